Background: an optimization exercise with open tools, aiming at small area. Do not read the settings as production practice.
Function was checked by simulation only, so behaviour that the tests miss may differ from the original.
Order is by start time. A run may have started before the one above it ended, and the first run may already hold edits.
The series may have gaps, and a smaller design here may also do less where the tests do not look.
The clock cells of runs 7 to 14 come from the design's own scripts or RTL, not from TritonCTS.
The flow treats the clock pin as an ideal source. Dropping or thinning the clock tree relies on that and would not hold on a real chip.
Power and IR drop assume default switching activity.

==> run.sh <==
#!/bin/bash
# synth_recipe.tcl (not shown) runs the flow's synth.tcl, then flattens the netlist and writes it again
# the make line also repeats each setting of config.mk as NAME=value (left out here)
make -C /OpenROAD-flow-scripts/flow DESIGN_CONFIG=/design/flow/config.mk WORK_HOME=/design/flow/orfs CLKGATE_MAP_FILE= SYNTH_SCRIPT=/design/flow/synth_recipe.tcl finish
==> constraint.sdc <==
create_clock -name core_clock -period 70.0 [get_ports {clk}]
set_input_delay 14.0000 -clock core_clock [delete_from_list [all_inputs] [get_ports {clk}]]
set_output_delay 14.0000 -clock core_clock [all_outputs]
set_load 0.01 [all_outputs]
==> design.v <==
module ALU #(
  parameter integer REG     = 4,
  parameter integer ARIF    = 4,
  parameter integer IND_1   = 11,
  parameter integer CONTROL = 3,
  parameter integer BIG_1   = 11
)(
  input [ REG - 1  : 00 ] reg_1_from_sw,
  input [ REG - 1  : 00 ] reg_2_from_sw,
  input [ ARIF - 1 : 00 ] arif_from_top,
  input clk_ALU,
  input rst_ALU,
  output reg [ IND_1 - 1   : 00 ] ind_1,
  output reg [ CONTROL - 1 : 00 ] control
);
  parameter integer PLUS    = 4'b1110;
  parameter integer MINUS   = 4'b1101;
  parameter integer UMNOG   = 4'b1011;
  parameter integer DELEN   = 4'b0111;
  parameter integer CODE_P  = 0;
  parameter integer CODE_M  = 1;
  parameter integer CODE_D0 = 2;
  parameter integer CODE_D  = 4;
  wire [ BIG_1 - 1 : 00 ] big_1 = reg_1_from_sw;
  always@(posedge clk_ALU)
    begin
      if(rst_ALU)
        begin
          ind_1 <= 0;
          control <= CODE_P;
        end
      else
      case(arif_from_top)
        PLUS: begin
          ind_1 <= reg_1_from_sw + reg_2_from_sw;
          control <= CODE_P;
        end
        MINUS: begin
          if(reg_1_from_sw < reg_2_from_sw)
            begin
              ind_1 <= reg_2_from_sw - reg_1_from_sw;
              control <= CODE_M;
            end
          else
            begin
              ind_1 <= reg_1_from_sw - reg_2_from_sw;
              control <= CODE_P;
            end
        end
        UMNOG: begin
          ind_1 <= reg_1_from_sw * reg_2_from_sw;
          control <= CODE_P;
        end
        DELEN:  begin
          if(reg_2_from_sw == 0)
            begin
              control <= CODE_D0;
            end
          else
            begin
              ind_1 <= (big_1 * 100) / reg_2_from_sw;
              control <= CODE_D;
            end
        end
      endcase
    end
endmodule
module segment #(
  parameter integer IND_SW  = 4,
  parameter integer IND_ALU = 11,
  parameter integer C_ALU   = 3,
  parameter integer ARIFS   = 4,
  parameter integer ANODES  = 4,
  parameter integer SEG     = 8,
  parameter integer DATA    = 11,
  parameter integer CONTR   = 3,
  parameter integer CNT     = 12
)(
  input clk,
  input rst,
  input [ IND_SW - 1   : 00 ] ind_from_sw,
  input [ IND_ALU - 1  : 00 ] ind_from_ALU,
  input [ C_ALU - 1    : 00 ] c_from_ALU,
  input [ ARIFS - 1    : 00 ] arifs,
  output [ ANODES - 1  : 00 ] anodes,
  output reg [ SEG - 1 : 00 ] segments
);
  reg [ DATA - 1  : 00 ] data;
  reg [ CONTR - 1 : 00 ] contr;
  parameter integer NUMBER_TO_SEG  = 4;
  parameter integer ANODE_1        = 4'b1110;
  parameter integer ANODE_2        = 4'b1101;
  parameter integer ANODE_3        = 4'b1011;
  parameter integer ANODE_4        = 4'b0111;
  parameter DIG_0                  = 7'b1000000;
  parameter DIG_1                  = 7'b1111001;
  parameter DIG_2                  = 7'b0100100;
  parameter DIG_3                  = 7'b0110000;
  parameter DIG_4                  = 7'b0011001;
  parameter DIG_5                  = 7'b0010010;
  parameter DIG_6                  = 7'b0000010;
  parameter DIG_7                  = 7'b1111000;
  parameter DIG_8                  = 7'b0000000;
  parameter DIG_9                  = 7'b0010000;
  parameter MINUS                  = 7'b0111111;
  parameter ERROR                  = 7'b0000110;
  parameter OFF_DOT                = 1'b1;
  parameter ON_DOT                 = 1'b0; 
  always@ (posedge clk)
    begin
      if(rst)
        begin
          data <= 0;
          contr <= 0;
        end
      else if(arifs == 15)
        begin
          data <= ind_from_sw;
          contr <= 0;
        end
      else if(arifs <15)
        begin
          data <= ind_from_ALU;
          contr <= c_from_ALU;
        end
    end
  reg [ CNT - 1 : 00 ] cnt;
  reg clk2;
  reg [1:0]shift;
  always@ (posedge clk)
    begin
      if(rst)
        begin
          cnt <= 0;
          clk2 <= 1'b0;
          shift <= 0;
        end
      else
        begin
          cnt <= cnt + 'b1;
          clk2 <= cnt[ CNT - 1 ];
          if(!clk2 && cnt[ CNT - 1 ])
            shift <= shift + 2'b1;
        end
    end
  assign anodes = (4'b1111 - (4'b0001 << shift));
  reg [ NUMBER_TO_SEG - 1 : 00 ] number_to_seg;
  always@ (posedge clk)
    begin
      if(rst) begin
        number_to_seg <= 0;
        segments <= {OFF_DOT, DIG_0};
      end
      else if(contr == 0) begin
        case (anodes)
          ANODE_1: number_to_seg <= (data%10);
          ANODE_2: number_to_seg <= ((data - (data % 10)) % 100) / 10;
          ANODE_3: number_to_seg <= ((data - (data % 100)) % 1000) / 100;
          ANODE_4: number_to_seg <= ((data - (data % 1000)) % 10000) / 1000;
        endcase
        case (number_to_seg)
          4'd0:    segments <= {OFF_DOT, DIG_0};
          4'd1:    segments <= {OFF_DOT, DIG_1};
          4'd2:    segments <= {OFF_DOT, DIG_2};
          4'd3:    segments <= {OFF_DOT, DIG_3};
          4'd4:    segments <= {OFF_DOT, DIG_4};
          4'd5:    segments <= {OFF_DOT, DIG_5};
          4'd6:    segments <= {OFF_DOT, DIG_6};
          4'd7:    segments <= {OFF_DOT, DIG_7};
          4'd8:    segments <= {OFF_DOT, DIG_8};
          4'd9:    segments <= {OFF_DOT, DIG_9};
          default: segments <= {OFF_DOT, DIG_0};
        endcase
      end
      else if(contr == 1) begin
        case (anodes)
          ANODE_1: number_to_seg <= (data%10);
          ANODE_2: number_to_seg <= ((data - (data % 10)) % 100) / 10;
          ANODE_3: number_to_seg <= ((data - (data % 100)) % 1000) / 100;
          ANODE_4: number_to_seg <= 10;
        endcase
        case (number_to_seg)
          4'd0:   segments <= {OFF_DOT, DIG_0};
          4'd1:   segments <= {OFF_DOT, DIG_1};
          4'd2:   segments <= {OFF_DOT, DIG_2};
          4'd3:   segments <= {OFF_DOT, DIG_3};
          4'd4:   segments <= {OFF_DOT, DIG_4};
          4'd5:   segments <= {OFF_DOT, DIG_5};
          4'd6:   segments <= {OFF_DOT, DIG_6};
          4'd7:   segments <= {OFF_DOT, DIG_7};
          4'd8:   segments <= {OFF_DOT, DIG_8};
          4'd9:   segments <= {OFF_DOT, DIG_9};
          4'd10:  segments <= {OFF_DOT, MINUS};
          default segments <= {OFF_DOT, DIG_0};
        endcase
      end
      else if(contr == 2) begin
        case (anodes)
          ANODE_1: number_to_seg <= 11;
          ANODE_2: number_to_seg <= 0;
          ANODE_3: number_to_seg <= 0;
          ANODE_4: number_to_seg <= 0;
        endcase
        case (number_to_seg)
          4'd0:   segments <= {OFF_DOT, DIG_0};
          4'd11:  segments <= {OFF_DOT, ERROR};
          default segments <= {OFF_DOT, DIG_0};
        endcase
      end
      else if(contr == 4) begin
        case (anodes)
          ANODE_1: number_to_seg <= (data%10);
          ANODE_2: number_to_seg <= ((data - (data % 10)) % 100) / 10;
          ANODE_3: number_to_seg <= ((data - (data % 100)) % 1000) / 100;
          ANODE_4: number_to_seg <= ((data - (data % 1000)) % 10000) / 1000;
        endcase
        if (anodes == ANODE_3)
          begin
            case (number_to_seg)
          4'd0:   segments <= {ON_DOT, DIG_0};
          4'd1:   segments <= {ON_DOT, DIG_1};
          4'd2:   segments <= {ON_DOT, DIG_2};
          4'd3:   segments <= {ON_DOT, DIG_3};
          4'd4:   segments <= {ON_DOT, DIG_4};
          4'd5:   segments <= {ON_DOT, DIG_5};
          4'd6:   segments <= {ON_DOT, DIG_6};
          4'd7:   segments <= {ON_DOT, DIG_7};
          4'd8:   segments <= {ON_DOT, DIG_8};
          4'd9:   segments <= {ON_DOT, DIG_9};
          default segments <= {OFF_DOT, DIG_0};
            endcase
          end
        else
          begin
            case (number_to_seg)
          4'd0:   segments <= {OFF_DOT, DIG_0};
          4'd1:   segments <= {OFF_DOT, DIG_1};
          4'd2:   segments <= {OFF_DOT, DIG_2};
          4'd3:   segments <= {OFF_DOT, DIG_3};
          4'd4:   segments <= {OFF_DOT, DIG_4};
          4'd5:   segments <= {OFF_DOT, DIG_5};
          4'd6:   segments <= {OFF_DOT, DIG_6};
          4'd7:   segments <= {OFF_DOT, DIG_7};
          4'd8:   segments <= {OFF_DOT, DIG_8};
          4'd9:   segments <= {OFF_DOT, DIG_9};
          default segments <= {OFF_DOT, DIG_0};
            endcase
          end
      end
    end
endmodule
module calculator #(
  parameter integer ENTER_SW = 4,
  parameter integer ALU_SW   = 4,
  parameter integer RECORD   = 2,
  parameter integer ANODES   = 4,
  parameter integer SEG_7    = 8,
  parameter integer LED      = 3,
  parameter integer IND_REG  = 4,
  parameter integer CONTROLS = 3,
  parameter integer IND_CON  = 11
)(
  input clk,
  input rst,
  input [ ENTER_SW - 1 : 00 ] in_number,
  input [ ALU_SW - 1   : 00 ] arif,
  input [ RECORD -1    : 00 ] key,
  output [ ANODES -1   : 00 ] anodes,
  output [ SEG_7 -1    : 00 ] segments,
  output reg [ LED -1  : 00 ] led
);
  parameter integer LED1 = 3'b110;
  parameter integer LED2 = 3'b101;
  parameter integer LED3 = 3'b011;
  parameter integer KEY1 = 2'b10;
  parameter integer KEY2 = 2'b01;
  reg [ IND_REG - 1 : 00 ] ind;
  reg [ IND_REG - 1 : 00 ] reg_1;
  reg [ IND_REG - 1 : 00 ] reg_2;
  always@(posedge clk)
    begin
      if(rst)
        begin
          led <= LED1;
        end
      else
        begin
          if(arif < 15)
            begin
              led <= LED1;
            end
          case(key)
            KEY1: led <= LED2;
            KEY2: led <= LED3;
          endcase
        end
    end
  always@(posedge clk)
    begin
      if(rst)
        begin
          ind <= 0;
          reg_1 <= 0;
          reg_2 <= 0;
        end
      else
        begin
          ind <= ~in_number;
          case(key)
            KEY2: begin
              reg_2 <= ~in_number;
            end
            KEY1: begin
              reg_1 <= ~in_number;
            end
          endcase
        end
    end
  wire [ CONTROLS - 1 : 00 ] controls;
  wire [  IND_CON - 1 : 00 ] ind_con;
  ALU ALU(
    .clk_ALU(clk),
    .rst_ALU(rst),
    .reg_1_from_sw  (reg_1   ),
    .reg_2_from_sw  (reg_2   ),
    .arif_from_top  (arif    ),
    .ind_1          (ind_con ),
    .control        (controls)
  );
  segment segment(
    .clk           (clk     ),
    .rst           (rst     ),
    .ind_from_sw   (ind     ),
    .ind_from_ALU  (ind_con ),
    .c_from_ALU    (controls),
    .arifs         (arif    ),
    .anodes        (anodes  ),
    .segments      (segments)
  );
endmodule
==> config.mk <==
export PLATFORM = sky130hd
export DESIGN_NAME = calculator
export DESIGN_NICKNAME = calculator
export VERILOG_FILES = /design/flow/design.v
export SDC_FILE = /design/flow/constraint.sdc
export NUM_CORES = 8
export LEC_CHECK = 0
export CAP_MARGIN = 20
export CORE_MARGIN = 2
export CORE_UTILIZATION = 40
export SLEW_MARGIN = 20
==> flow_summary.yaml, run 1 <==
run_status:
  status: "finished clean"
placement:
  dpl.hpwl_um: 102000
  place_ws_ns: -0.877
  placement.io_buffers: 26
  placed_area_sq_mm: 0.0388
  gp_congestion: 0.957
critical_path:
  critical_path_required_ns: 70.22
  path_max_fanout: 16
  slowest_stage: "or4_4"
  crit_type: "register to register"
  end_kind: "register"
  critPathLaunchType: "register"
  cp_common_cell: "ha_1"
  critPathArrivalTime_ns: 65.00
  crit_start: "reg_1[1]"
  reg2reg_from: "reg_1[1]"
  max_stage_delay_ns: 0.62
synth:
  synth_top_area_share_pct: 7.41
  syn-cell-area_sq_mm: 0.0370
  synth_edf_count: 0
  synth_cell_types: 163
  synth_commonest_cells: "561 x nor2_1, 465 x nand2_1, 411 x a21oi_1"
  synthesis.instances: 5403
  ys_seq_area_share_pct: 4.60
  ys_warn_count: 3
  synth_largest_area_cell: "xnor2_1"
  synth.avg_cell_area_sq_um: 6.84
  async_flop_share_pct: 0
  ys_ff_latch: 85
  synth_most_common_cell: "nor2_1"
  synth_top_flop_cell: "dfxtp_1"
  synthTopCellsByArea: "xnor2_1 7.4%, ha_1 7.0%, nor2_1 5.7%"
  syn_nets: 5631
sta:
  finalMaxSlewViolations: 0
  hold_ws_ns: 0.449
  fin_skew_ns: 0.0142
  setup_viol: 0
  setup_ws_ns: 5.22
  worst_pin_slew_ns: 1.04
  hold_viol: 0
  max_slew_margin_pct: 30.0
  fmax_ghz: 0.0154
  fin_crit_ns: 64.78
  fin_crit_sh_pct: 92.5
clocking:
  cts_tree: "done"
  clock_latency_ns: 0.35
  htreeDepth: 3
  cts_made_buffers: 9
  cts-hold-fix-buffers: 0
  clkTransAtPathRegs_ns: 0.08
  root_buffer: "clkbuf_16"
  cts_max_path_buffers: 2
  numClockSinks: 85
job:
  maxCapViolations: 0
grt:
  grt_use_total_pct: 25.4
  grt_max_degree: 62
  grt_pass1_vias: 38300
  grt_first_pass_wirelength_um: 203000
  antenna_found_initial: 3
  gr-total-overflow: 0
cells_and_area:
  area_growth_syn_to_layout_pct: 7.82
  fill_cells: 9549
  drive_gt1_share_pct: 11.0
  nets: 5684
  design_area_sq_mm: 0.0399
die:
  die_area_sq_mm: 0.0949
  die_w_um: 308
  fp.dieH_um: 308
  core_area_sq_mm: 0.0917
  ioPinCount: 27
  rows: 111
  start_util_pct: 40.3
route:
  totalWireLength_um: 127000
  vias_per_cell: 6.34
  dr.pass1.iters: 5
  drt_first_iter_violations: 4029
  drc: 0
  wl_per_cell_um: 19.2
  antenna_left: 0
  num_vias: 42100
hold_path:
  worstHoldPathType: "register to register"
  worstHoldStart: "segment.cnt[0]"
path summary, 6_finish.rpt:
check	slack (ns)	cells past startpoint	endpoint
setup / recovery	5.22	317	ALU.ind_1[0]
setup reg to reg	5.22	317	ALU.ind_1[0]
hold reg to reg	0.45	1	segment.cnt[0]
hold / removal	0.45	1	segment.cnt[0]
cells by family (layout without fill, tap and decap cells):
family / after synthesis / count (layout) / share of synthesized area [%]
other: 0 / 1 / 0
AOI/OAI and AO/OA: 1724 / 1724 / 32.6
muxes: 113 / 113 / 3.22
buffers and inverters: 375 / 433 / 5.17
adders and majority gates: 232 / 232 / 7.92
and+or+nand+nor: 2382 / 2382 / 34.6
xor gates and xnor gates: 492 / 492 / 11.8
DFF: 85 / 85 / 4.60
repair_timing:
item | in CTS | in global routing
pin swaps | 0 | 14
resized for setup | 9 | 87
buffers inserted | 0 | 40
endpoints found under the setup margin | 1 | 4
per-stage QoR:
stage          TNS, ns  util, %  cells
3_5_place_dp    -0.877     42.3   6591
3_3_place_gp         0     42.3   6591
5_1_grt         -0.157     43.5   6647
4_1_cts              0     42.7   6607
2_1_floorplan        0        -   5403
6_report             0     43.5   6648
layout make-up:
cell class              count  area [sq um]  share of cell area, %
diodes                      1          2.50                0.00628
clock buffers               9           225                  0.565
clock inverters             7          91.3                  0.229
inverters                 175           662                   1.66
multi-input cells        4943         33800                   84.8
flip-flops and latches     85          1700                   4.27
well taps                1186          1480                   3.72
repair buffers            242          1880                   4.73
layer usage:
metal	track usage, %	vias to the layer above	routed length [um]
met5	0	-	24
met4	5.74	4	2720
met3	1.78	197	6920
met2	41.9	1436	57500
met1	35.8	19900	60100
li1	-	20600	-
worst max-delay path: cells and delay by family, from the launching register on:
| kind | cells | cell delay, ns |
|---|---|---|
| adders and majority gates | 35 | 10.99 |
| muxes | 4 | 1.11 |
| and+or+nand+nor | 143 | 26.50 |
| xor gates and xnor gates | 5 | 0.79 |
| buffers and inverters | 19 | 3.17 |
| DFF | 1 | 0.34 |
| AOI/OAI and AO/OA | 111 | 21.58 |
layout by cell type, fill, tap and decap left out, types with 91 or more instances in the layout:
master	Yosys	routed
xnor2_1	313	313
inv_1	168	165
ha_1	207	207
and3_1	92	91
a21o_1	106	106
nor2_1	561	551
buf_4	70	214
nand2_1	465	461
a31oi_1	95	94
and2_1	99	97
a21oi_1	411	396
xor2_1	170	170
o21ai_0	286	281
nand4_1	101	101
nand3_1	192	188
nor3_1	196	193
Power of run 1 is left out: the tool's default activity adds up to more than one toggle a clock period on the data nets, which glitch-free logic cannot reach.
==> run 2, diff against run 1 <==
==> design.v (replaced) <==
module digit_unit (
  input  [3:0] a,
  input  [3:0] b,
  input  [1:0] k,
  input  [1:0] s,
  output reg [3:0] g,
  output neg,
  output dz
);
  function [4:0] rstep;            
    input [3:0] pr; input bitin; input [3:0] d;
    reg [4:0] t; reg [4:0] df;
    begin
      t = {pr, bitin};
      df = t - {1'b0, d};
      rstep = df[4] ? {1'b0, t[3:0]} : {1'b1, df[3:0]};
    end
  endfunction
  assign neg = (k == 2'd1) & (a < b);
  assign dz  = (k == 2'd3) & (b == 4'd0);
  wire [4:0] sum = a + b;
  wire [3:0] dif = neg ? b - a : a - b;
  wire [7:0] prd = a * b;
  wire [4:0] s3 = rstep(4'd0,  a[3], b);
  wire [4:0] s2 = rstep(s3[3:0], a[2], b);
  wire [4:0] s1 = rstep(s2[3:0], a[1], b);
  wire [4:0] s0 = rstep(s1[3:0], a[0], b);
  wire [3:0] qi = {s3[4], s2[4], s1[4], s0[4]};
  wire [3:0] r  = s0[3:0];
  wire [8:0] y  = r * 5'd25;                  
  wire [4:0] z6 = rstep(y[8:5], y[4], b);
  wire [4:0] z5 = rstep(z6[3:0], y[3], b);
  wire [4:0] z4 = rstep(z5[3:0], y[2], b);
  wire [4:0] z3 = rstep(z4[3:0], y[1], b);
  wire [4:0] z2 = rstep(z3[3:0], y[0], b);
  wire [4:0] z1 = rstep(z2[3:0], 1'b0, b);
  wire [4:0] z0 = rstep(z1[3:0], 1'b0, b);
  wire [6:0] z  = {z6[4], z5[4], z4[4], z3[4], z2[4], z1[4], z0[4]};
  wire [7:0] v = (k == 2'd0) ? {3'd0, sum} : (k == 2'd1) ? {4'd0, dif} :
                 (k == 2'd2) ? prd : {1'b0, z};
  wire [4:0] c4 = rstep({1'b0, v[7:5]}, v[4], 4'd10);
  wire [4:0] c3 = rstep(c4[3:0], v[3], 4'd10);
  wire [4:0] c2 = rstep(c3[3:0], v[2], 4'd10);
  wire [4:0] c1 = rstep(c2[3:0], v[1], 4'd10);
  wire [4:0] c0 = rstep(c1[3:0], v[0], 4'd10);
  wire [4:0] q10 = {c4[4], c3[4], c2[4], c1[4], c0[4]};    
  wire [3:0] u   = c0[3:0];
  wire       h2  = (q10 >= 5'd20);
  wire       h1  = (q10 >= 5'd10) & ~h2;
  wire [3:0] t   = q10[3:0] - (h2 ? 4'd4 : h1 ? 4'd10 : 4'd0);    
  always @* begin
    if (dz) g = (s == 2'd0) ? 4'd11 : 4'd0;
    else case (s)
      2'd0: g = u;
      2'd1: g = t;
      2'd2: g = (k == 2'd3) ? ((qi >= 4'd10) ? qi - 4'd10 : qi) : {2'b00, h2, h1};
      default: g = (k == 2'd3) ? {3'd0, qi >= 4'd10} : (neg ? 4'd10 : 4'd0);
    endcase
  end
endmodule
module calculator (
  input        clk,
  input        rst,
  input  [3:0] in_number,
  input  [3:0] arif,
  input  [1:0] key,
  output [3:0] anodes,
  output [7:0] segments,
  output [2:0] led
);
  wire [3:0] nin = rst ? 4'd0 : ~in_number;
  wire ld1 = (key == 2'b10);
  wire ld2 = (key == 2'b01);
  reg [3:0] r1, r2, ind;
  reg [1:0] lq;                       
  always @(posedge clk) begin
    ind <= nin;
    if (ld1 | rst) r1 <= nin;
    if (ld2 | rst) r2 <= nin;
    if (rst) lq <= 2'b10;
    else if (ld1) lq <= 2'b01;
    else if (ld2) lq <= 2'b11;
    else if (arif != 4'b1111) lq <= 2'b10;
  end
  assign led = {~(lq[1] & lq[0]), lq};
  reg [3:0] aA, aB;
  reg [1:0] ak;
  wire valid = (arif == 4'b1110) | (arif == 4'b1101) | (arif == 4'b1011) | (arif == 4'b0111);
  always @(posedge clk) begin
    if (valid | rst) begin
      aA <= r1;
      aB <= rst ? 4'd0 : r2;
      ak <= rst ? 2'd2 : {~arif[2] | ~arif[3], ~arif[1] | ~arif[3]};
    end
  end
  wire       sw = (arif == 4'b1111);
  wire [3:0] xA = sw ? ind : aA;
  wire [3:0] xB = sw ? 4'd0 : aB;
  wire [1:0] xk = sw ? 2'd0 : ak;
  reg  [11:0] sr;
  reg  [1:0]  shift;
  wire        z11   = (sr[10:0] == 11'd0);
  wire        pulse = z11 & ~sr[11];
  wire        fb    = sr[11] ^ sr[0] ^ sr[1] ^ sr[7] ^ z11;
  wire [1:0]  shift_n = shift + {1'b0, pulse};
  always @(posedge clk) begin
    sr    <= rst ? 12'hd41 : {sr[10:0], fb};
    shift <= rst ? 2'd0 : shift_n;
  end
  assign anodes = ~(4'b0001 << shift);
  wire [3:0] g;
  wire neg, dz;
  digit_unit du (.a(xA), .b(xB), .k(xk), .s(shift_n), .g(g), .neg(neg), .dz(dz));
  wire [1:0] cc = dz ? 2'd2 : (xk == 2'd3) ? 2'd3 : neg ? 2'd1 : 2'd0;
  reg [3:0] p;           
  reg [4:0] s1;          
  reg [4:0] code;        
  wire le9 = (p <= 4'd9);
  reg [4:0] f;
  always @* begin
    case (cc)
      2'd0: f = {1'b0, le9 ? p : 4'd0};
      2'd1: f = {1'b0, (p <= 4'd10) ? p : 4'd0};
      2'd2: f = {1'b0, (p == 4'd11) ? 4'd11 : 4'd0};
      default: f = {le9 & (shift_n == 2'd2), le9 ? p : 4'd0};
    endcase
  end
  always @(posedge clk) begin
    p    <= rst ? 4'd0 : g;
    s1   <= rst ? 5'd0 : f;
    code <= rst ? 5'd0 : s1;
  end
  wire [3:0] c = code[3:0];
  wire [15:0] hot = 16'd1 << c;
  wire seg_a = hot[1] | hot[4] | hot[10];
  wire seg_b = hot[5] | hot[6] | hot[11] | hot[10];
  wire seg_c = hot[2] | hot[10] | hot[11];
  wire seg_d = hot[1] | hot[4] | hot[7] | hot[10];
  wire seg_e = hot[1] | hot[3] | hot[4] | hot[5] | hot[7] | hot[9] | hot[10];
  wire seg_f = hot[1] | hot[2] | hot[3] | hot[7] | hot[10];
  wire seg_g = hot[0] | hot[1] | hot[7];
  assign segments = {~code[4], seg_g, seg_f, seg_e, seg_d, seg_c, seg_b, seg_a};
endmodule
==> flow/run.sh (new file) <==
#!/bin/bash
# Own layout flow: the standard ORFS flow, with
#  - an area-only ABC script and no hard adder cells in synthesis (registers are untouched),
#  - minimum-size port buffers and a small clock tree.
set -euo pipefail
W=$(pwd)
rm -rf "$W/own_scripts"
cp -r "$FLOW_HOME/scripts" "$W/own_scripts"
cp "$W/flow/abc_area.script" "$W/own_scripts/abc_area.script"
ARGS=(
  "SCRIPTS_DIR=$W/own_scripts"
  "ADDER_MAP_FILE="
  "ABC_AREA=1"
  "SYNTH_INSBUF=0"
  "BUFFER_PORTS_ARGS=-buffer_cell sky130_fd_sc_hd__buf_1"
  "CTS_ARGS=-sink_clustering_enable -repair_clock_nets -dont_use_dummy_load -buf_list sky130_fd_sc_hd__clkbuf_8 -root_buf sky130_fd_sc_hd__clkbuf_8"
)
bash standard.sh "${ARGS[@]}" synth > "$W/own_synth.log" 2>&1
bash standard.sh "${ARGS[@]}" finish > "$W/own_layout.log" 2>&1
==> flow/abc_area.script (new file) <==
strash
&get -n
&deepsyn -T 120
&put
dch -f
amap
topo
==> standard.sh (new file) <==
#!/bin/bash
# synth_recipe.tcl (not shown) runs the flow's synth.tcl, then flattens the netlist and writes it again
# the make line also repeats each setting of config.mk as NAME=value (left out here)
make -C /OpenROAD-flow-scripts/flow DESIGN_CONFIG=/design/flow/config.mk WORK_HOME=/design/flow/orfs CLKGATE_MAP_FILE= SYNTH_SCRIPT=/design/flow/synth_recipe.tcl "${@:-finish}"
removed: run.sh
==> run 2 against run 1 <==
Net effect:
- clock skew up 0.019 ns
- clock-buffer cell count down 4
- die area down 89%
- fmax up 140%
- critical path depth down 247
- register-to-register slack better by 50 ns
- synthesized cell count down 90%
- utilization up 0.58 points
- critical endpoint is now p[1]
- highest routed layer is now met4
==> flow_summary.yaml, run 2 <==
critical_path:
  max_stage_delay_ns: 0.55
  critical_path_required_ns: 70.20
  cp_common_cell: "nor2_1"
  crit_type: "input port to register"
  path_max_fanout: 12
  path_buf_inv: 7
  critPathTopFamily: "compound AO/OA/AOI/OAI gates"
  slowest_stage: "o32ai_1"
  critPathArrivalTime_ns: 27.21
  end_kind: "register"
  critPathLaunchType: "input port"
cells_and_area:
  fill_cells: 980
  area_growth_syn_to_layout_pct: 8.45
  design_area_sq_mm: 0.00402
  final_common_cell: "nor2_1"
  final_cell_mix: "139 x nor2_1, 63 x clkinv_1, 63 x nand2_1"
  largestRegisters: "sr: 12 flops, code: 5 flops, s1: 5 flops"
  nets: 605
  largest_register_ffs: 12
  antenna_cells: 0
  largest-register: "sr"
  drive_gt1_share_pct: 1.02
sta:
  max_slew_margin_pct: 55.6
  fin_crit_ns: 27.01
  fin_skew_ns: 0.0331
  setup_viol: 0
  tns_ns: 0
  finalMaxSlewViolations: 0
  fmax_ghz: 0.0370
  hold_viol: 0
  rsz0062_at_grt: "false"
  fin_crit_sh_pct: 38.6
  worst_pin_slew_ns: 0.662
clocking:
  root_buffer: "clkbuf_8"
  cts_resized: 0
  htreeDepth: 2
  cts_tree: "done"
  cts_max_path_buffers: 2
  cts_setup_buffers: 0
  clkTransAtPathRegs_ns: 0.09
  cts_made_buffers: 5
  cts-hold-fix-buffers: 0
  numClockSinks: 52
  clock_latency_ns: 0.30
placement:
  gp_congestion: 0.958
  placement.io_buffers: 26
  dpl.hpwl_um: 7800
  placed_area_sq_mm: 0.00395
route:
  vias_per_cell: 5.66
  drt_first_iter_violations: 367
  totalWireLength_um: 9930
  dr.pass1.iters: 5
  antenna_left: 0
  drc: 0
  wl_per_cell_um: 14.2
  num_vias: 3974
synth:
  synth_commonest_cells: "139 x nor2_1, 63 x clkinv_1, 63 x nand2_1"
  synth_edf_count: 18
  ys_ff_latch: 52
  synthesis.instances: 559
  syn_nets: 571
  synth_cell_types: 38
  ys_warn_count: 2
  synth_most_common_cell: "nor2_1"
  synthTopCellsByArea: "dfxtp_1 18%, edfxtp_1 15%, nor2_1 14%"
  synth_largest_area_cell: "dfxtp_1"
  synth.avg_cell_area_sq_um: 6.62
  synth_top_area_share_pct: 18.4
  synth_top_flop_cell: "dfxtp_1"
  ys_seq_area_share_pct: 33.0
  syn-cell-area_sq_mm: 0.00370
  async_flop_share_pct: 0
die:
  start_util_pct: 40.6
  die_area_sq_mm: 0.0100
  rows: 35
  core_area_sq_mm: 0.00911
  fp.dieH_um: 100
  ioPinCount: 27
  die_w_um: 100
power:
  vdd_drop_max_mv: 0.0142
  finalPower_uw: 120
  power.density_mw_per_mm2: 30.0
  p_leak_nw: 1.38
grt:
  grt_use_total_pct: 20.4
  grt_pass1_vias: 3530
  grt_max_degree: 30
  gr-total-overflow: 0
  grt_first_pass_wirelength_um: 16600
  antenna_found_initial: 0
run_status:
  status: "finished clean"
hold_path:
  worstHoldPathType: "register to register"
job:
  maxCapViolations: 0
[run 2: changes by cell type after synthesis, sizes merged, moves of 105 or more]
cell / previous run / this run
buf: 122 / 0
o21ai: 343 / 41
a21oi: 418 / 34
nand3: 195 / 15
nand2: 474 / 63
inv: 171 / 0
nor2: 571 / 139
xor2: 172 / 1
ha: 207 / 0
nand4: 105 / 0
nor3: 208 / 21
xnor2: 320 / 0
a21o: 106 / 0
[run 2: metal layers]
layer	vias up	wire (um)	global-route usage (%)
met1	1765	4640	27.8
met5	-	0	0
li1	2045	-	-
met2	133	4440	33.1
met3	31	562	2.58
met4	0	289	7.27
[run 2: logic make-up after synthesis]
kind of cell,after synthesis,share of synthesized area [%]
buffers and inverters,63,6.39
xor gates and xnor gates,1,0.237
AOI/OAI and AO/OA,159,27.2
DFF,52,33.0
and+or+nand+nor,284,33.2
[run 2: final timing paths]
path / from / end / slack [ns] / cells past startpoint
worst max register to register: aB[1] / p[1] / 55.23 / 72
worst max-delay path: arif[3] / p[1] / 42.99 / 70
worst min-delay path: r1[1] / aA[1] / 0.42 / 0
worst min register to register: r1[1] / aA[1] / 0.42 / 0
[run 2: worst register-to-register path: cells and delay by family (launching register included)]
family | cells | cell delay [ns]
AOI/OAI and AO/OA | 35 | 8.64
and+or+nand+nor | 31 | 3.93
buffers and inverters | 6 | 1.40
DFF | 1 | 0.72
[run 2: metrics by stage]
stage	hold slack, ns	util, %	std cells	setup slack, ns
final	0.417	44.1	702	42.99
after global routing	0.428	44.1	702	40.93
after CTS	0.418	44.1	702	43.20
after detailed placement	0.405	43.3	697	42.91
after global placement	0.402	43.3	697	43.56
after floorplan	0.400	-	559	45.68
[run 2: layout make-up]
cell class	count	area [sq um]	area share (%)
multi-input combinational	444	2240	55.9
sequential	52	1220	30.4
inverter	63	236	5.89
tap	111	139	3.46
timing repair buffer	27	105	2.62
clock buffer	5	68.8	1.71
[run 2: where the power goes]
part | internal (mW) | switching (mW) | total (mW) | leakage (nW)
sequential | 0.0351 | 0.00341 | 0.0385 | 0.464
clock | 0.00646 | 0.00828 | 0.0147 | 0.0359
combinational | 0.0229 | 0.0441 | 0.0670 | 0.880
==> run 3, diff against run 2 <==
--- a/flow/run.sh
+++ b/flow/run.sh
@@ -13,7 +13,7 @@
   "ABC_AREA=1"
   "SYNTH_INSBUF=0"
   "BUFFER_PORTS_ARGS=-buffer_cell sky130_fd_sc_hd__buf_1"
-  "CTS_ARGS=-sink_clustering_enable -repair_clock_nets -dont_use_dummy_load -buf_list sky130_fd_sc_hd__clkbuf_8 -root_buf sky130_fd_sc_hd__clkbuf_8"
+  "CTS_ARGS=-repair_clock_nets -dont_use_dummy_load -buf_list sky130_fd_sc_hd__clkbuf_8 -root_buf sky130_fd_sc_hd__clkbuf_8 -sink_clustering_size 30 -sink_clustering_max_diameter 400 -sink_clustering_enable"
 )
 bash standard.sh "${ARGS[@]}" synth > "$W/own_synth.log" 2>&1
 bash standard.sh "${ARGS[@]}" finish > "$W/own_layout.log" 2>&1
==> run 3 against run 2 <==
Net effect:
- still clean on timing, DRC and antenna
- sequential cell count did not move
- clock power barely moved
- register-to-register slack barely moved
- critical path depth did not move
- final cell count did not move
- first-iteration DRC count did not move
- design area did not move
- critical endpoint unchanged
- largest cell class unchanged
- largest power group unchanged
- highest routed layer unchanged
==> flow_summary.yaml, run 3 <==
die:
  ioPinCount: 27
  fp.dieH_um: 100
  start_util_pct: 40.6
  core_area_sq_mm: 0.00911
  die_w_um: 100
  die_area_sq_mm: 0.0100
  rows: 35
critical_path:
  end_kind: "register"
  slowest_stage: "o32ai_1"
  path_max_fanout: 12
  reg2reg_depth: 72
  cp_common_cell: "nor2_1"
  critPathLaunchType: "input port"
  reg2reg_to: "p[1]"
  r2r_slack_ns: 55.23
  critical_path_required_ns: 70.20
  critPathArrivalTime_ns: 27.21
  max_stage_delay_ns: 0.55
  reg2reg_from: "aB[1]"
  crit_type: "input port to register"
placement:
  placement.io_buffers: 26
  placed_area_sq_mm: 0.00395
  gp_congestion: 0.958
  dpl.hpwl_um: 7800
cells_and_area:
  final_cell_mix: "139 x nor2_1, 63 x clkinv_1, 63 x nand2_1"
  nets: 605
  multi_input_comb_area_sq_mm: 0.00224
  regArea_sq_mm: 0.00122
  drive_gt1_share_pct: 1.02
  largest_register_ffs: 12
  largest-register: "sr"
  largestRegisters: "sr: 12 flops, code: 5 flops, s1: 5 flops"
  area_growth_syn_to_layout_pct: 8.45
  final_common_cell: "nor2_1"
  fill_cells: 980
  design_area_sq_mm: 0.00402
  antenna_cells: 0
sta:
  hold_ws_ns: 0.417
  setup_viol: 0
  hold_viol: 0
  fin_crit_ns: 27.01
  rsz0062_at_grt: "false"
  fin_crit_sh_pct: 38.6
  fmax_ghz: 0.0370
  finalMaxSlewViolations: 0
  max_slew_margin_pct: 55.6
  tns_ns: 0
  fin_skew_ns: 0.0331
  worst_pin_slew_ns: 0.662
synth:
  synth-simple-area-share_pct: 33.2
  ys_warn_count: 2
  syn_nets: 571
  synthTopCellsByArea: "dfxtp_1 18%, edfxtp_1 15%, nor2_1 14%"
  async_flop_share_pct: 0
  synth_top_family_by_area: "simple AND/OR/NAND/NOR gates"
  synthXorXnorAreaFrac_pct: 0.237
  synth_compound_area_share_pct: 27.2
  syn-cell-area_sq_mm: 0.00370
  synth_cell_types: 38
  synth_most_common_cell: "nor2_1"
  ys_ff_latch: 52
  synth_top_area_share_pct: 18.4
  synthesis.instances: 559
  synth.area.mux_share_pct: 0
  synth_largest_area_cell: "dfxtp_1"
  synth_top_flop_cell: "dfxtp_1"
  synth.avg_cell_area_sq_um: 6.62
  synth_commonest_cells: "139 x nor2_1, 63 x clkinv_1, 63 x nand2_1"
  ys_seq_area_share_pct: 33.0
  synthAdderAreaFrac_pct: 0
  synth_edf_count: 18
route:
  dr.pass1.iters: 5
  drc: 0
  num_vias: 3974
  antenna_left: 0
  wl_per_cell_um: 14.2
  totalWireLength_um: 9930
  vias_per_cell: 5.66
  drt_first_iter_violations: 367
grt:
  grt_max_degree: 30
  antenna_found_initial: 0
  grt_pass1_vias: 3530
  gr-total-overflow: 0
  grt_first_pass_wirelength_um: 16600
  grt_use_total_pct: 20.4
job:
  maxCapViolations: 0
power:
  p_leak_nw: 1.38
  vdd_drop_max_mv: 0.0142
  power.density_mw_per_mm2: 30.0
hold_path:
  worstHoldStart: "r1[1]"
  hold_end: "aA[1]"
  worstHoldPathType: "register to register"
  hold_depth: 0
clocking:
  cts_max_path_buffers: 2
  htreeDepth: 2
  cts_made_buffers: 5
  clock_latency_ns: 0.30
  cts_resized: 0
  cts_setup_buffers: 0
  cts_tree: "done"
  root_buffer: "clkbuf_8"
  numClockSinks: 52
  clkTransAtPathRegs_ns: 0.09
  cts-hold-fix-buffers: 0
run_status:
  status: "finished clean"
run 3: cell counts after synthesis:
No cell type changed its count.
run 3: stage by stage:
step	std cells	worst slack, ns	util [%]	power, mW
floorplan	559	45.68	-	0.0904
global placement	697	43.56	43.3	0.104
detailed placement	697	42.91	43.3	0.105
CTS	702	43.20	44.1	0.120
global route	702	40.93	44.1	0.132
finish	702	42.99	44.1	0.120
run 3: where the power goes:
part           total (mW)  internal (mW)  switching, mW
Clock              0.0147        0.00646        0.00828
Combinational      0.0670         0.0229         0.0441
Sequential         0.0385         0.0351        0.00341
Total               0.120         0.0645         0.0558
run 3: worst max-delay path, delay by kind of cell:
kind	cells	cell delay, ns
AO/OA/AOI/OAI	30	7.36
AND/OR/NAND/NOR	33	4.40
buffers and inverters	7	1.41
run 3: cells by family (layout without fill, tap and decap cells):
group,count (synthesis),count (layout)
AND/OR/NAND/NOR,284,284
buffers and inverters,63,95
XOR/XNOR,1,1
flip-flops,52,52
AO/OA/AOI/OAI,159,159
run 3: how the worst max path moves through the flow:
stage,start,endpoint,slack [ns],depth (start not counted)
2_1_floorplan,arif[3],p[1],45.68,69
3_3_place_gp,arif[3],p[1],43.56,70
3_5_place_dp,arif[3],p[1],42.91,70
4_1_cts,arif[3],p[1],43.20,70
5_1_grt,arif[3],p[1],40.93,70
6_report,arif[3],p[1],42.99,70
run 3: cell type report:
class                   instances  share of cell area [%]
multi-input cells             444                    55.9
inverters                      63                    5.89
clock buffers                   5                    1.71
flip-flops and latches         52                    30.4
repair buffers                 27                    2.62
well taps                     111                    3.46
run 3: per-layer routing:
layer	vias up	wire length (um)	track usage, %
li1	2045	-	-
met1	1765	4640	27.8
met2	133	4440	33.1
met3	31	562	2.58
met4	0	289	7.27
met5	-	0	0
==> run 4, diff against run 3 <==
--- a/flow/run.sh
+++ b/flow/run.sh
@@ -13,7 +13,7 @@
   "ABC_AREA=1"
   "SYNTH_INSBUF=0"
   "BUFFER_PORTS_ARGS=-buffer_cell sky130_fd_sc_hd__buf_1"
-  "CTS_ARGS=-repair_clock_nets -dont_use_dummy_load -buf_list sky130_fd_sc_hd__clkbuf_8 -root_buf sky130_fd_sc_hd__clkbuf_8 -sink_clustering_size 30 -sink_clustering_max_diameter 400 -sink_clustering_enable"
+  "CTS_ARGS=-sink_clustering_enable -repair_clock_nets -dont_use_dummy_load -buf_list sky130_fd_sc_hd__clkbuf_16 -root_buf sky130_fd_sc_hd__clkbuf_16 -sink_clustering_size 64 -sink_clustering_max_diameter 400"
 )
 bash standard.sh "${ARGS[@]}" synth > "$W/own_synth.log" 2>&1
 bash standard.sh "${ARGS[@]}" finish > "$W/own_layout.log" 2>&1
==> run 4 against run 3 <==
Net effect:
- largest power group unchanged
- still clean on timing, DRC and antenna
- register-to-register slack got worse by 0.16 ns
- die area is the same
- clock skew fell by 0.010 ns
- sequential cell count did not move
- via count increased by 0.15%
- synthesized area stayed put
- clock power increased by 47%
- critical path depth stayed put
- synthesized cell count unchanged
==> flow_summary.yaml, run 4 <==
synth:
  syn-cell-area_sq_mm: 0.00370
  async_flop_share_pct: 0
  synth_cell_types: 38
  ys_warn_count: 2
  syn_nets: 571
  synthTopCellsByArea: "dfxtp_1 18%, edfxtp_1 15%, nor2_1 14%"
  ys_seq_area_share_pct: 33.0
  synth_edf_count: 18
  synth_largest_area_cell: "dfxtp_1"
  synth_most_common_cell: "nor2_1"
  ys_ff_latch: 52
  synth_commonest_cells: "139 x nor2_1, 63 x clkinv_1, 63 x nand2_1"
  synthesis.instances: 559
  synth_top_area_share_pct: 18.4
  synth.avg_cell_area_sq_um: 6.62
  synth_top_flop_cell: "dfxtp_1"
critical_path:
  crit_start: "arif[3]"
  path_depth: 70
  r2r_slack_ns: 55.07
  reg2reg_from: "aB[1]"
  reg2reg_to: "p[1]"
  critPathTopFamily: "compound AO/OA/AOI/OAI gates"
  critPathLaunchType: "input port"
  reg2reg_depth: 72
  path_buf_inv: 7
  crit_type: "input port to register"
  critical_path_required_ns: 70.18
  critPathArrivalTime_ns: 27.34
  crit_path_end: "p[1]"
  slowest_stage: "o32ai_1"
  cp_common_cell: "nor2_1"
  path_max_fanout: 12
  max_stage_delay_ns: 0.57
  end_kind: "register"
power:
  p_leak_nw: 1.41
  power.density_mw_per_mm2: 31.3
  finalPower_uw: 128
  vdd_drop_max_mv: 0.0165
clocking:
  clock_latency_ns: 0.28
  root_buffer: "clkbuf_16"
  cts_max_path_buffers: 2
  cts-hold-fix-buffers: 0
  htreeDepth: 2
  cts_setup_buffers: 0
  cts_resized: 0
  numClockSinks: 52
  clkTransAtPathRegs_ns: 0.07
  cts_made_buffers: 5
  cts_tree: "done"
sta:
  fmax_ghz: 0.0368
  max_slew_margin_pct: 54.1
  setup_viol: 0
  rsz0062_at_grt: "false"
  hold_viol: 0
  finalMaxSlewViolations: 0
  tns_ns: 0
  fin_crit_sh_pct: 38.8
  fin_skew_ns: 0.0229
  fin_crit_ns: 27.16
  hold_ws_ns: 0.413
  worst_pin_slew_ns: 0.685
cells_and_area:
  final_cell_mix: "139 x nor2_1, 63 x clkinv_1, 63 x nand2_1"
  regArea_sq_mm: 0.00122
  largest_register_ffs: 12
  final_util_pct: 44.7
  largestRegisters: "sr: 12 flops, code: 5 flops, s1: 5 flops"
  multi_input_comb_area_sq_mm: 0.00224
  drive_gt1_share_pct: 1.02
  area_growth_syn_to_layout_pct: 9.97
  nets: 605
  fill_cells: 975
  antenna_cells: 0
  final_common_cell: "nor2_1"
  largest-register: "sr"
job:
  maxCapViolations: 0
grt:
  antenna_found_initial: 0
  grt_pass1_vias: 3564
  grt_use_total_pct: 20.3
  grt_max_degree: 30
  gr-total-overflow: 0
  grt_first_pass_wirelength_um: 16700
die:
  start_util_pct: 40.6
  die_w_um: 100
  rows: 35
  fp.dieH_um: 100
  ioPinCount: 27
  die_area_sq_mm: 0.0100
  core_area_sq_mm: 0.00911
placement:
  dpl.hpwl_um: 7800
  gp_congestion: 0.958
  placement.io_buffers: 26
route:
  drt_first_iter_violations: 377
  totalWireLength_um: 10000
  drc: 0
  num_vias: 3980
  wl_per_cell_um: 14.3
  dr.pass1.iters: 5
  vias_per_cell: 5.67
  antenna_left: 0
hold_path:
  worstHoldPathType: "register to register"
run_status:
  status: "finished clean"
[run 4: final cells by class]
class | count | area share [%]
tap | 111 | 3.41
timing repair buffer | 27 | 2.58
multi-input combinational | 444 | 55.1
clock buffer | 5 | 3.07
inverter | 63 | 5.81
sequential | 52 | 30.0
[run 4: worst register-to-register path, delay by kind of cell (launching register included)]
family / cells / cell delay, ns
flip-flops: 1 / 0.71
AO/OA/AOI/OAI: 35 / 8.77
buffers and inverters: 6 / 1.41
AND/OR/NAND/NOR: 31 / 3.99
[run 4: worst min-delay path by stage]
stage / from / endpoint / depth (start not counted)
finish: r1[0] / aA[0] / 0
global route: r1[1] / aA[1] / 0
CTS: r1[0] / aA[0] / 0
detailed placement: r1[0] / aA[0] / 0
global placement: r1[0] / aA[0] / 0
floorplan: r1[0] / aA[0] / 0
[run 4: kinds of logic (layout without fill, tap and decap cells)]
kind of cell	count (synthesis)	count (layout)	share of synthesized area [%]
and+or+nand+nor	284	284	33.2
DFF	52	52	33.0
buffers and inverters	63	95	6.39
xor gates and xnor gates	1	1	0.237
AOI/OAI and AO/OA	159	159	27.2
[run 4: layer usage]
layer,routed length [um],share of wire (%),up-vias,global-route usage (%)
li1,-,-,2046,-
met1,4610,46,1750,27.8
met2,4450,44,159,33.1
met3,716,7.1,25,2.44
met4,260,2.6,0,7.27
met5,0,0,-,0
[run 4: power by group]
| part | internal (mW) | switching (mW) | total [mW] |
|---|---|---|---|
| logic | 0.0229 | 0.0444 | 0.0673 |
| clock network | 0.0126 | 0.00899 | 0.0216 |
| registers | 0.0352 | 0.00344 | 0.0386 |
| total | 0.0707 | 0.0568 | 0.128 |
[run 4: through the flow]
stage                     std cells  cell area (sq um)  setup WS (ns)
after global placement          697               3950          43.56
after global routing            702               4070          40.92
after detailed placement        697               3950          42.91
after floorplan                 559               3700          45.68
after CTS                       702               4070          43.19
final                           702               4070          42.84
==> run 5, diff against run 4 <==
--- a/flow/run.sh
+++ b/flow/run.sh
@@ -13,7 +13,7 @@
   "ABC_AREA=1"
   "SYNTH_INSBUF=0"
   "BUFFER_PORTS_ARGS=-buffer_cell sky130_fd_sc_hd__buf_1"
-  "CTS_ARGS=-sink_clustering_enable -repair_clock_nets -dont_use_dummy_load -buf_list sky130_fd_sc_hd__clkbuf_16 -root_buf sky130_fd_sc_hd__clkbuf_16 -sink_clustering_size 64 -sink_clustering_max_diameter 400"
+  "CTS_ARGS=-sink_clustering_enable -repair_clock_nets -dont_use_dummy_load -buf_list sky130_fd_sc_hd__clkbuf_2 -root_buf sky130_fd_sc_hd__clkbuf_8"
 )
 bash standard.sh "${ARGS[@]}" synth > "$W/own_synth.log" 2>&1
 bash standard.sh "${ARGS[@]}" finish > "$W/own_layout.log" 2>&1
==> run 5 against run 4 <==
Net effect:
- sequential cell count unchanged
- critical endpoint unchanged
- die area unchanged
- largest power group unchanged
- clock-buffer cell count unchanged
==> flow_summary.yaml, run 5 <==
clocking:
  cts_made_buffers: 5
  clkTransAtPathRegs_ns: 0.09
  cts_tree: "done"
  cts_max_path_buffers: 2
  cts_resized: 0
  htreeDepth: 2
  root_buffer: "clkbuf_8"
  clock_latency_ns: 0.30
  cts_setup_buffers: 0
  numClockSinks: 52
  cts-hold-fix-buffers: 0
sta:
  fmax_ghz: 0.0370
  fin_crit_ns: 27.01
  max_slew_margin_pct: 55.6
  setup_viol: 0
  tns_ns: 0
  fin_crit_sh_pct: 38.6
  fin_skew_ns: 0.0331
  worst_pin_slew_ns: 0.662
  finalMaxSlewViolations: 0
  rsz0062_at_grt: "false"
  hold_viol: 0
  setup_ws_ns: 42.99
critical_path:
  critical_path_required_ns: 70.20
  path_max_fanout: 12
  max_stage_delay_ns: 0.55
  slowest_stage: "o32ai_1"
  end_kind: "register"
  crit_type: "input port to register"
  critPathLaunchType: "input port"
  critPathArrivalTime_ns: 27.21
  cp_common_cell: "nor2_1"
die:
  die_area_sq_mm: 0.0100
  die_w_um: 100
  start_util_pct: 40.6
  fp.dieH_um: 100
  rows: 35
  ioPinCount: 27
  core_area_sq_mm: 0.00911
synth:
  synthesis.instances: 559
  ys_seq_area_share_pct: 33.0
  synth.avg_cell_area_sq_um: 6.62
  synthTopCellsByArea: "dfxtp_1 18%, edfxtp_1 15%, nor2_1 14%"
  syn_nets: 571
  synth_commonest_cells: "139 x nor2_1, 63 x clkinv_1, 63 x nand2_1"
  synth_largest_area_cell: "dfxtp_1"
  synth_cell_types: 38
  synth_most_common_cell: "nor2_1"
  synth_edf_count: 18
  async_flop_share_pct: 0
  synth_top_flop_cell: "dfxtp_1"
  ys_warn_count: 2
  synth_top_area_share_pct: 18.4
  syn-cell-area_sq_mm: 0.00370
  ys_ff_latch: 52
power:
  p_leak_nw: 1.38
  power.density_mw_per_mm2: 30.0
  finalPower_uw: 120
  vdd_drop_max_mv: 0.0142
cells_and_area:
  drive_gt1_share_pct: 1.02
  area_growth_syn_to_layout_pct: 8.45
  largest-register: "sr"
  final_cell_mix: "139 x nor2_1, 63 x clkinv_1, 63 x nand2_1"
  largest_register_ffs: 12
  nets: 605
  final_common_cell: "nor2_1"
  largestRegisters: "sr: 12 flops, code: 5 flops, s1: 5 flops"
  antenna_cells: 0
placement:
  gp_congestion: 0.958
  place_ws_ns: 42.91
  dpl.hpwl_um: 7800
  placement.io_buffers: 26
route:
  drc: 0
  wl_per_cell_um: 14.2
  totalWireLength_um: 9930
  num_vias: 3974
  vias_per_cell: 5.66
  antenna_left: 0
  drt_first_iter_violations: 367
  dr.pass1.iters: 5
run_status:
  status: "finished clean"
hold_path:
  worstHoldPathType: "register to register"
job:
  maxCapViolations: 0
grt:
  grt_max_degree: 30
  grt_first_pass_wirelength_um: 16600
  antenna_found_initial: 0
  gr-total-overflow: 0
  grt_pass1_vias: 3530
  grt_use_total_pct: 20.4
[run 5: cell type report]
type | count | area (sq um)
Clock buffer | 5 | 68.8
Fill cell | 980 | 5090
Inverter | 63 | 236
Multi-Input combinational cell | 444 | 2240
Sequential cell | 52 | 1220
Tap cell | 111 | 139
Timing Repair Buffer | 27 | 105
[run 5: per-stage QoR]
| stage | cells | utilization (%) | hold WS [ns] | instance area, sq um |
|---|---|---|---|---|
| 6_report | 702 | 44.1 | 0.417 | 4020 |
| 5_1_grt | 702 | 44.1 | 0.428 | 4020 |
| 4_1_cts | 702 | 44.1 | 0.418 | 4020 |
| 3_5_place_dp | 697 | 43.3 | 0.405 | 3950 |
| 3_3_place_gp | 697 | 43.3 | 0.402 | 3950 |
| 2_1_floorplan | 559 | - | 0.400 | 3700 |
[run 5: kinds of logic after synthesis]
family	share of synthesized area, %
DFF	33.0
and+or+nand+nor	33.2
xor gates and xnor gates	0.237
buffers and inverters	6.39
AOI/OAI and AO/OA	27.2
[run 5: worst paths after layout]
check           to    start  depth (start not counted)  slack [ns]
min reg2reg  aA[1]    r1[1]                          0        0.42
max reg2reg   p[1]    aB[1]                         72       55.23
max           p[1]  arif[3]                         70       42.99
min          aA[1]    r1[1]                          0        0.42
[run 5: critical path: cells and delay by family]
kind                   cells  cell delay (ns)
buffers and inverters      7             1.41
AOI/OAI and AO/OA         30             7.36
and+or+nand+nor           33             4.40
[run 5: power breakdown]
part | switching, mW | internal (mW) | leakage, nW
Combinational | 0.0441 | 0.0229 | 0.880
Sequential | 0.00341 | 0.0351 | 0.464
Clock | 0.00828 | 0.00646 | 0.0359
[run 5: per-layer routing]
layer | share of wire [%] | track usage, % | wire, um | vias up
met5 | 0 | 0 | 0 | -
met3 | 5.7 | 2.58 | 562 | 31
met1 | 47 | 27.8 | 4640 | 1765
met2 | 45 | 33.1 | 4440 | 133
li1 | - | - | - | 2045
met4 | 2.9 | 7.27 | 289 | 0
==> run 6, diff against run 5 <==
--- a/flow/run.sh
+++ b/flow/run.sh
@@ -13,7 +13,7 @@
   "ABC_AREA=1"
   "SYNTH_INSBUF=0"
   "BUFFER_PORTS_ARGS=-buffer_cell sky130_fd_sc_hd__buf_1"
-  "CTS_ARGS=-sink_clustering_enable -repair_clock_nets -dont_use_dummy_load -buf_list sky130_fd_sc_hd__clkbuf_2 -root_buf sky130_fd_sc_hd__clkbuf_8"
+  "CTS_ARGS=-sink_clustering_enable -repair_clock_nets -dont_use_dummy_load -buf_list sky130_fd_sc_hd__clkbuf_4 -root_buf sky130_fd_sc_hd__clkbuf_8"
 )
 bash standard.sh "${ARGS[@]}" synth > "$W/own_synth.log" 2>&1
 bash standard.sh "${ARGS[@]}" finish > "$W/own_layout.log" 2>&1
==> run 6 against run 5 <==
Net effect:
- fmax stayed put
- setup slack did not move
- critical path depth unchanged
- register-to-register slack about the same
- via count unchanged
- power unchanged
- clock-buffer cell count unchanged
- sequential power about the same
- utilization unchanged
- first-iteration DRC count did not move
- largest power group unchanged
- highest routed layer unchanged
==> flow_summary.yaml, run 6 <==
route:
  antenna_left: 0
  drc: 0
  vias_per_cell: 5.66
  dr.pass1.iters: 5
  wl_per_cell_um: 14.2
  totalWireLength_um: 9930
  num_vias: 3974
  drt_first_iter_violations: 367
synth:
  synth_top_area_share_pct: 18.4
  ys_warn_count: 2
  syn_nets: 571
  synth.avg_cell_area_sq_um: 6.62
  synth_most_common_cell: "nor2_1"
  syn-cell-area_sq_mm: 0.00370
  synth_commonest_cells: "139 x nor2_1, 63 x clkinv_1, 63 x nand2_1"
  synth_cell_types: 38
  synth_top_flop_cell: "dfxtp_1"
  ys_ff_latch: 52
  synthesis.instances: 559
  async_flop_share_pct: 0
  ys_seq_area_share_pct: 33.0
  synth_edf_count: 18
  synthTopCellsByArea: "dfxtp_1 18%, edfxtp_1 15%, nor2_1 14%"
  synth_largest_area_cell: "dfxtp_1"
critical_path:
  max_stage_delay_ns: 0.55
  critPathLaunchType: "input port"
  end_kind: "register"
  r2r_slack_ns: 55.23
  reg2reg_from: "aB[1]"
  reg2reg_to: "p[1]"
  reg2reg_depth: 72
  crit_type: "input port to register"
  critical_path_required_ns: 70.20
  slowest_stage: "o32ai_1"
  critPathArrivalTime_ns: 27.21
  cp_common_cell: "nor2_1"
  crit_start: "arif[3]"
  path_max_fanout: 12
power:
  power.density_mw_per_mm2: 30.0
  finalPower_uw: 120
  vdd_drop_max_mv: 0.0142
  p_leak_nw: 1.38
sta:
  fin_crit_sh_pct: 38.6
  setup_viol: 0
  tns_ns: 0
  fin_skew_ns: 0.0331
  max_slew_margin_pct: 55.6
  finalMaxSlewViolations: 0
  fmax_ghz: 0.0370
  fin_crit_ns: 27.01
  hold_viol: 0
  worst_pin_slew_ns: 0.662
  setup_ws_ns: 42.99
  rsz0062_at_grt: "false"
cells_and_area:
  largest-register: "sr"
  largest_register_ffs: 12
  final_common_cell: "nor2_1"
  final_cell_mix: "139 x nor2_1, 63 x clkinv_1, 63 x nand2_1"
  area_growth_syn_to_layout_pct: 8.45
  antenna_cells: 0
  largestRegisters: "sr: 12 flops, code: 5 flops, s1: 5 flops"
  drive_gt1_share_pct: 1.02
  nets: 605
clocking:
  cts_made_buffers: 5
  cts_max_path_buffers: 2
  root_buffer: "clkbuf_8"
  clkTransAtPathRegs_ns: 0.09
  numClockSinks: 52
  htreeDepth: 2
  cts_setup_buffers: 0
  cts_resized: 0
  cts-hold-fix-buffers: 0
  clock_latency_ns: 0.30
  cts_tree: "done"
grt:
  grt_max_degree: 30
  antenna_found_initial: 0
  gr-total-overflow: 0
  grt_use_total_pct: 20.4
  grt_first_pass_wirelength_um: 16600
  grt_pass1_vias: 3530
hold_path:
  worstHoldStart: "r1[1]"
  worstHoldPathType: "register to register"
  hold_end: "aA[1]"
  hold_depth: 0
die:
  die_w_um: 100
  die_area_sq_mm: 0.0100
  fp.dieH_um: 100
  ioPinCount: 27
  start_util_pct: 40.6
  rows: 35
  core_area_sq_mm: 0.00911
placement:
  place_ws_ns: 42.91
  dpl.hpwl_um: 7800
  placement.io_buffers: 26
  gp_congestion: 0.958
run_status:
  status: "finished clean"
job:
  maxCapViolations: 0
[run 6: cell type report]
| cell class | instances | area [sq um] |
|---|---|---|
| clock buffer | 5 | 68.8 |
| fill | 980 | 5090 |
| inverter | 63 | 236 |
| tap | 111 | 139 |
| timing repair buffer | 27 | 105 |
| sequential | 52 | 1220 |
| multi-input combinational | 444 | 2240 |
[run 6: how the worst max path moves through the flow]
| stage | end | cells after the start |
|---|---|---|
| global placement | p[1] | 70 |
| global route | p[1] | 70 |
| floorplan | p[1] | 69 |
| CTS | p[1] | 70 |
| detailed placement | p[1] | 70 |
| finish | p[1] | 70 |
[run 6: layer usage]
layer / GRT usage, % / wire, um / vias to the layer above
met5: 0 / 0 / -
met4: 7.27 / 289 / 0
met3: 2.58 / 562 / 31
met2: 33.1 / 4440 / 133
met1: 27.8 / 4640 / 1765
li1: - / - / 2045
[run 6: power breakdown]
group	switching [mW]	internal, mW	total [mW]
clock	0.00828	0.00646	0.0147
combinational	0.0441	0.0229	0.0670
sequential	0.00341	0.0351	0.0385
[run 6: worst max-delay path, delay by kind of cell]
kind,cells,cell delay [ns]
AOI/OAI and AO/OA,30,7.36
buffers and inverters,7,1.41
and+or+nand+nor,33,4.40
[run 6: per-stage QoR]
stage	area (sq um)	util, %	hold slack, ns	instances
after floorplan	3700	-	0.400	559
after global placement	3950	43.3	0.402	697
after detailed placement	3950	43.3	0.405	697
after CTS	4020	44.1	0.418	702
after global routing	4020	44.1	0.428	702
final	4020	44.1	0.417	702
[run 6: logic make-up (layout without fill, tap and decap cells)]
| logic type | count (synthesis) | count (layout) | synth area share, % |
|---|---|---|---|
| DFF | 52 | 52 | 33.0 |
| buffers and inverters | 63 | 95 | 6.39 |
| AOI/OAI and AO/OA | 159 | 159 | 27.2 |
| and+or+nand+nor | 284 | 284 | 33.2 |
| xor gates and xnor gates | 1 | 1 | 0.237 |
==> run 7, diff against run 6 <==
--- a/design.v
+++ b/design.v
@@ -1,33 +1,26 @@
 module digit_unit (
-  input  [3:0] a,
-  input  [3:0] b,
-  input  [1:0] k,
-  input  [1:0] s,
-  output reg [3:0] g,
-  output neg,
-  output dz
-);
-  function [4:0] rstep;            
-    input [3:0] pr; input bitin; input [3:0] d;
+  input  [3:0] a, input  [3:0] b, input  [1:0] k, input  [1:0] s,
+  output reg [3:0] g, output neg, output dz);
+  function [4:0] rstep; input [3:0] pr; input bitin; input [3:0] d;
     reg [4:0] t; reg [4:0] df;
-    begin
-      t = {pr, bitin};
-      df = t - {1'b0, d};
-      rstep = df[4] ? {1'b0, t[3:0]} : {1'b1, df[3:0]};
-    end
+    begin t = {pr, bitin}; df = t - {1'b0, d}; rstep = df[4] ? {1'b0, t[3:0]} : {1'b1, df[3:0]}; end
   endfunction
   assign neg = (k == 2'd1) & (a < b);
   assign dz  = (k == 2'd3) & (b == 4'd0);
-  wire [4:0] sum = a + b;
-  wire [3:0] dif = neg ? b - a : a - b;
-  wire [7:0] prd = a * b;
+  wire        sub = (k == 2'd1);
+  wire        n   = a < b;
+  wire [3:0] ma = a ^ {4{sub & n}};
+  wire [3:0] mb = (k == 2'd2) ? b : 4'd1;
+  wire [3:0] mc = (k == 2'd0) ? b : sub ? (b ^ {4{~n}}) : 4'd0;
+  wire [7:0] full = ma * mb + mc + {7'd0, sub};
+  wire [7:0] prd = sub ? {4'd0, full[3:0]} : full;
   wire [4:0] s3 = rstep(4'd0,  a[3], b);
   wire [4:0] s2 = rstep(s3[3:0], a[2], b);
   wire [4:0] s1 = rstep(s2[3:0], a[1], b);
   wire [4:0] s0 = rstep(s1[3:0], a[0], b);
   wire [3:0] qi = {s3[4], s2[4], s1[4], s0[4]};
   wire [3:0] r  = s0[3:0];
-  wire [8:0] y  = r * 5'd25;                  
+  wire [8:0] y  = r * 5'd25;
   wire [4:0] z6 = rstep(y[8:5], y[4], b);
   wire [4:0] z5 = rstep(z6[3:0], y[3], b);
   wire [4:0] z4 = rstep(z5[3:0], y[2], b);
@@ -36,18 +29,17 @@
   wire [4:0] z1 = rstep(z2[3:0], 1'b0, b);
   wire [4:0] z0 = rstep(z1[3:0], 1'b0, b);
   wire [6:0] z  = {z6[4], z5[4], z4[4], z3[4], z2[4], z1[4], z0[4]};
-  wire [7:0] v = (k == 2'd0) ? {3'd0, sum} : (k == 2'd1) ? {4'd0, dif} :
-                 (k == 2'd2) ? prd : {1'b0, z};
+  wire [7:0] v = (k == 2'd3) ? {1'b0, z} : prd;
   wire [4:0] c4 = rstep({1'b0, v[7:5]}, v[4], 4'd10);
   wire [4:0] c3 = rstep(c4[3:0], v[3], 4'd10);
   wire [4:0] c2 = rstep(c3[3:0], v[2], 4'd10);
   wire [4:0] c1 = rstep(c2[3:0], v[1], 4'd10);
   wire [4:0] c0 = rstep(c1[3:0], v[0], 4'd10);
-  wire [4:0] q10 = {c4[4], c3[4], c2[4], c1[4], c0[4]};    
+  wire [4:0] q10 = {c4[4], c3[4], c2[4], c1[4], c0[4]};
   wire [3:0] u   = c0[3:0];
   wire       h2  = (q10 >= 5'd20);
   wire       h1  = (q10 >= 5'd10) & ~h2;
-  wire [3:0] t   = q10[3:0] - (h2 ? 4'd4 : h1 ? 4'd10 : 4'd0);    
+  wire [3:0] t   = q10[3:0] - (h2 ? 4'd4 : h1 ? 4'd10 : 4'd0);
   always @* begin
     if (dz) g = (s == 2'd0) ? 4'd11 : 4'd0;
     else case (s)
==> flow/run.sh (replaced) <==
#!/bin/bash
# Own layout flow: the standard ORFS flow (standard.sh) with these changes:
#  - synthesis: no hard adder cells, and an area-only ABC script (deepsyn + amap, no upsizing);
#    it runs with several random seeds in parallel and keeps the smallest netlist. The Yosys
#    steps that make the registers are the standard flow's own, so the registers are the standard ones.
#  - minimum-size port buffers (every port still gets one);
#  - a small clock tree: the clock port drives a few clock buffers, one per cluster of flip-flops.
set -euo pipefail
W=$(pwd)
SEEDS=${OWN_SEEDS:-6}
T=${OWN_T:-240}
COMMON=(
  "ADDER_MAP_FILE="
  "ABC_AREA=1"
  "SYNTH_INSBUF=0"
  "BUFFER_PORTS_ARGS=-buffer_cell sky130_fd_sc_hd__buf_1"
)
make_scripts() {   # $1 folder, $2 seed
  rm -rf "$1"
  cp -r "$FLOW_HOME/scripts" "$1"
  sed "s/@SEED@/$2/; s/@T@/$T/" "$W/flow/abc_area.script" > "$1/abc_area.script"
  # the clock tree: own_clock_tree in place of TritonCTS
  sed -i "s|^log_cmd clock_tree_synthesis {\*}\$cts_args|source $W/flow/own_cts.tcl\nown_clock_tree 3 sky130_fd_sc_hd__clkbuf_8\nset_propagated_clock [all_clocks]|" "$1/cts.tcl"
  grep -q own_clock_tree "$1/cts.tcl"
}
for i in $(seq 1 "$SEEDS"); do
  make_scripts "$W/own_scripts_$i" "$i"
  sed "s|$W/orfs|$W/cand_$i|g" "$W/standard.sh" > "$W/standard_$i.sh"
  ( bash "$W/standard_$i.sh" "SCRIPTS_DIR=$W/own_scripts_$i" "${COMMON[@]}" synth > "$W/own_synth_$i.log" 2>&1 \
      && echo ok > "$W/cand_$i.done" ) &
done
wait
best=""; barea=""
for i in $(seq 1 "$SEEDS"); do
  [[ -f "$W/cand_$i.done" ]] || continue
  a=$(grep -o "Chip area for module.*: [0-9.]*" "$W/cand_$i/reports/sky130hd/calculator/base/synth_stat.txt" | grep -o "[0-9.]*$")
  echo "seed $i: synthesis area $a" | tee -a "$W/own_choice.log"
  if [[ -z "$best" ]] || awk "BEGIN{exit !($a < $barea)}"; then best=$i; barea=$a; fi
done
[[ -n "$best" ]]
echo "chosen seed $best ($barea)" | tee -a "$W/own_choice.log"
rm -rf "$W/orfs"
cp -a "$W/cand_$best" "$W/orfs"
for i in $(seq 1 "$SEEDS"); do [[ "$i" == "$best" ]] || rm -rf "$W/cand_$i"; done
bash standard.sh "SCRIPTS_DIR=$W/own_scripts_$best" "${COMMON[@]}" finish > "$W/own_layout.log" 2>&1
==> flow/abc_area.script (replaced) <==
strash
&get -n
&deepsyn -T @T@ -S @SEED@
&put
dch -f
amap
topo
==> flow/own_cts.tcl (new file) <==
# Own clock tree: the clock port drives K buffers directly, each placed at the centre of a
# k-means cluster of the flip-flops and driving that cluster's clock pins.
proc own_clock_tree { k cell } {
  set block [ord::get_db_block]
  set pts {}
  foreach inst [$block getInsts] {
    set m [[$inst getMaster] getName]
    if {![regexp {__e?dfxtp_} $m]} { continue }
    set bb [$inst getBBox]
    lappend pts [list [$inst getName] [expr {([$bb xMin] + [$bb xMax]) / 2.0}] [expr {([$bb yMin] + [$bb yMax]) / 2.0}]]
  }
  set pts [lsort -real -index 1 $pts]
  set n [llength $pts]
  # initial centres: spread along x
  set cs {}
  for {set i 0} {$i < $k} {incr i} {
    set p [lindex $pts [expr {int(($i + 0.5) * $n / $k)}]]
    lappend cs [list [lindex $p 1] [lindex $p 2]]
  }
  for {set it 0} {$it < 50} {incr it} {
    set sum {}
    for {set i 0} {$i < $k} {incr i} { lappend sum [list 0.0 0.0 0] }
    set asg {}
    foreach p $pts {
      set best 0; set bd 1e30
      for {set i 0} {$i < $k} {incr i} {
        set c [lindex $cs $i]
        set d [expr {abs([lindex $p 1] - [lindex $c 0]) + abs([lindex $p 2] - [lindex $c 1])}]
        if {$d < $bd} { set bd $d; set best $i }
      }
      lappend asg $best
      set s [lindex $sum $best]
      lset sum $best [list [expr {[lindex $s 0] + [lindex $p 1]}] [expr {[lindex $s 1] + [lindex $p 2]}] [expr {[lindex $s 2] + 1}]]
    }
    for {set i 0} {$i < $k} {incr i} {
      set s [lindex $sum $i]
      if {[lindex $s 2] > 0} { lset cs $i [list [expr {[lindex $s 0] / [lindex $s 2]}] [expr {[lindex $s 1] / [lindex $s 2]}]] }
    }
  }
  set dbu [$block getDbUnitsPerMicron]
  for {set i 0} {$i < $k} {incr i} {
    set pins {}
    foreach p $pts a $asg { if {$a == $i} { lappend pins [get_pins [lindex $p 0]/CLK] } }
    if {![llength $pins]} { continue }
    set c [lindex $cs $i]
    insert_buffer -buffer_cell $cell -net clk -load_pins $pins \
      -location [list [expr {[lindex $c 0] / $dbu}] [expr {[lindex $c 1] / $dbu}]] \
      -buffer_name clkbuf_own_$i -net_name clk_own_$i
    puts "own clock tree: buffer $i $cell drives [llength $pins] flip-flops"
  }
}
==> run 7 against run 6 <==
Net effect:
- still clean
- setup slack worse by 0.88 ns
- via count down 0.45%
- synthesized area down 0.14%
- combinational power up 19%
- critical path depth up 1
- fmax down 3.2%
- utilization down 0.27 points
==> flow_summary.yaml, run 7 <==
run_status:
  status: "finished clean"
synth:
  synth_top_area_share_pct: 18.4
  async_flop_share_pct: 0
  ys_warn_count: 2
  synth_largest_area_cell: "dfxtp_1"
  synth_top_flop_cell: "dfxtp_1"
  synth_commonest_cells: "126 x nor2_1, 68 x clkinv_1, 67 x o21ai_0"
  synthTopCellsByArea: "dfxtp_1 18%, edfxtp_1 15%, nor2_1 13%"
  synth_most_common_cell: "nor2_1"
  syn_nets: 568
  synth.avg_cell_area_sq_um: 6.65
  syn-cell-area_sq_mm: 0.00370
  synth_edf_count: 18
  synth_cell_types: 37
  ys_ff_latch: 52
  ys_seq_area_share_pct: 33.0
  synthesis.instances: 556
power:
  power.density_mw_per_mm2: 32.0
  p_clk_share_pct: 8.5
  combPwrFrac_pct: 62.5
  internal_power_uw: 65.4
  finalPower_uw: 128
  sequentialPowerShare_pct: 29.0
  p_sw_share_pct: 48.8
  p_leak_nw: 1.34
  switching_power_uw: 62.4
  vdd_drop_max_mv: 0.0165
cells_and_area:
  final_cell_mix: "126 x nor2_1, 68 x clkinv_1, 67 x o21ai_0"
  antenna_cells: 0
  area_growth_syn_to_layout_pct: 7.92
  fill_cells: 987
  largest-register: "sr"
  largest_register_ffs: 12
  design_area_sq_mm: 0.00399
  drive_gt1_share_pct: 0.852
  final_common_cell: "nor2_1"
  largestRegisters: "sr: 12 flops, code: 5 flops, s1: 5 flops"
  nets: 601
die:
  start_util_pct: 40.6
  die_w_um: 100
  fp.dieH_um: 100
  die_area_sq_mm: 0.0100
  ioPinCount: 27
  core_area_sq_mm: 0.00911
  rows: 35
placement:
  gp_congestion: 0.961
  dpl.hpwl_um: 7740
  placement.io_buffers: 26
  placed_area_sq_mm: 0.00395
clocking:
  cts_setup_buffers: 0
  cts_resized: 0
  clkTransAtPathRegs_ns: 0.11
  cts-hold-fix-buffers: 0
  clock_latency_ns: 0.16
route:
  antenna_left: 0
  vias_per_cell: 5.67
  drt_first_iter_violations: 367
  totalWireLength_um: 9930
  drc: 0
  num_vias: 3956
  dr.pass1.iters: 5
  wl_per_cell_um: 14.2
critical_path:
  path_max_fanout: 13
  critPathLaunchType: "input port"
  end_kind: "register"
  critPathArrivalTime_ns: 27.88
  crit_start: "arif[3]"
  max_stage_delay_ns: 0.73
  reg2reg_from: "aB[2]"
  crit_type: "input port to register"
  r2r_slack_ns: 55.09
  slowest_stage: "a2111oi_0"
  critical_path_required_ns: 69.99
sta:
  fin_crit_sh_pct: 39.8
  setup_viol: 0
  tns_ns: 0
  rsz0062_at_grt: "false"
  worst_pin_slew_ns: 0.901
  finalMaxSlewViolations: 0
  hold_viol: 0
  fin_crit_ns: 27.89
  max_slew_margin_pct: 38.4
  fmax_ghz: 0.0359
  fin_skew_ns: 0.0229
grt:
  antenna_found_initial: 0
  grt_pass1_vias: 3491
  grt_use_total_pct: 19.9
  grt_first_pass_wirelength_um: 16800
  gr-total-overflow: 0
  grt_max_degree: 32
job:
  maxCapViolations: 0
hold_path:
  worstHoldPathType: "register to register"
  worstHoldStart: "r1[2]"
## run 7: changes by cell type after synthesis, sizes merged, moves of 4 or more
cell,before,now
nand3,15,8
nor2,139,126
nor2b,24,28
o21ai,41,67
o21a,8,2
clkinv,63,68
a211oi,11,7
nand2,63,49
## run 7: path summary, 6_finish.rpt
check	to	cells after the start
setup / recovery	p[0]	71
hold / removal	aA[2]	0
setup reg to reg	p[0]	69
hold reg to reg	aA[2]	0
## run 7: kinds of logic after synthesis
kind of cell	share of synthesized area, %
AO/OA/AOI/OAI	28.7
XOR/XNOR	0.237
buffers and inverters	6.90
flip-flops	33.0
AND/OR/NAND/NOR	31.2
## run 7: power groups by stage
stage,clock network [mW],logic (mW),registers [mW]
global placement,0,0.0766,0.0377
detailed placement,0,0.0779,0.0378
global route,0.0121,0.0911,0.0376
finish,0.0109,0.0799,0.0371
floorplan,0,0.0617,0.0369
CTS,0.0112,0.0783,0.0371
## run 7: metrics by stage
stage / util, % / worst slack (ns) / cells / hold slack (ns)
2_1_floorplan: - / 45.42 / 556 / 0.400
3_3_place_gp: 43.4 / 43.02 / 695 / 0.403
3_5_place_dp: 43.4 / 42.44 / 695 / 0.405
4_1_cts: 43.8 / 42.58 / 698 / 0.431
5_1_grt: 43.8 / 40.26 / 698 / 0.440
6_report: 43.8 / 42.11 / 698 / 0.429
## run 7: area by class of cell, clock buffers not listed
class                      instances  area (sq um)  share of cell area [%]
sequential                        52          1220                    30.6
inverter                          68           255                    6.40
timing repair buffer              28           113                    2.82
multi-input combinational        436          2220                    55.7
tap                              111           139                    3.48
## run 7: critical path: cells and delay by family
kind	cells	cell delay [ns]
AOI/OAI and AO/OA	37	8.55
buffers and inverters	7	1.06
and+or+nand+nor	27	4.27
## run 7: layer usage
layer / vias to the layer above / track usage [%] / wire [um]
li1: 2042 / - / -
met1: 1749 / 29.3 / 4770
met3: 19 / 1.53 / 567
met2: 146 / 32.1 / 4370
met5: - / 0 / 0
met4: 0 / 4.21 / 210
==> run 8, diff against run 7 <==
--- a/config.mk
+++ b/config.mk
@@ -7,5 +7,6 @@
 export LEC_CHECK = 0
 export CAP_MARGIN = 20
 export CORE_MARGIN = 2
-export CORE_UTILIZATION = 40
+export CORE_UTILIZATION = 60
+export GPL_TIMING_DRIVEN = 0
 export SLEW_MARGIN = 20
==> run 8 against run 7 <==
Net effect:
- clock power barely moved
- largest power group unchanged
- clock skew fell by 0.0082 ns
- synthesized area did not move
- die area fell by 32%
- register-to-register slack improved by 0.02 ns
- design area fell by 1.5%
- fmax fell by 0.51%
==> flow_summary.yaml, run 8 <==
job:
  maxCapViolations: 0
critical_path:
  critPathLaunchType: "input port"
  path_buf_inv: 6
  critPathTopFamily: "compound AO/OA/AOI/OAI gates"
  end_kind: "register"
  path_max_fanout: 13
  crit_path_end: "p[0]"
  critPathArrivalTime_ns: 28.04
  r2r_slack_ns: 55.11
  path_depth: 71
  crit_start: "arif[3]"
  reg2reg_to: "p[0]"
  max_stage_delay_ns: 0.70
  reg2reg_depth: 69
  critical_path_required_ns: 70.01
  slowest_stage: "nor2_1"
  reg2reg_from: "aB[2]"
  crit_type: "input port to register"
hold_path:
  worstHoldPathType: "register to register"
  worstHoldStart: "r1[2]"
  hold_depth: 0
cells_and_area:
  area_growth_syn_to_layout_pct: 6.33
  finalNonFillerCells: 660
  antenna_cells: 0
  largest-register: "sr"
  largestRegisters: "sr: 12 flops, code: 5 flops, s1: 5 flops"
  drive_gt1_share_pct: 0.684
  fill_cells: 539
  design_area_sq_mm: 0.00393
  nets: 599
  final_cell_mix: "126 x nor2_1, 68 x clkinv_1, 66 x o21ai_0"
  largest_register_ffs: 12
  final_common_cell: "nor2_1"
clocking:
  clkTransAtPathRegs_ns: 0.10
  cts_resized: 0
  cts-hold-fix-buffers: 0
  clock_latency_ns: 0.16
  cts_setup_buffers: 0
route:
  dr_wl_met2_um: 4560
  top_layer: "met4"
  vias_per_cell: 6.11
  wl_met3_um: 688
  drt_first_iter_violations: 289
  dr.pass1.iters: 5
  wl_met1_um: 4230
  wl_per_cell_um: 14.7
  drc: 0
  antenna_left: 0
  totalWireLength_um: 9710
  num_vias: 4034
sta:
  hold_viol: 0
  setup_ws_ns: 41.97
  finalMaxSlewViolations: 0
  fin_skew_ns: 0.0147
  tns_ns: 0
  max_slew_margin_pct: 38.5
  fmax_ghz: 0.0357
  worst_pin_slew_ns: 0.919
  fin_crit_sh_pct: 40.0
  setup_viol: 0
  rsz0062_at_grt: "false"
  fin_crit_ns: 28.03
synth:
  ys_ff_latch: 52
  synth_top_flop_cell: "dfxtp_1"
  synth_top_area_share_pct: 18.4
  ys_warn_count: 2
  synth_commonest_cells: "126 x nor2_1, 68 x clkinv_1, 67 x o21ai_0"
  synth.avg_cell_area_sq_um: 6.65
  synth_cell_types: 37
  synthTopCellsByArea: "dfxtp_1 18%, edfxtp_1 15%, nor2_1 13%"
  synth_largest_area_cell: "dfxtp_1"
  syn-cell-area_sq_mm: 0.00370
  async_flop_share_pct: 0
  ys_seq_area_share_pct: 33.0
  synth_most_common_cell: "nor2_1"
  synthesis.instances: 556
  synth_edf_count: 18
  syn_nets: 568
die:
  rows: 28
  fp.dieH_um: 82.5
  core_area_sq_mm: 0.00596
  die_w_um: 82.5
  die_area_sq_mm: 0.00681
  start_util_pct: 62.1
  ioPinCount: 27
placement:
  dp.cells: 657
  placement.io_buffers: 26
  dpl.hpwl_um: 7510
  gp_congestion: 1.03
  place_ws_ns: 42.18
  placed_area_sq_mm: 0.00389
power:
  finalPower_uw: 127
  p_leak_nw: 1.33
  vdd_drop_max_mv: 0.0173
  power.density_mw_per_mm2: 32.3
grt:
  grt_first_pass_wirelength_um: 15500
  grt_use_total_pct: 28.6
  antenna_found_initial: 0
  grt_pass1_vias: 3582
  grt_max_degree: 32
  gr-total-overflow: 0
run_status:
  status: "finished clean"
==> run 8: cell counts after synthesis <==
Identical to the previous run, type by type.
==> run 8: through the flow <==
step	util (%)	hold WS [ns]
4_1_cts	66.0	0.431
2_1_floorplan	-	0.400
3_3_place_gp	65.3	0.400
3_5_place_dp	65.3	0.406
5_1_grt	66.0	0.444
6_report	66.0	0.431
==> run 8: report_power, final <==
group / total (mW) / switching [mW] / internal, mW / leakage (nW)
Sequential: 0.0372 / 0.00261 / 0.0346 / 0.464
Combinational: 0.0792 / 0.0524 / 0.0268 / 0.849
Clock: 0.0107 / 0.00672 / 0.00397 / 0.0216
Total: 0.127 / 0.0617 / 0.0654 / 1.33
==> run 8: layer usage <==
metal,track usage (%),up-vias
met5,0,-
met4,9.51,0
met3,4.89,21
met2,51.8,169
met1,34.3,1820
li1,-,2024
==> run 8: worst min-delay path by stage <==
| stage | slack [ns] | to |
|---|---|---|
| floorplan | 0.40 | aA[0] |
| global placement | 0.40 | aA[0] |
| detailed placement | 0.41 | aA[0] |
| CTS | 0.43 | aA[0] |
| global route | 0.44 | aA[2] |
| finish | 0.43 | aA[2] |
==> run 8: kinds of logic (layout without fill, tap and decap cells) <==
kind of cell	Yosys count	in the layout	share of synthesized area, %
simple gates	260	260	31.2
flops	52	52	33.0
compound gates	175	175	28.7
buf+inv	68	97	6.90
xor+xnor	1	1	0.237
==> run 8: cell type report, clock buffers not listed <==
| type | instances | area [sq um] | area share [%] |
|---|---|---|---|
| Sequential cell | 52 | 1220 | 31.1 |
| Tap cell | 75 | 93.8 | 2.39 |
| Timing Repair Buffer | 26 | 98.8 | 2.51 |
| Inverter | 68 | 255 | 6.49 |
| Multi-Input combinational cell | 436 | 2220 | 56.5 |
==> run 9, diff against run 8 <==
--- a/design.v
+++ b/design.v
@@ -41,7 +41,7 @@
   wire       h1  = (q10 >= 5'd10) & ~h2;
   wire [3:0] t   = q10[3:0] - (h2 ? 4'd4 : h1 ? 4'd10 : 4'd0);
   always @* begin
-    if (dz) g = (s == 2'd0) ? 4'd11 : 4'd0;
+    if (dz) g = (s == 2'd0) ? 4'd14 : 4'd0;
     else case (s)
       2'd0: g = u;
       2'd1: g = t;
@@ -107,29 +107,26 @@
   reg [3:0] p;           
   reg [4:0] s1;          
   reg [4:0] code;        
-  wire le9 = (p <= 4'd9);
-  reg [4:0] f;
-  always @* begin
-    case (cc)
-      2'd0: f = {1'b0, le9 ? p : 4'd0};
-      2'd1: f = {1'b0, (p <= 4'd10) ? p : 4'd0};
-      2'd2: f = {1'b0, (p == 4'd11) ? 4'd11 : 4'd0};
-      default: f = {le9 & (shift_n == 2'd2), le9 ? p : 4'd0};
-    endcase
-  end
+  wire       a3 = (shift_n == 2'd2);
+  wire [4:0] f;
+  assign f[0] = (p[0] & ~cc[1]) | (p[0] & cc[0]);
+  assign f[1] = (~p[3] & p[1] & ~cc[1]) | (~p[2] & p[1] & ~cc[1] & cc[0]) | (p[3] & p[2] & cc[1] & ~cc[0]) | (~p[3] & p[1] & cc[0]);
+  assign f[2] = (~p[3] & p[2] & ~cc[1]) | (p[3] & p[2] & cc[1] & ~cc[0]) | (~p[3] & p[2] & cc[0]);
+  assign f[3] = (p[3] & ~p[1] & ~cc[1]) | (p[3] & ~p[1] & cc[0]) | (p[3] & ~p[2] & ~cc[1] & cc[0]) | (p[3] & p[2] & cc[1] & ~cc[0]);
+  assign f[4] = (~p[1] & cc[1] & cc[0] & a3) | (~p[3] & cc[1] & cc[0] & a3);
   always @(posedge clk) begin
     p    <= rst ? 4'd0 : g;
     s1   <= rst ? 5'd0 : f;
     code <= rst ? 5'd0 : s1;
   end
   wire [3:0] c = code[3:0];
-  wire [15:0] hot = 16'd1 << c;
-  wire seg_a = hot[1] | hot[4] | hot[10];
-  wire seg_b = hot[5] | hot[6] | hot[11] | hot[10];
-  wire seg_c = hot[2] | hot[10] | hot[11];
-  wire seg_d = hot[1] | hot[4] | hot[7] | hot[10];
-  wire seg_e = hot[1] | hot[3] | hot[4] | hot[5] | hot[7] | hot[9] | hot[10];
-  wire seg_f = hot[1] | hot[2] | hot[3] | hot[7] | hot[10];
-  wire seg_g = hot[0] | hot[1] | hot[7];
-  assign segments = {~code[4], seg_g, seg_f, seg_e, seg_d, seg_c, seg_b, seg_a};
+  wire [6:0] sg;
+  assign sg[0] = (~c[3] & ~c[2] & ~c[1] & c[0]) | (c[3] & ~c[2] & c[1]) | (c[2] & ~c[1] & ~c[0]);
+  assign sg[1] = (c[3] & c[1]) | (c[2] & ~c[1] & c[0]) | (c[2] & c[1] & ~c[0]);
+  assign sg[2] = (~c[2] & c[1] & ~c[0]) | (c[3] & c[1]);
+  assign sg[3] = (~c[3] & ~c[2] & ~c[1] & c[0]) | (c[3] & ~c[2] & c[1]) | (c[2] & ~c[1] & ~c[0]) | (c[2] & c[1] & c[0]);
+  assign sg[4] = (c[0]) | (c[3] & ~c[2] & c[1]) | (c[2] & ~c[1]);
+  assign sg[5] = (~c[3] & ~c[2] & c[0]) | (~c[2] & c[1]) | (c[1] & c[0]);
+  assign sg[6] = (~c[3] & ~c[2] & ~c[1]) | (c[2] & c[1] & c[0]);
+  assign segments = {~code[4], sg};
 endmodule
==> run 9 against run 8 <==
Net effect:
- register-to-register slack gained 0.40 ns
- first-iteration DRC count grew 32%
- via count shrank 0.57%
- power shrank 3.0%
- critical path depth grew 2
- utilization shrank 0.31 points
- highest routed layer unchanged
==> flow_summary.yaml, run 9 <==
critical_path:
  end_kind: "register"
  path_buf_inv: 12
  slowest_stage: "nor2_1"
  cp_common_cell: "nor2_1"
  max_stage_delay_ns: 0.68
  critical_path_required_ns: 70.03
  path_max_fanout: 14
  critPathTopFamily: "compound AO/OA/AOI/OAI gates"
  critPathLaunchType: "input port"
  critPathArrivalTime_ns: 28.66
  crit_type: "input port to register"
sta:
  setup_ws_ns: 41.37
  rsz0062_at_grt: "false"
  hold_viol: 0
  tns_ns: 0
  fin_crit_sh_pct: 40.9
  fin_skew_ns: 0.0281
  setup_viol: 0
  fmax_ghz: 0.0349
  fin_crit_ns: 28.63
  finalMaxSlewViolations: 0
  max_slew_margin_pct: 40.5
  worst_pin_slew_ns: 0.890
synth:
  synth_top_flop_cell: "dfxtp_1"
  synth_commonest_cells: "121 x nor2_1, 60 x clkinv_1, 60 x nand2_1"
  ys_warn_count: 2
  synth_largest_area_cell: "dfxtp_1"
  synth.avg_cell_area_sq_um: 6.72
  syn_nets: 556
  synth_most_common_cell: "nor2_1"
  async_flop_share_pct: 0
  synthesis.instances: 544
  synth_cell_types: 39
  ys_seq_area_share_pct: 33.4
  synth_top_area_share_pct: 18.6
  syn-cell-area_sq_mm: 0.00366
  synthTopCellsByArea: "dfxtp_1 19%, edfxtp_1 15%, nor2_1 12%"
  ys_ff_latch: 52
  synth_edf_count: 18
die:
  fp.dieH_um: 82.1
  die_area_sq_mm: 0.00673
  start_util_pct: 61.7
  core_area_sq_mm: 0.00592
  die_w_um: 82.1
  rows: 28
  ioPinCount: 27
cells_and_area:
  final_util_pct: 65.7
  largestRegisters: "sr: 12 flops, code: 5 flops, s1: 5 flops"
  largest_register_ffs: 12
  antenna_cells: 0
  final_common_cell: "nor2_1"
  finalNonFillerCells: 648
  area_growth_syn_to_layout_pct: 6.40
  largest-register: "sr"
  drive_gt1_share_pct: 0.698
  nets: 587
  design_area_sq_mm: 0.00389
  final_cell_mix: "121 x nor2_1, 60 x nand2_1, 60 x clkinv_1"
grt:
  antenna_found_initial: 0
  gr-total-overflow: 0
  grt_first_pass_wirelength_um: 14700
  grt_use_total_pct: 27.4
  grt_max_degree: 36
  grt_pass1_vias: 3298
route:
  wl_per_cell_um: 14.5
  antenna_left: 0
  totalWireLength_um: 9390
  num_vias: 4011
  drc: 0
  drt_first_iter_violations: 382
  vias_per_cell: 6.19
  dr.pass1.iters: 5
clocking:
  cts-hold-fix-buffers: 0
  cts_setup_buffers: 0
  cts_resized: 0
  clock_latency_ns: 0.17
  clkTransAtPathRegs_ns: 0.11
placement:
  dpl.hpwl_um: 7250
  dp.cells: 645
  placement.io_buffers: 26
  place_ws_ns: 41.73
  placed_area_sq_mm: 0.00385
  gp_congestion: 0.983
power:
  vdd_drop_max_mv: 0.0193
  p_leak_nw: 1.33
  power.density_mw_per_mm2: 31.7
job:
  maxCapViolations: 0
hold_path:
  worstHoldPathType: "register to register"
run_status:
  status: "finished clean"
run 9: power breakdown:
part,internal (mW),switching (mW),total [mW]
Sequential,0.0346,0.00288,0.0375
Clock,0.00397,0.00657,0.0105
Combinational,0.0258,0.0495,0.0753
run 9: logic make-up (layout without fill, tap and decap cells):
| family | after synthesis | in the layout | synth area share, % |
|---|---|---|---|
| flip-flops | 52 | 52 | 33.4 |
| AO/OA/AOI/OAI | 181 | 181 | 30.9 |
| buffers and inverters | 60 | 89 | 6.16 |
| AND/OR/NAND/NOR | 251 | 251 | 29.5 |
run 9: final timing paths:
path	startpoint	endpoint	slack, ns	depth (start not counted)
max	arif[3]	p[2]	41.37	73
min	r1[0]	aA[0]	0.43	0
max reg2reg	aB[3]	p[2]	55.51	70
min reg2reg	r1[0]	aA[0]	0.43	0
run 9: area by class of cell, clock buffers not listed:
type | count | area, sq um
tap | 75 | 93.8
fill | 533 | 2030
timing repair buffer | 26 | 98.8
inverter | 60 | 225
sequential | 52 | 1220
multi-input combinational | 432 | 2210
run 9: metrics by stage:
stage                     hold slack, ns  power (mW)
after floorplan                    0.400      0.0959
after global placement             0.401       0.109
after detailed placement           0.405       0.111
after CTS                          0.432       0.122
after global routing               0.442       0.134
final                              0.429       0.123
run 9: per-layer routing:
| layer | GRT usage [%] | vias up | wire [um] |
|---|---|---|---|
| li1 | - | 2020 | - |
| met1 | 37.8 | 1772 | 4250 |
| met2 | 45.9 | 189 | 4190 |
| met3 | 2.09 | 30 | 705 |
| met4 | 7.83 | 0 | 248 |
| met5 | 0 | - | 0 |
==> run 10, diff against run 9 <==
--- a/flow/run.sh
+++ b/flow/run.sh
@@ -7,7 +7,10 @@
 #  - a small clock tree: the clock port drives a few clock buffers, one per cluster of flip-flops.
 set -euo pipefail
 W=$(pwd)
-SEEDS=${OWN_SEEDS:-6}
+# candidates: deepsyn seeds 1-8 with an mfs3 clean-up after mapping (mfs3 sometimes aborts, which
+# only drops that candidate) and seeds 1-4 without it
+CANDS=(1:mfs3 2:mfs3 3:mfs3 4:mfs3 5:mfs3 6:mfs3 7:mfs3 8:mfs3 1:- 2:- 3:- 4:-)
+SEEDS=${#CANDS[@]}
 T=${OWN_T:-240}
 COMMON=(
   "ADDER_MAP_FILE="
@@ -15,16 +18,18 @@
   "SYNTH_INSBUF=0"
   "BUFFER_PORTS_ARGS=-buffer_cell sky130_fd_sc_hd__buf_1"
 )
-make_scripts() {   # $1 folder, $2 seed
+make_scripts() {   # $1 folder, $2 seed, $3 mapped-netlist clean-up command (or nothing)
   rm -rf "$1"
   cp -r "$FLOW_HOME/scripts" "$1"
-  sed "s/@SEED@/$2/; s/@T@/$T/" "$W/flow/abc_area.script" > "$1/abc_area.script"
+  sed "s/@SEED@/$2/; s/@T@/$T/; s/@POST@/$3/" "$W/flow/abc_area.script" > "$1/abc_area.script"
   # the clock tree: own_clock_tree in place of TritonCTS
   sed -i "s|^log_cmd clock_tree_synthesis {\*}\$cts_args|source $W/flow/own_cts.tcl\nown_clock_tree 3 sky130_fd_sc_hd__clkbuf_8\nset_propagated_clock [all_clocks]|" "$1/cts.tcl"
   grep -q own_clock_tree "$1/cts.tcl"
 }
 for i in $(seq 1 "$SEEDS"); do
-  make_scripts "$W/own_scripts_$i" "$i"
+  c=${CANDS[$((i - 1))]}
+  post=""; [[ "${c#*:}" == mfs3 ]] && post="mfs3 -ae"
+  make_scripts "$W/own_scripts_$i" "${c%%:*}" "$post"
   sed "s|$W/orfs|$W/cand_$i|g" "$W/standard.sh" > "$W/standard_$i.sh"
   ( bash "$W/standard_$i.sh" "SCRIPTS_DIR=$W/own_scripts_$i" "${COMMON[@]}" synth > "$W/own_synth_$i.log" 2>&1 \
       && echo ok > "$W/cand_$i.done" ) &
@@ -34,7 +39,7 @@
 for i in $(seq 1 "$SEEDS"); do
   [[ -f "$W/cand_$i.done" ]] || continue
   a=$(grep -o "Chip area for module.*: [0-9.]*" "$W/cand_$i/reports/sky130hd/calculator/base/synth_stat.txt" | grep -o "[0-9.]*$")
-  echo "seed $i: synthesis area $a" | tee -a "$W/own_choice.log"
+  echo "candidate $i (${CANDS[$((i - 1))]}): synthesis area $a" | tee -a "$W/own_choice.log"
   if [[ -z "$best" ]] || awk "BEGIN{exit !($a < $barea)}"; then best=$i; barea=$a; fi
 done
 [[ -n "$best" ]]
==> flow/abc_area.script (replaced) <==
strash
&get -n
&deepsyn -T @T@ -S @SEED@
&put
dch -f
amap
@POST@
topo
==> run 10 against run 9 <==
Net effect:
- still clean
- setup slack lost 0.16 ns
- clock skew shrank 0.0076 ns
- synthesized cell count shrank 2.4%
- utilization shrank 0.12 points
- critical path type unchanged
- highest routed layer unchanged
==> flow_summary.yaml, run 10 <==
critical_path:
  path_max_fanout: 12
  slowest_stage: "o32ai_1"
  critPathLaunchType: "input port"
  critPathArrivalTime_ns: 28.82
  end_kind: "register"
  max_stage_delay_ns: 0.59
  cp_common_cell: "nor2_1"
  critical_path_required_ns: 70.03
  crit_type: "input port to register"
cells_and_area:
  largest-register: "sr"
  antenna_cells: 0
  drive_gt1_share_pct: 0.714
  largest_register_ffs: 12
  largestRegisters: "sr: 12 flops, code: 5 flops, s1: 5 flops"
  final_util_pct: 65.6
  nets: 574
  design_area_sq_mm: 0.00386
  final_common_cell: "nor2_1"
  final_cell_mix: "113 x nor2_1, 57 x a21oi_1, 56 x nand2_1"
  area_growth_syn_to_layout_pct: 6.45
route:
  dr.pass1.iters: 5
  drt_first_iter_violations: 382
  antenna_left: 0
  num_vias: 3979
  vias_per_cell: 6.27
  totalWireLength_um: 9670
  wl_per_cell_um: 15.2
  drc: 0
sta:
  fin_crit_sh_pct: 41.1
  rsz0062_at_grt: "false"
  max_slew_margin_pct: 50.5
  tns_ns: 0
  hold_ws_ns: 0.426
  finalMaxSlewViolations: 0
  worst_pin_slew_ns: 0.739
  fin_crit_ns: 28.79
  setup_ws_ns: 41.21
  hold_viol: 0
  fmax_ghz: 0.0347
  fin_skew_ns: 0.0205
  setup_viol: 0
die:
  fp.dieH_um: 81.7
  core_area_sq_mm: 0.00589
  die_w_um: 81.7
  die_area_sq_mm: 0.00668
  ioPinCount: 27
  start_util_pct: 61.6
  rows: 28
clocking:
  clkTransAtPathRegs_ns: 0.09
  cts-hold-fix-buffers: 0
  clock_latency_ns: 0.16
  cts_resized: 0
  cts_setup_buffers: 0
synth:
  syn_nets: 543
  synth_most_common_cell: "nor2_1"
  synthesis.instances: 531
  synth.avg_cell_area_sq_um: 6.83
  ys_warn_count: 2
  syn-cell-area_sq_mm: 0.00363
  async_flop_share_pct: 0
  synth_commonest_cells: "113 x nor2_1, 57 x a21oi_1, 56 x nand2_1"
  synth_top_flop_cell: "dfxtp_1"
  synth_edf_count: 18
  ys_seq_area_share_pct: 33.7
  synthTopCellsByArea: "dfxtp_1 19%, edfxtp_1 15%, nor2_1 12%"
  ys_ff_latch: 52
  synth_largest_area_cell: "dfxtp_1"
  synth_cell_types: 44
  synth_top_area_share_pct: 18.8
job:
  maxCapViolations: 0
run_status:
  status: "finished clean"
grt:
  grt_first_pass_wirelength_um: 15800
  grt_pass1_vias: 3500
  gr-total-overflow: 0
  antenna_found_initial: 0
  grt_max_degree: 36
  grt_use_total_pct: 29.2
power:
  power.density_mw_per_mm2: 30.2
  p_leak_nw: 1.32
  vdd_drop_max_mv: 0.0204
placement:
  placed_area_sq_mm: 0.00382
  placement.io_buffers: 26
  place_ws_ns: 41.58
  gp_congestion: 0.985
  dpl.hpwl_um: 7440
hold_path:
  worstHoldPathType: "register to register"
==> run 10: cell types whose count changed in the layout (fill, tap and decap cells not counted), sizes merged, moves of 2 or more <==
cell | previous run | this run
a21oi | 54 | 57
nand2b | 1 | 5
a22oi | 7 | 5
clkinv | 60 | 49
nand2 | 60 | 56
nor2 | 121 | 113
nor2b | 15 | 20
and2 | 0 | 2
==> run 10: final cells by class, clock buffers not listed <==
| cell class | instances | area (sq um) |
|---|---|---|
| sequential | 52 | 1220 |
| multi-input combinational | 430 | 2220 |
| inverter | 49 | 184 |
| tap | 75 | 93.8 |
| fill | 561 | 2030 |
| timing repair buffer | 26 | 98.8 |
==> run 10: where the power goes <==
part / leakage (nW) / internal [mW] / total (mW) / switching, mW
clock network: 0.0216 / 0.00397 / 0.0106 / 0.00660
logic: 0.838 / 0.0241 / 0.0685 / 0.0444
registers: 0.463 / 0.0346 / 0.0376 / 0.00299
total: 1.32 / 0.0627 / 0.117 / 0.0540
==> run 10: critical path, delay by kind of cell <==
family                    cells  cell delay [ns]
AOI/OAI and AO/OA            32             8.68
and+or+nand+nor              27             3.98
buffers and inverters         9             2.07
xor gates and xnor gates      1             0.07
==> run 10: logic make-up (layout without fill, tap and decap cells) <==
family | after synthesis | count (layout) | share of synthesized area, %
buf+inv | 49 | 78 | 5.07
other cells | 1 | 1 | 0.103
xor+xnor | 1 | 1 | 0.242
simple gates | 249 | 249 | 30.4
flops | 52 | 52 | 33.7
compound gates | 179 | 179 | 30.5
==> run 10: layer usage <==
layer / wire length [um] / up-vias / track usage [%]
met1: 4370 / 1820 / 40.8
met5: 0 / - / 0
met3: 595 / 21 / 1.87
li1: - / 1977 / -
met2: 4490 / 161 / 49.7
met4: 207 / 0 / 6.50
==> run 10: path summary, 6_finish.rpt <==
path / start / end / slack, ns / depth (start not counted)
worst max-delay path: arif[3] / p[2] / 41.21 / 69
worst min-delay path: sr[2] / sr[3] / 0.43 / 2
worst max register to register: aB[3] / p[2] / 55.36 / 66
worst min register to register: sr[2] / sr[3] / 0.43 / 2
==> run 10: per-stage QoR <==
step,cells,power [mW]
2_1_floorplan,531,0.0903
3_3_place_gp,632,0.103
3_5_place_dp,632,0.105
4_1_cts,635,0.115
5_1_grt,635,0.127
6_report,635,0.117
==> run 11, diff against run 10 <==
--- a/design.v
+++ b/design.v
@@ -89,14 +89,16 @@
   wire [3:0] xA = sw ? ind : aA;
   wire [3:0] xB = sw ? 4'd0 : aB;
   wire [1:0] xk = sw ? 2'd0 : ak;
-  reg  [11:0] sr;
+  localparam [11:0] POL = 12'haaa;
+  reg  [11:0] q;
+  wire [11:0] sr = q ^ POL;
   reg  [1:0]  shift;
   wire        z11   = (sr[10:0] == 11'd0);
   wire        pulse = z11 & ~sr[11];
   wire        fb    = sr[11] ^ sr[0] ^ sr[1] ^ sr[7] ^ z11;
   wire [1:0]  shift_n = shift + {1'b0, pulse};
   always @(posedge clk) begin
-    sr    <= rst ? 12'hd41 : {sr[10:0], fb};
+    q     <= rst ? (12'hd41 ^ POL) : ({sr[10:0], fb} ^ POL);
     shift <= rst ? 2'd0 : shift_n;
   end
   assign anodes = ~(4'b0001 << shift);
@@ -105,7 +107,7 @@
   digit_unit du (.a(xA), .b(xB), .k(xk), .s(shift_n), .g(g), .neg(neg), .dz(dz));
   wire [1:0] cc = dz ? 2'd2 : (xk == 2'd3) ? 2'd3 : neg ? 2'd1 : 2'd0;
   reg [3:0] p;           
-  reg [4:0] s1;          
+  reg [4:0] s1n;         
   reg [4:0] code;        
   wire       a3 = (shift_n == 2'd2);
   wire [4:0] f;
@@ -116,8 +118,8 @@
   assign f[4] = (~p[1] & cc[1] & cc[0] & a3) | (~p[3] & cc[1] & cc[0] & a3);
   always @(posedge clk) begin
     p    <= rst ? 4'd0 : g;
-    s1   <= rst ? 5'd0 : f;
-    code <= rst ? 5'd0 : s1;
+    s1n  <= rst ? 5'h1f : ~f;
+    code <= rst ? 5'd0 : ~s1n;
   end
   wire [3:0] c = code[3:0];
   wire [6:0] sg;
==> run 11 against run 10 <==
Net effect:
- global-route usage decreased by 0.38 points
- sequential cell count unchanged
- via count decreased by 1.5%
- sequential share of layout area increased by 0.60 points
- final cell count decreased by 2.5%
- combinational power increased by 8.8%
- clock power about the same
- die area decreased by 2.2%
- highest routed layer unchanged
- setup slack got worse by 0.31 ns
- design area decreased by 1.8%
- clock skew decreased by 0.00090 ns
- sequential power about the same
==> flow_summary.yaml, run 11 <==
run_status:
  status: "finished clean"
sta:
  fmax_ghz: 0.0344
  fin_crit_sh_pct: 41.6
  setup_viol: 0
  fin_crit_ns: 29.10
  max_slew_margin_pct: 46.3
  finalMaxSlewViolations: 0
  setup_ws_ns: 40.90
  tns_ns: 0
  rsz0062_at_grt: "false"
  worst_pin_slew_ns: 0.796
  hold_viol: 0
  fin_skew_ns: 0.0196
synth:
  syn-cell-area_sq_mm: 0.00354
  synthAdderAreaFrac_pct: 0
  synth-simple-area-share_pct: 28.7
  synthXorXnorAreaFrac_pct: 0.494
  synth.avg_cell_area_sq_um: 6.85
  ys_ff_latch: 52
  synthesis.instances: 517
  synth_top_flop_cell: "dfxtp_1"
  synth_edf_count: 18
  synth_largest_area_cell: "dfxtp_1"
  ys_seq_area_share_pct: 34.5
  synth_commonest_cells: "120 x nor2_1, 67 x nand2_1, 51 x clkinv_1"
  async_flop_share_pct: 0
  syn_nets: 529
  synthTopCellsByArea: "dfxtp_1 19%, edfxtp_1 15%, nor2_1 13%"
  synth_cell_types: 44
  synth_top_family_by_area: "compound AO/OA/AOI/OAI gates"
  synth_compound_area_share_pct: 30.4
  synth_top_area_share_pct: 19.2
  synth_most_common_cell: "nor2_1"
  synth.area.mux_share_pct: 0.600
  ys_warn_count: 2
cells_and_area:
  largest-register: "q"
  fill_cells: 520
  largest_register_ffs: 12
  nets: 561
  final_cell_mix: "120 x nor2_1, 67 x nand2_1, 51 x clkinv_1"
  area_growth_syn_to_layout_pct: 6.92
  final_common_cell: "nor2_1"
  largestRegisters: "q: 12 flops, code: 5 flops, s1n: 5 flops"
  antenna_cells: 0
  drive_gt1_share_pct: 1.10
clocking:
  clkTransAtPathRegs_ns: 0.08
  clock_latency_ns: 0.16
  cts_setup_buffers: 0
  cts_resized: 0
  cts-hold-fix-buffers: 0
power:
  p_clk_share_pct: 8.7
  power.density_mw_per_mm2: 32.5
  sequentialPowerShare_pct: 30.7
  internal_power_uw: 64.5
  p_sw_share_pct: 47.6
  vdd_drop_max_mv: 0.0219
  switching_power_uw: 58.5
  p_leak_nw: 1.32
  combPwrFrac_pct: 60.6
critical_path:
  reg2reg_to: "p[1]"
  critical_path_required_ns: 70.08
  critPathArrivalTime_ns: 29.18
  crit_type: "input port to register"
  slowest_stage: "o21ai_0"
  path_max_fanout: 12
  cp_common_cell: "nor2_1"
  r2r_slack_ns: 55.01
  max_stage_delay_ns: 0.65
  reg2reg_from: "aB[1]"
  crit_start: "arif[2]"
  reg2reg_depth: 67
  crit_path_end: "p[1]"
  critPathLaunchType: "input port"
  end_kind: "register"
grt:
  grt_busiest_layer: "met2"
  gr-total-overflow: 0
  met3_usage_pct: 2.11
  use_met2_pct: 52.9
  use_met1_pct: 36.5
  antenna_found_initial: 0
  grt_pass1_vias: 3473
  grt_max_degree: 25
  grt_first_pass_wirelength_um: 15300
  grt_use_total_pct: 28.8
placement:
  placement.io_buffers: 26
  dpl.hpwl_um: 7150
  place_ws_ns: 41.39
  gp_congestion: 0.917
die:
  die_w_um: 80.9
  rows: 27
  fp.dieH_um: 80.9
  ioPinCount: 27
  die_area_sq_mm: 0.00654
  core_area_sq_mm: 0.00561
  start_util_pct: 63.2
route:
  wl_per_cell_um: 15.2
  num_vias: 3919
  drt_first_iter_violations: 350
  totalWireLength_um: 9380
  dr.pass1.iters: 5
  drc: 0
  antenna_left: 0
  vias_per_cell: 6.33
hold_path:
  worstHoldPathType: "register to register"
job:
  maxCapViolations: 0
run 11: cell count changes after synthesis, moves of 4 or more:
cell       before  now
o21ai_0        46   40
o211ai_1        1    5
a31oi_1         5   14
nor2_1        113  120
or2_0          11    3
nor3_1         25   17
a2111oi_0       0    4
a21oi_1        57   46
nor2b_1        20   12
nand2_1        56   67
a22oi_1         5    1
run 11: how the worst min path moves through the flow:
stage          start  endpoint  depth (start not counted)
2_1_floorplan   p[0]    s1n[0]                          1
3_3_place_gp    p[0]    s1n[0]                          1
3_5_place_dp    p[0]    s1n[0]                          1
4_1_cts         p[0]    s1n[0]                          1
5_1_grt         p[0]    s1n[0]                          1
6_report        p[0]    s1n[0]                          1
run 11: logic make-up after synthesis:
family                 count (synthesis)
AO/OA/AOI/OAI                        170
buffers and inverters                 51
AND/OR/NAND/NOR                      240
multiplexers                           2
XOR/XNOR                               2
flip-flops                            52
run 11: cell type report, clock buffers not listed:
type                            count  area [sq um]  area share [%]
Multi-Input combinational cell    414          2140            56.4
Sequential cell                    52          1220            32.2
Inverter                           51           191            5.05
Timing Repair Buffer               27           106            2.81
Tap cell                           72          90.1            2.38
run 11: metrics by stage:
| step | instance area [sq um] | cells | total power, mW | hold WS, ns | utilization, % |
|---|---|---|---|---|---|
| after floorplan | 3540 | 517 | 0.0954 | 0.343 | - |
| after global placement | 3730 | 615 | 0.108 | 0.349 | 66.5 |
| after detailed placement | 3750 | 616 | 0.110 | 0.351 | 66.8 |
| after CTS | 3790 | 619 | 0.121 | 0.379 | 67.5 |
| after global routing | 3790 | 619 | 0.133 | 0.388 | 67.6 |
| final | 3790 | 619 | 0.123 | 0.379 | 67.6 |
run 11: worst max-delay path: cells and delay by family:
| kind | cells | cell delay, ns |
|---|---|---|
| compound gates | 38 | 9.76 |
| simple gates | 23 | 3.41 |
| buf+inv | 10 | 1.99 |
run 11: power by group through the flow:
stage | sequential (mW) | clock, mW | combinational (mW)
2_1_floorplan | 0.0373 | 0 | 0.0581
3_3_place_gp | 0.0381 | 0 | 0.0701
3_5_place_dp | 0.0382 | 0 | 0.0719
4_1_cts | 0.0376 | 0.0109 | 0.0723
5_1_grt | 0.0380 | 0.0117 | 0.0834
6_report | 0.0377 | 0.0107 | 0.0745
run 11: routing by layer:
metal	part of all wire (%)	vias up
met5	0	-
met4	2.1	0
met3	6.6	24
met2	48	185
met1	43	1781
li1	-	1929
==> run 12, diff against run 11 <==
--- a/flow/run.sh
+++ b/flow/run.sh
@@ -7,9 +7,11 @@
 #  - a small clock tree: the clock port drives a few clock buffers, one per cluster of flip-flops.
 set -euo pipefail
 W=$(pwd)
-# candidates: deepsyn seeds 1-8 with an mfs3 clean-up after mapping (mfs3 sometimes aborts, which
-# only drops that candidate) and seeds 1-4 without it
-CANDS=(1:mfs3 2:mfs3 3:mfs3 4:mfs3 5:mfs3 6:mfs3 7:mfs3 8:mfs3 1:- 2:- 3:- 4:-)
+# Synthesis candidates, each an ABC script: "s1 s2 ..." runs deepsyn with seed s1, maps (amap),
+# cleans the mapped netlist with mfs3, and for each further seed repeats deepsyn, amap and mfs3
+# on the result; "plain s" is deepsyn and amap only. mfs3 sometimes aborts, which only drops
+# that candidate. The smallest netlist is kept.
+CANDS=("2 10 11" "2 10" "12 10 11" "7 41 42 43 44" "9 10 11" "6 9 10" "plain 2" "plain 6")
 SEEDS=${#CANDS[@]}
 T=${OWN_T:-240}
 COMMON=(
@@ -18,18 +20,29 @@
   "SYNTH_INSBUF=0"
   "BUFFER_PORTS_ARGS=-buffer_cell sky130_fd_sc_hd__buf_1"
 )
-make_scripts() {   # $1 folder, $2 seed, $3 mapped-netlist clean-up command (or nothing)
+make_scripts() {   # $1 folder, $2 candidate
   rm -rf "$1"
   cp -r "$FLOW_HOME/scripts" "$1"
-  sed "s/@SEED@/$2/; s/@T@/$T/; s/@POST@/$3/" "$W/flow/abc_area.script" > "$1/abc_area.script"
+  local c=($2) t=$T
+  {
+    echo strash
+    if [[ "${c[0]}" == plain ]]; then
+      printf '&get -n\n&deepsyn -T %s -S %s\n&put\ndch -f\namap\n' "$T" "${c[1]}"
+    else
+      for s in "${c[@]}"; do
+        [[ $t == "$T" ]] || echo strash
+        printf '&get -n\n&deepsyn -T %s -S %s\n&put\ndch -f\namap\nmfs3 -ae\n' "$t" "$s"
+        t=120
+      done
+    fi
+    echo topo
+  } > "$1/abc_area.script"
   # the clock tree: own_clock_tree in place of TritonCTS
   sed -i "s|^log_cmd clock_tree_synthesis {\*}\$cts_args|source $W/flow/own_cts.tcl\nown_clock_tree 3 sky130_fd_sc_hd__clkbuf_8\nset_propagated_clock [all_clocks]|" "$1/cts.tcl"
   grep -q own_clock_tree "$1/cts.tcl"
 }
 for i in $(seq 1 "$SEEDS"); do
-  c=${CANDS[$((i - 1))]}
-  post=""; [[ "${c#*:}" == mfs3 ]] && post="mfs3 -ae"
-  make_scripts "$W/own_scripts_$i" "${c%%:*}" "$post"
+  make_scripts "$W/own_scripts_$i" "${CANDS[$((i - 1))]}"
   sed "s|$W/orfs|$W/cand_$i|g" "$W/standard.sh" > "$W/standard_$i.sh"
   ( bash "$W/standard_$i.sh" "SCRIPTS_DIR=$W/own_scripts_$i" "${COMMON[@]}" synth > "$W/own_synth_$i.log" 2>&1 \
       && echo ok > "$W/cand_$i.done" ) &
--- a/config.mk
+++ b/config.mk
@@ -5,8 +5,8 @@
 export SDC_FILE = /design/flow/constraint.sdc
 export NUM_CORES = 8
 export LEC_CHECK = 0
-export CAP_MARGIN = 20
+export CAP_MARGIN = 0
 export CORE_MARGIN = 2
 export CORE_UTILIZATION = 60
 export GPL_TIMING_DRIVEN = 0
-export SLEW_MARGIN = 20
+export SLEW_MARGIN = 0
removed: flow/abc_area.script
==> run 12 against run 11 <==
Net effect:
- sequential power grew 1%
- utilization shrank 0.96 points
- final cell count decreased by 2.6%
- global-route usage decreased by 2.0 points
- wire length is 9.3% lower
- design area shrank 2.6%
- clock power about the same
- via count down 6.3%
- first-iteration DRC count decreased by 21%
- sequential share of layout area rose by 0.86 points
- synthesized area is 2.3% lower
- synthesized cell count fell by 2.9%
==> flow_summary.yaml, run 12 <==
run_status:
  status: "finished clean"
die:
  die_area_sq_mm: 0.00639
  core_area_sq_mm: 0.00554
  ioPinCount: 27
  fp.dieH_um: 79.9
  rows: 27
  start_util_pct: 62.5
  die_w_um: 79.9
critical_path:
  critPathArrivalTime_ns: 25.55
  path_buf_inv: 7
  cp_common_cell: "nor2_1"
  slowest_stage: "a311oi_1"
  critPathLaunchType: "input port"
  critical_path_required_ns: 70.07
  path_max_fanout: 8
  critPathTopFamily: "compound AO/OA/AOI/OAI gates"
  crit_start: "arif[3]"
  reg2reg_from: "aB[1]"
  max_stage_delay_ns: 0.60
  end_kind: "register"
  crit_type: "input port to register"
cells_and_area:
  largest-register: "q"
  final_util_pct: 66.6
  antenna_cells: 0
  area_growth_syn_to_layout_pct: 6.62
  nets: 545
  largest_register_ffs: 12
  final_cell_mix: "109 x nor2_1, 64 x nand2_1, 51 x o21ai_0"
  largestRegisters: "q: 12 flops, code: 5 flops, s1n: 5 flops"
  drive_gt1_share_pct: 0.565
  design_area_sq_mm: 0.00369
  final_common_cell: "nor2_1"
placement:
  dpl.hpwl_um: 6580
  placement.io_buffers: 26
  gp_congestion: 0.918
  placed_area_sq_mm: 0.00365
clocking:
  clkTransAtPathRegs_ns: 0.08
  clock_latency_ns: 0.16
  cts_setup_buffers: 0
  cts-hold-fix-buffers: 0
  cts_resized: 0
grt:
  grt_pass1_vias: 3181
  use_met2_pct: 47.9
  grt_busiest_layer: "met2"
  grt_max_degree: 24
  antenna_found_initial: 0
  gr-total-overflow: 0
  grt_use_total_pct: 26.8
  met3_usage_pct: 2.38
  use_met1_pct: 35.3
  grt_first_pass_wirelength_um: 14200
synth:
  synth_largest_area_cell: "dfxtp_1"
  synth_top_family_by_area: "simple AND/OR/NAND/NOR gates"
  synth_top_flop_cell: "dfxtp_1"
  synthXorXnorAreaFrac_pct: 0
  synth_most_common_cell: "nor2_1"
  synth-simple-area-share_pct: 30.3
  synth.avg_cell_area_sq_um: 6.89
  ys_warn_count: 2
  synth_compound_area_share_pct: 29.9
  synth_edf_count: 18
  synthesis.instances: 502
  synthTopCellsByArea: "dfxtp_1 20%, edfxtp_1 16%, nor2_1 12%"
  syn-cell-area_sq_mm: 0.00346
  synth_commonest_cells: "109 x nor2_1, 64 x nand2_1, 51 x o21ai_0"
  ys_ff_latch: 52
  synth_top_area_share_pct: 19.7
  syn_nets: 514
  synthAdderAreaFrac_pct: 0
  async_flop_share_pct: 0
  ys_seq_area_share_pct: 35.3
  synth_cell_types: 41
  synth.area.mux_share_pct: 0
sta:
  rsz0062_at_grt: "false"
  tns_ns: 0
  setup_viol: 0
  finalMaxSlewViolations: 0
  fin_crit_ns: 25.47
  worst_pin_slew_ns: 1.00
  fin_crit_sh_pct: 36.4
  hold_viol: 0
  hold_ws_ns: 0.369
  fmax_ghz: 0.0393
  fin_skew_ns: 0.0199
  max_slew_margin_pct: 33.1
route:
  totalWireLength_um: 8510
  antenna_left: 0
  num_vias: 3674
  drt_first_iter_violations: 276
  wl_per_cell_um: 14.1
  vias_per_cell: 6.09
  drc: 0
  dr.pass1.iters: 5
hold_path:
  worstHoldStart: "p[0]"
  worstHoldPathType: "register to register"
job:
  maxCapViolations: 0
power:
  vdd_drop_max_mv: 0.0226
  p_leak_nw: 1.28
  power.density_mw_per_mm2: 32.0
==> run 12: cell count changes after synthesis, sizes merged, moves of 4 or more <==
| cell | before | now |
|---|---|---|
| o21ai | 40 | 51 |
| a221oi | 4 | 0 |
| nor2b | 12 | 18 |
| a31oi | 14 | 4 |
| clkinv | 51 | 42 |
| and2 | 2 | 7 |
| nor2 | 120 | 109 |
| o22ai | 15 | 21 |
| a21oi | 46 | 41 |
==> run 12: routing by layer <==
metal / vias to the layer above / routed length [um]
li1: 1866 / -
met1: 1643 / 3730
met2: 152 / 3980
met3: 13 / 631
met4: 0 / 169
met5: - / 0
==> run 12: path summary, 6_finish.rpt <==
kind	endpoint	slack, ns	cells after the start
max	p[3]	44.53	58
min	s1n[0]	0.37	1
min reg2reg	s1n[0]	0.37	1
max reg2reg	p[3]	56.75	63
==> run 12: metrics by stage <==
stage | instances | total power [mW] | setup slack [ns]
floorplan | 502 | 0.0916 | 47.54
global placement | 600 | 0.104 | 45.07
detailed placement | 600 | 0.106 | 44.76
CTS | 603 | 0.117 | 44.86
global route | 603 | 0.129 | 43.50
finish | 603 | 0.118 | 44.53
==> run 12: cells by family after synthesis <==
logic type,Yosys count
AOI/OAI and AO/OA,168
buffers and inverters,42
and+or+nand+nor,240
DFF,52
==> run 12: layout make-up, clock buffers not listed <==
| cell class | count | area [sq um] |
|---|---|---|
| fill | 534 | 1850 |
| inverter | 42 | 158 |
| multi-input combinational | 408 | 2080 |
| timing repair buffer | 26 | 97.6 |
| tap | 72 | 90.1 |
| sequential | 52 | 1220 |
==> run 12: power breakdown <==
| part | total, mW | internal (mW) | switching, mW |
|---|---|---|---|
| sequential | 0.0381 | 0.0349 | 0.00322 |
| clock | 0.0105 | 0.00397 | 0.00650 |
| combinational | 0.0694 | 0.0240 | 0.0454 |
| total | 0.118 | 0.0629 | 0.0552 |
==> run 13, diff against run 12 <==
--- a/flow/run.sh
+++ b/flow/run.sh
@@ -8,10 +8,10 @@
 set -euo pipefail
 W=$(pwd)
 # Synthesis candidates, each an ABC script: "s1 s2 ..." runs deepsyn with seed s1, maps (amap),
-# cleans the mapped netlist with mfs3, and for each further seed repeats deepsyn, amap and mfs3
-# on the result; "plain s" is deepsyn and amap only. mfs3 sometimes aborts, which only drops
+# cleans the mapped netlist with mfs3, for each further seed repeats deepsyn, amap and mfs3 on the
+# result, and ends with two more rounds of amap and mfs3; "plain s" is deepsyn and amap only. mfs3 sometimes aborts, which only drops
 # that candidate. The smallest netlist is kept.
-CANDS=("2 10 11" "2 10" "12 10 11" "7 41 42 43 44" "9 10 11" "6 9 10" "plain 2" "plain 6")
+CANDS=("2 10 11" "2 10" "12 10 11" "7 41 42" "9 10 11" "6 9 10" "1 10 11" "plain 6")
 SEEDS=${#CANDS[@]}
 T=${OWN_T:-240}
 COMMON=(
@@ -34,6 +34,8 @@
         printf '&get -n\n&deepsyn -T %s -S %s\n&put\ndch -f\namap\nmfs3 -ae\n' "$t" "$s"
         t=120
       done
+      # two more rounds of mapping and clean-up on the result
+      printf 'strash\ndch -f\namap\nmfs3 -ae\nstrash\ndch -f\namap\nmfs3 -ae\n'
     fi
     echo topo
   } > "$1/abc_area.script"
==> run 13 against run 12 <==
Net effect:
- via count fell by 0.54%
- final cell count fell by 0.17%
- still clean
- die area fell by 0.69%
- highest routed layer unchanged
- critical endpoint unchanged
==> flow_summary.yaml, run 13 <==
cells_and_area:
  nets: 544
  fill_cells: 507
  drive_gt1_share_pct: 0.566
  multi_input_comb_area_sq_mm: 0.00205
  largest-register: "q"
  largest_register_ffs: 12
  largestRegisters: "q: 12 flops, code: 5 flops, s1n: 5 flops"
  final_util_pct: 66.6
  area_growth_syn_to_layout_pct: 6.66
  final_cell_mix: "119 x nor2_1, 63 x nand2_1, 54 x o21ai_0"
  final_common_cell: "nor2_1"
  antenna_cells: 0
  regArea_sq_mm: 0.00122
power:
  vdd_drop_max_mv: 0.0202
  finalPower_uw: 116
  power.density_mw_per_mm2: 31.6
  p_leak_nw: 1.29
synth:
  synth_commonest_cells: "119 x nor2_1, 63 x nand2_1, 54 x o21ai_0"
  synth_edf_count: 18
  ys_seq_area_share_pct: 35.5
  synthesis.instances: 501
  synth.avg_cell_area_sq_um: 6.86
  synthTopCellsByArea: "dfxtp_1 20%, edfxtp_1 16%, nor2_1 13%"
  syn-cell-area_sq_mm: 0.00344
  synth_top_flop_cell: "dfxtp_1"
  ys_warn_count: 2
  synth_top_area_share_pct: 19.8
  synth_largest_area_cell: "dfxtp_1"
  async_flop_share_pct: 0
  synth_most_common_cell: "nor2_1"
  syn_nets: 513
  ys_ff_latch: 52
  synth_cell_types: 43
die:
  fp.dieH_um: 79.7
  ioPinCount: 27
  die_area_sq_mm: 0.00635
  die_w_um: 79.7
  rows: 27
  core_area_sq_mm: 0.00551
  start_util_pct: 62.4
route:
  drc: 0
  num_vias: 3654
  wl_per_cell_um: 14.6
  drt_first_iter_violations: 357
  totalWireLength_um: 8790
  dr.pass1.iters: 7
  vias_per_cell: 6.07
  antenna_left: 0
sta:
  tns_ns: 0
  fin_crit_sh_pct: 36.1
  max_slew_margin_pct: 27.4
  rsz0062_at_grt: "false"
  hold_viol: 0
  finalMaxSlewViolations: 0
  fin_skew_ns: 0.0123
  fin_crit_ns: 25.24
  fmax_ghz: 0.0396
  setup_viol: 0
  worst_pin_slew_ns: 1.09
placement:
  gp_congestion: 0.929
  placement.io_buffers: 26
  dpl.hpwl_um: 6850
grt:
  grt_pass1_vias: 3266
  grt_first_pass_wirelength_um: 14800
  gr-total-overflow: 0
  grt_use_total_pct: 28.4
  grt_max_degree: 25
  antenna_found_initial: 0
clocking:
  cts-hold-fix-buffers: 0
  cts_setup_buffers: 0
  cts_resized: 0
  clkTransAtPathRegs_ns: 0.09
  clock_latency_ns: 0.16
critical_path:
  reg2reg_from: "aB[1]"
  slowest_stage: "nor2_1"
  path_max_fanout: 9
  critPathArrivalTime_ns: 25.26
  crit_start: "arif[3]"
  critPathLaunchType: "input port"
  crit_type: "input port to register"
  end_kind: "register"
  cp_common_cell: "nor2_1"
  critical_path_required_ns: 70.01
  max_stage_delay_ns: 0.48
job:
  maxCapViolations: 0
hold_path:
  worstHoldPathType: "register to register"
  worstHoldStart: "p[0]"
run_status:
  status: "finished clean"
run 13: logic make-up (layout without fill, tap and decap cells):
family | count (synthesis) | after routing | share of synthesized area (%)
and+or+nand+nor | 235 | 235 | 28.8
AOI/OAI and AO/OA | 170 | 170 | 30.7
DFF | 52 | 52 | 35.5
buffers and inverters | 43 | 72 | 4.70
xor gates and xnor gates | 1 | 1 | 0.255
run 13: critical path, delay by kind of cell:
kind	cells	cell delay [ns]
simple gates	23	3.50
compound gates	27	6.37
buf+inv	7	1.37
run 13: cell type report, clock buffers not listed:
type	count	area share [%]
multi-input cells	406	56.0
flip-flops and latches	52	33.3
inverters	43	4.40
repair buffers	26	2.66
well taps	72	2.46
run 13: layer usage:
| metal | part of all wire (%) | track usage [%] | routed length (um) |
|---|---|---|---|
| met5 | 0 | 0 | 0 |
| met4 | 1.1 | 4.14 | 99 |
| met3 | 6.6 | 2.04 | 580 |
| met2 | 46 | 48.9 | 4050 |
| met1 | 46 | 40.1 | 4060 |
run 13: stage by stage:
| step | instances | hold slack (ns) | setup slack [ns] | instance area, sq um |
|---|---|---|---|---|
| 2_1_floorplan | 501 | 0.343 | 47.66 | 3440 |
| 3_3_place_gp | 599 | 0.345 | 45.37 | 3620 |
| 3_5_place_dp | 599 | 0.361 | 45.04 | 3620 |
| 4_1_cts | 602 | 0.381 | 45.16 | 3660 |
| 5_1_grt | 602 | 0.397 | 43.47 | 3660 |
| 6_report | 602 | 0.382 | 44.76 | 3660 |
run 13: path summary, 6_finish.rpt:
check                           depth (start not counted)  slack [ns]      to
worst max-delay path                                   57       44.76    p[3]
worst min-delay path                                    1        0.38  s1n[0]
worst max register to register                         64       56.33    p[3]
worst min register to register                          1        0.38  s1n[0]
run 13: report_power, final:
group          switching [mW]  leakage (nW)  total, mW  internal (mW)
registers             0.00321         0.464     0.0381         0.0348
clock network         0.00685        0.0216     0.0108        0.00398
logic                  0.0440         0.806     0.0669         0.0230
==> run 14, diff against run 13 <==
--- a/flow/run.sh
+++ b/flow/run.sh
@@ -11,7 +11,7 @@
 # cleans the mapped netlist with mfs3, for each further seed repeats deepsyn, amap and mfs3 on the
 # result, and ends with two more rounds of amap and mfs3; "plain s" is deepsyn and amap only. mfs3 sometimes aborts, which only drops
 # that candidate. The smallest netlist is kept.
-CANDS=("2 10 11" "2 10" "12 10 11" "7 41 42" "9 10 11" "6 9 10" "1 10 11" "plain 6")
+CANDS=("2 10 11 24" "2 10 11" "2 10 11 25" "74 66" "2 10" "19 91 45" "12 10 11" "plain 6")
 SEEDS=${#CANDS[@]}
 T=${OWN_T:-240}
 COMMON=(
==> run 14 against run 13 <==
Net effect:
- global-route usage fell by 0.55 points
- sequential share of layout area rose by 0.30 points
- wire length fell by 2.2%
- design area fell by 0.89%
- die area fell by 0.89%
- power fell by 4.9%
- clock power barely moved
- largest power group unchanged
==> flow_summary.yaml, run 14 <==
sta:
  fin_crit_ns: 25.12
  max_slew_margin_pct: 25.4
  worst_pin_slew_ns: 1.12
  setup_viol: 0
  rsz0062_at_grt: "false"
  finalMaxSlewViolations: 0
  tns_ns: 0
  fin_skew_ns: 0.0235
  hold_viol: 0
  fmax_ghz: 0.0398
  hold_ws_ns: 0.366
  fin_crit_sh_pct: 35.9
grt:
  grt_max_degree: 25
  grt_busiest_layer: "met2"
  antenna_found_initial: 0
  grt_first_pass_wirelength_um: 14500
  grt_use_total_pct: 27.9
  grt_pass1_vias: 3225
  met3_usage_pct: 2.05
  use_met1_pct: 37.5
  gr-total-overflow: 0
  use_met2_pct: 48.5
synth:
  synth_cell_types: 40
  ys_seq_area_share_pct: 35.9
  ys_ff_latch: 52
  synth.avg_cell_area_sq_um: 6.90
  synthAdderAreaFrac_pct: 0
  synth_commonest_cells: "104 x nor2_1, 65 x nand2_1, 54 x o21ai_0"
  ys_warn_count: 2
  synth_top_flop_cell: "dfxtp_1"
  synth.area.mux_share_pct: 0
  synth_edf_count: 18
  synth-simple-area-share_pct: 30.1
  synthXorXnorAreaFrac_pct: 0
  synth_compound_area_share_pct: 29.6
  async_flop_share_pct: 0
  synth_most_common_cell: "nor2_1"
  syn-cell-area_sq_mm: 0.00340
  synthesis.instances: 493
  syn_nets: 505
  synth_top_family_by_area: "simple AND/OR/NAND/NOR gates"
  synth_top_area_share_pct: 20.0
  synthTopCellsByArea: "dfxtp_1 20%, edfxtp_1 16%, nor2_1 11%"
  synth_largest_area_cell: "dfxtp_1"
cells_and_area:
  largest-register: "q"
  final_common_cell: "nor2_1"
  largest_register_ffs: 12
  design_area_sq_mm: 0.00363
  antenna_cells: 0
  final_cell_mix: "104 x nor2_1, 65 x nand2_1, 54 x o21ai_0"
  nets: 536
  area_growth_syn_to_layout_pct: 6.73
  drive_gt1_share_pct: 0.575
  finalNonFillerCells: 594
  largestRegisters: "q: 12 flops, code: 5 flops, s1n: 5 flops"
clocking:
  clock_latency_ns: 0.16
  clkTransAtPathRegs_ns: 0.08
  cts_setup_buffers: 0
  cts_resized: 0
  cts-hold-fix-buffers: 0
critical_path:
  critPathArrivalTime_ns: 25.14
  cp_common_cell: "nor2_1"
  critPathLaunchType: "input port"
  slowest_stage: "a311oi_1"
  end_kind: "register"
  max_stage_delay_ns: 0.55
  path_max_fanout: 10
  critical_path_required_ns: 70.02
  crit_type: "input port to register"
route:
  antenna_left: 0
  drt_first_iter_violations: 339
  num_vias: 3625
  wl_per_cell_um: 14.5
  vias_per_cell: 6.10
  drc: 0
  dr.pass1.iters: 5
  totalWireLength_um: 8600
power:
  power.density_mw_per_mm2: 30.3
  p_leak_nw: 1.26
  vdd_drop_max_mv: 0.0183
job:
  maxCapViolations: 0
placement:
  placement.io_buffers: 26
  dpl.hpwl_um: 6640
  dp.cells: 591
  placed_area_sq_mm: 0.00359
  gp_congestion: 0.996
die:
  die_area_sq_mm: 0.00629
  rows: 27
  fp.dieH_um: 79.3
  core_area_sq_mm: 0.00551
  ioPinCount: 27
  die_w_um: 79.3
  start_util_pct: 61.8
run_status:
  status: "finished clean"
hold_path:
  worstHoldPathType: "register to register"
==> run 14: cell types whose count changed after synthesis, sizes merged, moves of 3 or more <==
| cell | change |
|---|---|
| a21oi | +4 |
| and2 | +5 |
| or2 | -5 |
| or3 | +3 |
| nor2b | +6 |
| clkinv | -3 |
| nor2 | -15 |
| nand3 | +4 |
==> run 14: per-stage QoR <==
step	worst slack [ns]	utilization (%)	total power, mW
6_report	44.88	66.0	0.110
2_1_floorplan	47.64	-	0.0853
4_1_cts	45.19	66.0	0.109
3_3_place_gp	45.24	65.2	0.0967
5_1_grt	43.78	66.0	0.120
3_5_place_dp	45.05	65.2	0.0983
==> run 14: area by class of cell, clock buffers not listed <==
class                      count  area, sq um
timing repair buffer          26         97.6
multi-input combinational    401         2030
sequential                    52         1220
tap                           72         90.1
inverter                      40          150
fill                         512         1870
==> run 14: worst max-delay path, delay by kind of cell <==
family,cells,cell delay (ns)
AOI/OAI and AO/OA,28,6.61
and+or+nand+nor,24,3.82
buffers and inverters,3,0.68
==> run 14: final timing paths <==
check / slack, ns / from / endpoint / cells after the start
worst min register to register: 0.37 / p[0] / s1n[0] / 1
worst max-delay path: 44.88 / arif[3] / p[3] / 55
worst max register to register: 57.17 / aB[1] / p[3] / 62
worst min-delay path: 0.37 / p[0] / s1n[0] / 1
==> run 14: kinds of logic (layout without fill, tap and decap cells) <==
kind of cell | count (synthesis) | in the layout
simple gates | 236 | 236
compound gates | 165 | 165
flops | 52 | 52
buf+inv | 40 | 69
==> run 14: routing by layer <==
layer | routed length [um] | vias up | part of all wire (%)
met1 | 3820 | 1600 | 44
met5 | 0 | - | 0
li1 | - | 1849 | -
met4 | 231 | 0 | 2.7
met2 | 4020 | 151 | 47
met3 | 527 | 25 | 6.1
==> run 14: report_power, final <==
part	switching, mW	internal [mW]
logic	0.0398	0.0213
clock network	0.00678	0.00397
registers	0.00325	0.0349

-- port drivers added, routing unchanged --
The results above use ideal ports. As a check the final layouts listed here were re-extracted and re-timed, cells and wires unchanged. Step 1 (the two cells are an assumption about what drives the block):
set clk [get_ports {clk}]
set_driving_cell -lib_cell sky130_fd_sc_hd__clkbuf_16 $clk
set_driving_cell -lib_cell sky130_fd_sc_hd__buf_2 [delete_from_list [all_inputs] $clk]
Step 2 moves the port delays by t, midway between the first and last clock arrival at a register: inputs arrive t later, outputs are due t later. That takes back most of the time a late clock gives input paths. a / b / c = ideal ports / drivers / drivers and shift; a / b = the first two.
run | t (ns) | setup slack, ns | slew at the worst register clock pin (ns)
run 1 | 0.399 | 5.221 / 5.221 / 5.221 | 0.08 / 0.08
run 2 | 0.316 | 42.994 / 43.000 / 42.684 | 0.09 / 0.09
run 3 | 0.316 | 42.994 / 43.000 / 42.684 | 0.09 / 0.09
run 4 | 0.306 | 42.836 / 42.845 / 42.539 | 0.07 / 0.07
run 5 | 0.316 | 42.994 / 43.000 / 42.684 | 0.09 / 0.09
run 6 | 0.316 | 42.994 / 43.000 / 42.684 | 0.09 / 0.09
run 7 | 0.200 | 42.114 / 42.138 / 41.938 | 0.11 / 0.11
run 8 | 0.198 | 41.971 / 41.996 / 41.798 | 0.10 / 0.10
run 9 | 0.200 | 41.371 / 41.396 / 41.196 | 0.11 / 0.11
run 10 | 0.201 | 41.214 / 41.238 / 41.038 | 0.11 / 0.11
run 11 | 0.204 | 40.899 / 40.920 / 40.716 | 0.11 / 0.11
run 12 | 0.198 | 44.525 / 44.551 / 44.353 | 0.10 / 0.10
run 13 | 0.200 | 44.755 / 44.782 / 44.582 | 0.10 / 0.10
run 14 | 0.198 | 44.884 / 44.910 / 44.712 | 0.11 / 0.11
After both steps setup and hold are still met in every run listed.
